Context: an optimization exercise on an open-source flow, tuned for small area and a short achievable clock period. The choices shown serve that exercise and are no tape-out recipe. Function was checked by simulation only, so behaviour that the tests miss may differ from the original. The runs stand in the order in which they began. Some may have run side by side, so a run need not build on the results above it, and the first need not be the original design. The series may have gaps, and a smaller design here may also do less where the tests do not look. No activity file was given, so power comes from the tool's default toggle rates.

==> flow/design.v <==
module mux2x1 #(parameter bit_size=32) 
	(
	input [bit_size-1:0] a,    
	input [bit_size-1:0] b, 
	input select,
	output [bit_size-1:0] c 
	);
assign c=(select==1)?b:a;
endmodule 
module adder (
	input [31:0]a,     
	input [31:0]b,  
	output [31:0]c   
);
assign c=a+b;
endmodule
module DFF (
	input clk,    
	input rst, 
	input [31:0] d,
	output reg[31:0] q
);
always @(posedge clk or posedge rst) 
	begin 
	if(rst)
		 q<=0;
	else 
		 q<=d;
	end
endmodule
module sign_extend (
	input[15:0] A,    
	output[31:0] extend
);
assign extend={{16{A[15]}},A[15:0]};
endmodule 
module shift2 (
	input [31:0] A,     
	output [31:0] shifted
);
assign shifted=A<<2;
endmodule 
module ALU (
	input[31:0] A,
	input[31:0] B,
	input [2:0] opcode,
	output reg[31:0] C
);
  always@(*)
  begin
  		casex (opcode)
		3'b000: C=A&B;
		3'b001: C=A|B;
		3'b010: C=A+B;
		3'b110: C=A-B;
		3'b111: C=(A<B)?1:0 ;
		default: C=0;
       endcase
  end
endmodule 
module register_file (
	input clk,     
	input rst,
	input WE3,
	input[4:0] A1,
	input[4:0] A2,
	input[4:0] A3,
	output [31:0] RD1,
	output [31:0] RD2,
	input [31:0] WD3
);
reg[31:0]reg_file[31:0];
integer i;
assign RD1=(A1!=0)? reg_file[A1]:0;
assign RD2=(A2!=0)? reg_file[A2]:0;
always @(posedge clk or posedge rst) 
	begin 
	if(rst) 
	begin
	for (i = 0; i < 32; i=i+1) 
		reg_file[i]<=0;
	end 
	else if(WE3==1)
		reg_file[A3]<=WD3;
end
endmodule 
module maindic(
input [5:0]op,
output memtoreg,
output memwrite,
output alusrc,
output regdst,
output regwrite,
output branch,
output jump,
output[1:0]alu_op
);
reg [9:0] temp;
assign {regwrite,regdst,alusrc,branch,memwrite,memtoreg,jump,alu_op}=temp;
always @(*) 
	begin 
	case (op)
		6'b000000:begin temp=10'b110000010; end
		6'b100011:begin temp=10'b101001000; end
		6'b101011:begin temp=10'b001010000; end
		6'b000100:begin temp=10'b000100001; end
		6'b001000:begin temp=10'b101000000; end
		6'b000010:begin temp=10'b000000100; end
		default : begin temp=10'b000000000; end
	endcase
	end
endmodule
module aludec(
input[1:0] alu_op,
input [5:0] funct,
output reg [2:0] alucontrol
);
always @(*) 
	begin 
	if(alu_op==2'b00)
	   alucontrol=3'b010;
	else if(alu_op==2'b01)
	   alucontrol=3'b110;
	else
		begin
			if(funct==6'b100000)
				alucontrol=3'b010;
			else if (funct==6'b100010)
				alucontrol=3'b110;
			else if (funct==6'b100100)
				alucontrol=3'b000;
			else if (funct==6'b100101)
				alucontrol=3'b001;
			else if (funct==6'b101010)
				alucontrol=3'b111;
			else
				alucontrol=3'b000;
		end
	end
endmodule
 module controller(
 input [5:0]op,funct,
 input zero,
 output memtoreg,memwrite,
 output pcsrc,alusrc,
 output regdst,regwrite,
 output jump,
 output[2:0]alucontrol
 );
wire [1:0] alu_op;
wire branch;
maindic m(op,memtoreg,memwrite,alusrc,regdst,regwrite,branch,jump,alu_op);
aludec  a(alu_op,funct,alucontrol);
assign pcsrc =branch&zero;
endmodule 
module datapath (
	input clk,     
	input rst,
	input memtoreg,
 	input pcsrc,alusrc,
 	input regdst,regwrite,
 	input jump,
 	input[2:0]alucontrol,
 	input [31:0] reg_file_from_mem,
 	input [31:0] instr,
 	output [31:0] pc_val,
 	output [31:0] ALU_Result,
	output [31:0] mem_write_data,
	output zero_flag,
	output [5:0] funct, 
	output [5:0] op_code
);
wire [31:0] PCPLUS4;
adder pc_4(pc_val,4,PCPLUS4);
wire[31:0] PCBranch;
wire[31:0] pc_d;
mux2x1 #(.bit_size(32)) mux_pc(PCPLUS4,PCBranch,pcsrc,pc_d);
wire [31:0] jump_address;
assign jump_address={PCPLUS4[31:28],instr[25:0],2'b00};
wire [31:0] pc_dff;
mux2x1 #(.bit_size(32)) pc_input(pc_d,jump_address,jump,pc_dff);
DFF pc_dff_obj(clk,rst,pc_dff,pc_val);
wire [31:0] SignImm;
sign_extend sign_ex(instr[15:0],SignImm);
wire [31:0] SignImmx4;
shift2 inst_numx4(SignImm,SignImmx4);
adder pc_brunch(SignImmx4,PCPLUS4,PCBranch);
wire [4:0] write_into_reg;
wire [31:0] RD1;
wire [31:0] RD2;
wire [31:0] WD3;
register_file regs (clk,rst,regwrite,instr[25:21],instr[20:16],write_into_reg,RD1,RD2,WD3);
mux2x1 #(.bit_size(5)) mux_pc_reg_file(instr[20:16],instr[15:11],regdst,write_into_reg);
mux2x1 #(.bit_size(32)) write_reg_input(ALU_Result,reg_file_from_mem,memtoreg,WD3);
wire [31:0] SRCB;
mux2x1 #(.bit_size(32)) SRCB_mux(RD2,SignImm,alusrc,SRCB);
ALU ALU_cpu(RD1,SRCB,alucontrol,ALU_Result);
assign zero_flag=(ALU_Result==0)?1:0;
assign op_code=instr[31:26];
assign funct=instr[5:0];
assign mem_write_data=RD2;
endmodule 
module MIPS (
	input clk,     
	input rst,
	input [31:0] instr,
	input [31:0] read_mem_data,
	output [31:0] pc,
	output [31:0] data_mem_addr,
	output Mem_Write,
	output [31:0] write_mem_data
);
wire memtoreg,pcsrc,alusrc,regdst,regwrite,jump;
wire [2:0]alucontrol;
wire [5:0]op,funct;
wire zeroFlag;
controller cont_obj(op,funct,zeroFlag,memtoreg,Mem_Write,pcsrc,alusrc,regdst,regwrite,jump,alucontrol);
datapath data_obj(clk,rst,memtoreg,pcsrc,alusrc,regdst,regwrite,jump,alucontrol,read_mem_data,instr,pc,data_mem_addr,write_mem_data,zeroFlag,funct,op);
endmodule
==> flow/run.sh <==
#!/bin/bash
# synth_recipe.tcl (not shown) runs the flow's synth.tcl, then flattens the netlist and writes it again
# the make line also repeats each setting of config.mk as NAME=value (left out here)
make -C /OpenROAD-flow-scripts/flow DESIGN_CONFIG=/design/flow/config.mk WORK_HOME=/design/flow/orfs CLKGATE_MAP_FILE= SYNTH_SCRIPT=/design/flow/synth_recipe.tcl finish
==> flow/config.mk <==
export PLATFORM = sky130hd
export DESIGN_NAME = MIPS
export DESIGN_NICKNAME = MIPS
export VERILOG_FILES = /design/flow/design.v
export SDC_FILE = /design/flow/constraint.sdc
export NUM_CORES = 4
export LEC_CHECK = 0
export CAP_MARGIN = 20
export CORE_MARGIN = 2
export CORE_UTILIZATION = 40
export SETUP_SLACK_MARGIN = 0.3
export SLEW_MARGIN = 20
==> flow/constraint.sdc <==
create_clock -name core_clock -period 12.5 [get_ports {clk}]
set_input_delay 2.5000 -clock core_clock [delete_from_list [all_inputs] [get_ports {clk}]]
set_output_delay 2.5000 -clock core_clock [all_outputs]
set_load 0.01 [all_outputs]
==> flow_summary.toml, run 1 <==
[placement]
place_congestion = 1.00
placed_cells = 7879
port_buffers = 160
place_hpwl_mm = 189
place_ws_ps = 399
placed_cell_area_sq_um = 59800

[critical_path]
r2r_end = "data_obj.pc_dff_obj.q[7]"
critPathCaptureType = "primary output"
crit_type = "in -> out"
r2r_slack_ps = 4960
crit_start = "instr[22]"
worstSetupEndpoint = "data_mem_addr[26]"
reg2reg_depth = 19
cp.arrival_ps = 9700
path_max_fanout = 17
required_ps = 10000
r2r-start = "data_obj.regs.reg_file[3][22]"
startpoint_type = "primary input"

[sta]
hold_viol = 0
clock-skew-final_ps = 48.5
relSlewSlack = 0.154
worst_slew_pin_slew_ps = 1270
setup_viol = 0
post-route-period-util = 0.976
min_period_ps = 12200
maxSlewViolCount = 0
fmax_mhz = 82.0
fin_ws_ps = 302
rsz0062_at_grt = "no"
hold_slack_ps = 510

[min_path]
hp-start = "data_obj.regs.reg_file[27][14]"
hold_class = "reg -> reg"

[cts]
cts.sinks = 1022
root_buffer = "clkbuf_16"
numCtsBuffers = 110
cts_tree = "yes"
clockBufferDepth = 3
cts_hold_buf = 0
insertion_delay_ps = 760
htreeDepth = 3
clk_transition_reported_paths_ps = 60

[detailed_routing]
dr.pass1.iters = 9
vias = 56700
drtIter0Drc = 9707
route.detailed.drc = 0
vias_per_cell = 7.00
wire_per_inst_microns = 37.1
ant_nets = 0
wl_mm = 300

[pwr]
power_mw = 8.04
seqPwrFrac = 0.428
p_leak_nw = 27.1
internal-power_mw = 5.79
combPwrFrac = 0.132
power_density_nw_per_um2 = 126
clkPwrFrac = 0.440
peakVddDrop_mv = 0.0985
net-switching-power_mw = 2.25
swShare = 0.280

[logic_synthesis]
synthArstFlopShare = 1.00
synthTopCellsByArea = "dfrtp_1 (47%), o21ai_0 (9.6%), a22oi_1 (8.4%), nand2_1 (7.8%), clkbuf_1 (3.5%)"
synth_ff_type = "dfrtp_1"
yosys_warnings = 6
ys_seq_elements = 1022
synth_cells = 6215
synthTopCellsByCount = "nand2_1 (1147), o21ai_0 (1059), dfrtp_1 (1022)"
yosys.area.top_type = "dfrtp_1"
synth-edff-count = 0
syn_area_sq_um = 55000
synth_most_common_cell = "nand2_1"
syn-mean-instance-area_sq_um = 8.84
synth_top_area_frac = 0.465
yosysUniqueCellTypes = 98
seq_area_frac_synth = 0.465

[global_routing]
grt_max_degree = 166
grt_pass1_vias = 53000
antenna_found_initial = 16
gr-usage-all-layers = 0.418
grt_pass1_wl_mm = 419
overflow = 0

[finish]
fin_cells = 8103
area_growth_pct = 16.1
fin_nets = 6398
drive_gt1_frac = 0.106
num-fill-cells = 13200
stdcell_area_sq_um = 63800

[floorplan]
core_sq_um = 137000
die_area_sq_um = 140000
initial_core_util = 0.401
io-pin-count = 163
rows = 136
die_x_microns = 375
dieHeight_microns = 375

[job]
maxCapViolations = 0

[outcome]
status = "no timing/DRC/antenna violations"
-- timing repair --
action	in CTS	in global routing
buffers inserted	0	3
gates resized for setup	0	4
setup endpoints to repair	0	6
-- final cells by class --
cell class	instances	area, sq um	share of cell area
flip-flops and latches	1022	25600	0.401
well taps	1794	2240	0.0352
inverters	103	390	0.00612
repair buffers	430	3870	0.0607
clock inverters	50	601	0.00941
multi-input cells	4536	27800	0.436
diodes	13	32.5	0.000510
clock buffers	155	3250	0.0510
-- layout by cell type, fill, tap and decap left out, types with 16 or more instances in the layout --
| master | count |
|---|---|
| xnor2_1 | 39 |
| o21a_1 | 20 |
| a21o_1 | 22 |
| or3_1 | 30 |
| nand4_1 | 92 |
| a22oi_1 | 612 |
| a22o_1 | 145 |
| nand2_4 | 30 |
| clkdlybuf4s50_1 | 160 |
| a21oi_1 | 106 |
| clkbuf_16 | 112 |
| o21ai_0 | 1053 |
| o211ai_1 | 18 |
| nand2_1 | 1115 |
| nor2b_1 | 20 |
| or4_1 | 29 |
| nor2_4 | 63 |
| nand3_1 | 210 |
| xor2_1 | 17 |
| a222oi_1 | 64 |
| a221oi_1 | 155 |
| nor4_1 | 42 |
| o21bai_1 | 19 |
| dfrtp_1 | 1022 |
| nor2_1 | 138 |
| ha_1 | 126 |
| a211oi_1 | 21 |
| nor3_1 | 37 |
| inv_1 | 100 |
| mux2i_2 | 25 |
| clkbuf_8 | 29 |
| buf_4 | 252 |
| o21ai_1 | 16 |
| nand2b_1 | 17 |
| clkinv_2 | 22 |
-- how the worst min path moves through the flow --
stage	end	slack, ps	cells past startpoint
finish	data_obj.regs.reg_file[27][14]	510	2
global route	data_obj.regs.reg_file[15][8]	530	2
CTS	data_obj.regs.reg_file[26][28]	510	2
detailed placement	data_obj.regs.reg_file[8][12]	500	2
global placement	data_obj.regs.reg_file[4][15]	480	2
floorplan	data_obj.regs.reg_file[12][26]	470	2
-- worst max-delay path, stage by stage --
cell	delay (ps)
clkdlybuf4s50_1	790
or3b_2	650
nor2_4	940
buf_4	590
a22oi_1	170
nand4_1	150
nor4_1	70
buf_4	160
inv_1	80
ha_1	260
nor4_1	570
buf_4	220
o21ai_0	70
nand2_1	90
a311oi_2	90
nor3_1	350
nor3_1	120
o21ai_0	410
mux2i_1	160
o211ai_1	380
and2_1	280
clkdlybuf4s50_1	570
-- logic make-up (layout without fill, tap and decap cells) --
| kind of cell | after synthesis | in the layout | synth area share |
|---|---|---|---|
| xor+xnor | 56 | 56 | 0.00892 |
| flops | 1022 | 1022 | 0.465 |
| simple gates | 1912 | 1912 | 0.154 |
| compound gates | 2387 | 2387 | 0.287 |
| buf+inv | 658 | 738 | 0.0463 |
| other cells | 1 | 15 | 0.0000682 |
| fa+ha+maj | 129 | 129 | 0.0298 |
| mux | 50 | 50 | 0.00940 |
-- layer usage --
layer	up-vias	GRT usage	routed length, microns
met5	-	0	365
met4	20	0.227	21300
met3	1450	0.163	43100
met2	4751	0.600	123000
met1	27600	0.538	113000
li1	22900	-	-
-- per-stage QoR --
stage	TNS, ps	utilization
after detailed placement	0	0.436
after global placement	0	0.436
final	0	0.466
after global routing	0	0.465
after floorplan	-4175850	-
after CTS	0	0.464
-- power by group through the flow --
stage	sequential [mW]	combinational (mW)	clock [mW]
4_1_cts	3.44	1.03	3.54
2_1_floorplan	3.50	0.611	0
6_report	3.44	1.06	3.54
5_1_grt	3.45	1.13	3.68
3_5_place_dp	3.50	1.03	0
3_3_place_gp	3.50	1.01	0
-- registers in the layout, summed over array words and instances (netlist names) --
name / flops
data_obj.pc_dff_obj.q: 30
data_obj.regs.reg_file: 992
==> run 2, diff against run 1 <==
==> flow/design.v (replaced) <==
module ALU (
	input  [31:0] A,
	input  [31:0] B,
	input  [5:0]  funct,
	output reg [31:0] C,
	output eq
);
wire        sub = funct[1];
wire [32:0] s   = {1'b0, A} + {1'b0, B ^ {32{sub}}} + {32'd0, sub};
wire        ltu = ~s[32];
assign eq = (A == B);
always @(*)
	case (funct)
	6'h20, 6'h22: C = s[31:0];
	6'h25:        C = A | B;
	6'h2a:        C = {31'd0, ltu};
	default:      C = A & B;
	endcase
endmodule
module register_file (
	input clk,
	input rst,
	input WE3,
	input  [4:0] A1,
	input  [4:0] A2,
	input  [4:0] A3,
	output [31:0] RD1,
	output [31:0] RD2,
	input  [31:0] WD3
);
reg [31:0] data [1:31];
reg [31:1] valid;
wire [31:1] wsel;
genvar i;
generate
	for (i = 1; i < 32; i = i + 1) begin : g
		assign wsel[i] = WE3 & (A3 == i);
		always @(posedge clk)
			data[i] <= (WD3 & {32{wsel[i]}}) | (data[i] & {32{~wsel[i]}});
	end
endgenerate
always @(posedge clk or posedge rst)
	if (rst) valid <= 31'd0;
	else     valid <= valid | wsel;
reg [31:0] r1, r2;
integer k;
always @(*) begin
	r1 = 32'd0;
	r2 = 32'd0;
	for (k = 1; k < 32; k = k + 1) begin
		r1 = r1 | (data[k] & {32{valid[k] & (A1 == k)}});
		r2 = r2 | (data[k] & {32{valid[k] & (A2 == k)}});
	end
end
assign RD1 = r1;
assign RD2 = r2;
endmodule
module MIPS (
	input clk,     
	input rst,
	input [31:0] instr,
	input [31:0] read_mem_data,
	output [31:0] pc,
	output [31:0] data_mem_addr,
	output Mem_Write,
	output [31:0] write_mem_data
);
wire [5:0] op    = instr[31:26];
wire [4:0] rs    = instr[25:21];
wire [4:0] rt    = instr[20:16];
wire [4:0] rd    = instr[15:11];
wire [31:0] imm  = {{16{instr[15]}}, instr[15:0]};
wire is_r    = (op == 6'b000000);
wire is_addi = (op == 6'b001000);
wire is_lw   = (op == 6'b100011);
wire is_sw   = (op == 6'b101011);
wire is_beq  = (op == 6'b000100);
wire is_j    = (op == 6'b000010);
wire [31:0] RD1, RD2;
wire        we    = is_r | is_addi | is_lw;
wire [4:0]  waddr = is_r ? rd : rt;
wire [31:0] wdata;
register_file regs (
	.clk(clk), .rst(rst), .WE3(we), .A1(rs), .A2(rt), .A3(waddr),
	.RD1(RD1), .RD2(RD2), .WD3(wdata)
);
wire [31:0] addr_sum = RD1 + imm;
wire [31:0] alu_out;
wire        eq;
ALU alu (.A(RD1), .B(RD2), .funct(instr[5:0]), .C(alu_out), .eq(eq));
assign wdata = is_lw ? read_mem_data : (is_r ? alu_out : addr_sum);
assign data_mem_addr  = addr_sum;
assign write_mem_data = RD2;
assign Mem_Write      = is_sw;
reg  [29:0] pcw;
wire [29:0] pc4w   = pcw + 30'd1;
wire [30:0] br_sum = {pcw, 1'b1} + {imm[29:0], 1'b1};
wire [29:0] brw    = br_sum[30:1];
wire [29:0] pc_next = is_j ? {pc4w[29:26], instr[25:0]} :
                      (is_beq & eq) ? brw : pc4w;
always @(posedge clk or posedge rst)
	if (rst) pcw <= 30'd0;
	else     pcw <= pc_next;
assign pc = {pcw, 2'b00};
endmodule
==> run 2 against run 1 <==
  * Worst setup slack better by 2.9 ps
  * Clock skew is 20 ps lower
  * Critical path depth is 3 lower
  * Still clean
  * Largest power group is now sequential cells
  * Register-to-register slack better by 300 ps
  * Largest cell class is now sequential cells
  * Routed wire length is 13% lower
  * Highest routed layer unchanged
==> flow_summary.toml, run 2 <==
[finish]
fin_cells = 6002
num-fill-cells = 11200
fin_nets = 4466
final_cell_mix = "edfxtp_1 (992), a22oi_1 (364), a221oi_1 (234)"
final_util = 0.471
drive_gt1_frac = 0.127
area_growth_pct = 16.6
mostFrequentLayoutCell = "edfxtp_1"

[global_routing]
grt_max_degree = 62
overflow = 0
grt_pass1_wl_mm = 349
antenna_found_initial = 7
grt_pass1_vias = 42600
gr-usage-all-layers = 0.383

[min_path]
hold_path_end = "regs.valid[1]"
hold_class = "reg -> reg"
min_path_cells = 1
hp-start = "regs.valid[1]"

[pwr]
p_leak_nw = 20.5
power_density_nw_per_um2 = 148
peakVddDrop_mv = 0.107
power_mw = 8.89

[logic_synthesis]
synthArstFlopShare = 0.0579
yosys_warnings = 4
synth_ff_type = "edfxtp_1"
yosys.area.top_type = "edfxtp_1"
synth_top_area_frac = 0.578
synth_cells = 4040
synthTopCellsByArea = "edfxtp_1 (58%), a22oi_1 (5.3%), a221oi_1 (4.0%), a22o_1 (3.8%), ha_1 (3.8%)"
syn-mean-instance-area_sq_um = 12.8
ys_seq_elements = 1053
synthTopCellsByCount = "edfxtp_1 (992), a22oi_1 (364), a221oi_1 (234)"
synth_most_common_cell = "edfxtp_1"
synth-edff-count = 992
syn_area_sq_um = 51500
seq_area_frac_synth = 0.608
yosysUniqueCellTypes = 80

[sta]
clock-skew-final_ps = 28.8
finalSetupTns_ps = 0
rsz0062_at_grt = "no"
min_period_ps = 12190
hold_viol = 0
post-route-period-util = 0.976
fin_ws_ps = 305
relSlewSlack = 0.132
worst_slew_pin_slew_ps = 1300
fmax_mhz = 82.0
maxSlewViolCount = 0
setup_viol = 0

[cts]
clockBufferDepth = 3
root_buffer = "clkbuf_16"
clk_transition_reported_paths_ps = 60
cts.sinks = 1053
insertion_delay_ps = 750
numCtsBuffers = 109
cts_tree = "yes"
cts_hold_buf = 0
htreeDepth = 3

[detailed_routing]
wire_per_inst_microns = 43.4
vias_per_cell = 7.69
ant_nets = 0
dr.pass1.iters = 13
route.detailed.drc = 0
drtIter0Drc = 11400
wl_mm = 261
vias = 46200

[floorplan]
initial_core_util = 0.404
core_sq_um = 128000
io-pin-count = 163
die_x_microns = 363
die_area_sq_um = 132000
rows = 131
dieHeight_microns = 363

[job]
maxCapViolations = 0

[critical_path]
path_max_fanout = 21
r2r_slack_ps = 5260
required_ps = 10000
cp.arrival_ps = 9690
reg2reg_depth = 18
critPathCaptureType = "primary output"
r2r-start = "regs.valid[11]"
startpoint_type = "primary input"
crit_type = "in -> out"

[placement]
place_congestion = 0.991
port_buffers = 160
placed_cells = 5788
place_hpwl_mm = 155
place_ws_ps = 283

[outcome]
status = "no timing/DRC/antenna violations"
==> run 2: what timing repair did <==
item / CTS / global route
setup endpoints to repair: 1 / 3
gates resized for setup: 1 / 8
buffers inserted: 0 / 0
==> run 2: logic make-up (layout without fill, tap and decap cells) <==
kind of cell / after synthesis / count (layout) / share of synthesized area
DFF: 1053 / 1053 / 0.608
and+or+nand+nor: 930 / 930 / 0.0947
other: 1 / 7 / 0.0000728
adders and majority gates: 159 / 159 / 0.0390
xor gates and xnor gates: 129 / 129 / 0.0219
buffers and inverters: 363 / 657 / 0.0271
AOI/OAI and AO/OA: 1393 / 1393 / 0.207
muxes: 12 / 12 / 0.00240
==> run 2: worst max path at each step <==
| stage | start | end | slack (ps) |
|---|---|---|---|
| 2_1_floorplan | instr[23] | data_mem_addr[31] | 3150 |
| 3_3_place_gp | instr[24] | data_mem_addr[28] | 260 |
| 3_5_place_dp | instr[24] | data_mem_addr[28] | 280 |
| 4_1_cts | instr[23] | data_mem_addr[28] | 410 |
| 5_1_grt | instr[24] | data_mem_addr[28] | 250 |
| 6_report | instr[22] | data_mem_addr[28] | 310 |
==> run 2: critical path: stages <==
cell and delay, ps:
clkdlybuf4s50_1 680, nor2b_1 510, and3_2 1160, a22oi_1 220
and4_1 260, nand3_1 450, ha_1 420, a21o_1 210
a21o_1 170, a21oi_1 210, o21ai_0 170, a2111oi_1 620
buf_4 220, o21ai_0 120, a41oi_1 420, nand2b_1 100
a21oi_1 260, xnor2_1 310, clkdlybuf4s50_1 640
==> run 2: through the flow <==
stage               instance area [sq um]  hold WS, ps
floorplan                           51500          446
global placement                    56200          471
detailed placement                  56200          477
CTS                                 60000          492
global route                        60100          530
finish                              60100          501
==> run 2: area by class of cell <==
| type | instances | area, sq um | area share |
|---|---|---|---|
| sequential | 1053 | 31300 | 0.521 |
| multi-input combinational | 2625 | 19400 | 0.323 |
| timing repair buffer | 348 | 3080 | 0.0513 |
| clock buffer | 121 | 2820 | 0.0468 |
| tap | 1662 | 2080 | 0.0346 |
| clock inverter | 84 | 986 | 0.0164 |
| inverter | 104 | 390 | 0.00650 |
| antenna | 5 | 12.5 | 0.000208 |
==> run 2: per-layer routing <==
metal  track usage  share of wire
met5       0.00654         0.0014
met4         0.245          0.086
met3         0.177           0.18
met2         0.536           0.40
met1         0.474           0.34
==> run 2: power by group <==
group | internal, mW | total, mW | leakage [nW] | switching [mW]
sequential | 4.02 | 4.11 | 9.69 | 0.0878
clock | 2.02 | 3.50 | 1.83 | 1.48
combinational | 0.496 | 1.28 | 8.97 | 0.783
total | 6.54 | 8.89 | 20.5 | 2.35
==> run 3, diff against run 2 <==
--- a/flow/design.v
+++ b/flow/design.v
@@ -84,7 +84,18 @@
 	.clk(clk), .rst(rst), .WE3(we), .A1(rs), .A2(rt), .A3(waddr),
 	.RD1(RD1), .RD2(RD2), .WD3(wdata)
 );
-wire [31:0] addr_sum = RD1 + imm;
+wire [16:0] lo_sum = {1'b0, RD1[15:0]} + {1'b0, instr[15:0]};
+wire        c16    = lo_sum[16];
+wire        sg     = instr[15];
+wire [15:0] hi     = RD1[31:16];
+reg  [15:0] hi_inc, hi_dec;
+integer k;
+always @(*)
+	for (k = 0; k < 16; k = k + 1) begin
+		hi_inc[k] = hi[k] ^ ((hi & ((16'd1 << k) - 16'd1)) == ((16'd1 << k) - 16'd1));
+		hi_dec[k] = hi[k] ^ ((hi & ((16'd1 << k) - 16'd1)) == 16'd0);
+	end
+wire [31:0] addr_sum = {(c16 == sg) ? hi : (c16 ? hi_inc : hi_dec), lo_sum[15:0]};
 wire [31:0] alu_out;
 wire        eq;
 ALU alu (.A(RD1), .B(RD2), .funct(instr[5:0]), .C(alu_out), .eq(eq));
--- a/flow/config.mk
+++ b/flow/config.mk
@@ -8,5 +8,8 @@
 export CAP_MARGIN = 20
 export CORE_MARGIN = 2
 export CORE_UTILIZATION = 40
-export SETUP_SLACK_MARGIN = 0.3
+export CTS_BUF_LIST = sky130_fd_sc_hd__clkbuf_8
+export PLACE_DENSITY = 0.45
+export SETUP_SLACK_MARGIN = 3.5
 export SLEW_MARGIN = 20
+export TNS_END_PERCENT = 5
==> run 3 against run 2 <==
  * Via count is 2.6% higher
  * Combinational power is 9% higher
  * Worst setup slack better by 2700 ps
  * Cell area is 3.5% higher
  * Die area is 0.48% lower
  * Critical path depth is 4 lower
  * Final cell count is 5.9% higher
  * Clock skew is 37 ps higher
  * Critical endpoint is now data_mem_addr[29]
==> flow_summary.toml, run 3 <==
[global_routing]
grt_pass1_vias = 44200
top_usage_layer = "met2"
met3_usage = 0.185
antenna_found_initial = 14
grtUsageMet2 = 0.618
grt_pass1_wl_mm = 388
gr-usage-all-layers = 0.438
overflow = 0
grt_max_degree = 62
met1_usage = 0.555

[logic_synthesis]
synthTopCellsByCount = "edfxtp_1 (992), a22oi_1 (674), nand2_1 (283)"
seq_area_frac_synth = 0.611
synth_cells = 4062
ys_seq_elements = 1053
synth_most_common_cell = "edfxtp_1"
yosys_warnings = 4
syn_area_sq_um = 51300
yosys.area.top_type = "edfxtp_1"
synthTopCellsByArea = "edfxtp_1 (58%), a22oi_1 (9.9%), ha_1 (3.4%), dfrtp_1 (3.0%), nand2_1 (2.1%)"
synth_top_area_frac = 0.581
synth_ff_type = "edfxtp_1"
synth-edff-count = 992
synthArstFlopShare = 0.0579
syn-mean-instance-area_sq_um = 12.6
yosysUniqueCellTypes = 88

[pwr]
net-switching-power_mw = 2.52
swShare = 0.292
clkPwrFrac = 0.353
seqPwrFrac = 0.484
power_mw = 8.62
power_density_nw_per_um2 = 139
internal-power_mw = 6.10
combPwrFrac = 0.162
p_leak_nw = 22.5
peakVddDrop_mv = 0.124

[cts]
cts_tree = "yes"
insertion_delay_ps = 960
cts.sinks = 1053
root_buffer = "clkbuf_8"
clockBufferDepth = 3
htreeDepth = 4
cts_hold_buf = 0
clk_transition_reported_paths_ps = 60
numCtsBuffers = 179

[floorplan]
core_sq_um = 127000
initial_core_util = 0.403
die_x_microns = 362
die_area_sq_um = 131000
rows = 131
io-pin-count = 163
dieHeight_microns = 362

[placement]
placed_cells = 5839
place_ws_ps = 688
place_congestion = 0.984
place_hpwl_mm = 177
port_buffers = 160

[critical_path]
crit_type = "in -> out"
critPathSlowestCell = "a2111oi_1"
critPathCaptureType = "primary output"
cpPeakStageDelay_ps = 940
cp.arrival_ps = 6980
required_ps = 10000
path_cells = "buf_8 > nor3b_4 > and3_4 > buf_4 > a2111oi_1 > nand3_1 > or4_1 > nor4_4 > nand4_4 > nor4_4 > buf_4 > a21oi_2 > xnor2_1 > inv_1 > buf_2"
reg2reg_depth = 20
startpoint_type = "primary input"
path_max_fanout = 16

[detailed_routing]
drtIter0Drc = 10600
vias_per_cell = 7.45
ant_nets = 0
dr.pass1.iters = 14
wl_mm = 295
wire_per_inst_microns = 46.5
vias = 47400
route.detailed.drc = 0

[finish]
mostFrequentLayoutCell = "edfxtp_1"
area_growth_pct = 21.3
final_cell_mix = "edfxtp_1 (992), a22oi_1 (671), buf_4 (328)"
final_util = 0.488
fin_cells = 6356
drive_gt1_frac = 0.205
fin_nets = 4743

[sta]
setup_viol = 0
maxSlewViolCount = 0
relSlewSlack = 0.185
fin_ws_ps = 3020
hold_viol = 0
fmax_mhz = 105
finalSetupTns_ps = 0
worst_slew_pin_slew_ps = 1220
min_period_ps = 9480
rsz0062_at_grt = "yes"
post-route-period-util = 0.759
clock-skew-final_ps = 65.9

[min_path]
hold_class = "reg -> reg"
min_path_cells = 1

[outcome]
status = "no timing/DRC/antenna violations"

[job]
maxCapViolations = 0
-- run 3: what timing repair did --
action	4_1_cts	5_1_grt
resized for setup	298	65
gates cloned	5	3
setup buffers	136	31
pin swaps	95	60
setup endpoints to repair	374	331
-- run 3: cell families (layout without fill, tap and decap cells) --
| kind of cell | Yosys count | in the layout | share of synthesized area |
|---|---|---|---|
| flops | 1053 | 1053 | 0.611 |
| buf+inv | 369 | 980 | 0.0295 |
| simple gates | 1028 | 1031 | 0.106 |
| mux | 10 | 10 | 0.00200 |
| fa+ha+maj | 144 | 144 | 0.0356 |
| other cells | 1 | 18 | 0.0000731 |
| compound gates | 1319 | 1320 | 0.193 |
| xor+xnor | 138 | 138 | 0.0236 |
-- run 3: final cells by class --
type                    count  area, sq um
diodes                     16         40.0
repair buffers            546         5020
clock inverters           144          863
multi-input cells        2645        20000
clock buffers             182         2500
inverters                 108          405
flip-flops and latches   1053        31300
well taps                1662         2080
fillers                 11300        65200
-- run 3: critical path, delay by kind of cell --
kind | cells | cell delay (ps)
AO/OA/AOI/OAI | 2 | 970
AND/OR/NAND/NOR | 7 | 2390
XOR/XNOR | 1 | 260
buffers and inverters | 5 | 830
-- run 3: routing by layer --
layer / wire [microns] / part of all wire / up-vias
met5: 48 / 0.00016 / -
met4: 21800 / 0.074 / 6
met3: 48400 / 0.16 / 1312
met2: 121000 / 0.41 / 5094
met1: 104000 / 0.35 / 23500
li1: - / - / 17500
-- run 3: power by group through the flow --
stage	logic, mW	registers, mW	clock network [mW]
2_1_floorplan	0.703	4.23	0
3_3_place_gp	1.25	4.24	0
3_5_place_dp	1.27	4.24	0
4_1_cts	1.33	4.17	3.05
5_1_grt	1.49	4.18	3.21
6_report	1.40	4.17	3.05
-- run 3: worst paths after layout --
kind | start | end | slack (ps)
min in group asynchronous | rst | pcw[17] | 2170
worst max-delay path | instr[22] | data_mem_addr[29] | 3020
worst min-delay path | pcw[29] | pcw[29] | 470
max in group asynchronous | rst | regs.valid[8] | 9680
worst max register to register | regs.valid[19] | register | 5110
worst min register to register | pcw[29] | pcw[29] | 470
-- run 3: stage by stage --
step / hold WS, ps / instance area (sq um)
after global routing: 498 / 62200
after CTS: 478 / 61500
after detailed placement: 468 / 56100
after global placement: 470 / 56100
after floorplan: 461 / 51400
final: 473 / 62200
==> run 4, diff against run 3 <==
--- a/flow/design.v
+++ b/flow/design.v
@@ -2,13 +2,14 @@
 	input  [31:0] A,
 	input  [31:0] B,
 	input  [5:0]  funct,
+	input         op_beq,
 	output reg [31:0] C,
 	output eq
 );
-wire        sub = funct[1];
+wire        sub = funct[1] | op_beq;
 wire [32:0] s   = {1'b0, A} + {1'b0, B ^ {32{sub}}} + {32'd0, sub};
 wire        ltu = ~s[32];
-assign eq = (A == B);
+assign eq = (s[31:0] == 32'd0);
 always @(*)
 	case (funct)
 	6'h20, 6'h22: C = s[31:0];
@@ -28,32 +29,41 @@
 	output [31:0] RD2,
 	input  [31:0] WD3
 );
-reg [31:0] data [1:31];
-reg [31:1] valid;
+reg  [31:1] valid;
+wire [31:0] data [1:31];
 wire [31:1] wsel;
 genvar i;
 generate
 	for (i = 1; i < 32; i = i + 1) begin : g
+		reg [31:0] r;
 		assign wsel[i] = WE3 & (A3 == i);
 		always @(posedge clk)
-			data[i] <= (WD3 & {32{wsel[i]}}) | (data[i] & {32{~wsel[i]}});
+			if (wsel[i]) r <= WD3;
+		assign data[i] = r;
 	end
 endgenerate
 always @(posedge clk or posedge rst)
 	if (rst) valid <= 31'd0;
 	else     valid <= valid | wsel;
-reg [31:0] r1, r2;
-integer k;
-always @(*) begin
-	r1 = 32'd0;
-	r2 = 32'd0;
-	for (k = 1; k < 32; k = k + 1) begin
-		r1 = r1 | (data[k] & {32{valid[k] & (A1 == k)}});
-		r2 = r2 | (data[k] & {32{valid[k] & (A2 == k)}});
+wire [31:1] sel1, sel2;
+generate
+	for (i = 1; i < 32; i = i + 1) begin : s
+		assign sel1[i] = valid[i] & (A1 == i);
+		assign sel2[i] = valid[i] & (A2 == i);
 	end
-end
-assign RD1 = r1;
-assign RD2 = r2;
+endgenerate
+genvar b;
+generate
+	for (b = 0; b < 32; b = b + 1) begin : rb
+		wire [31:1] t1, t2;
+		for (i = 1; i < 32; i = i + 1) begin : t
+			assign t1[i] = data[i][b] & sel1[i];
+			assign t2[i] = data[i][b] & sel2[i];
+		end
+		assign RD1[b] = |t1;
+		assign RD2[b] = |t2;
+	end
+endgenerate
 endmodule
 module MIPS (
 	input clk,     
@@ -84,21 +94,10 @@
 	.clk(clk), .rst(rst), .WE3(we), .A1(rs), .A2(rt), .A3(waddr),
 	.RD1(RD1), .RD2(RD2), .WD3(wdata)
 );
-wire [16:0] lo_sum = {1'b0, RD1[15:0]} + {1'b0, instr[15:0]};
-wire        c16    = lo_sum[16];
-wire        sg     = instr[15];
-wire [15:0] hi     = RD1[31:16];
-reg  [15:0] hi_inc, hi_dec;
-integer k;
-always @(*)
-	for (k = 0; k < 16; k = k + 1) begin
-		hi_inc[k] = hi[k] ^ ((hi & ((16'd1 << k) - 16'd1)) == ((16'd1 << k) - 16'd1));
-		hi_dec[k] = hi[k] ^ ((hi & ((16'd1 << k) - 16'd1)) == 16'd0);
-	end
-wire [31:0] addr_sum = {(c16 == sg) ? hi : (c16 ? hi_inc : hi_dec), lo_sum[15:0]};
+wire [31:0] addr_sum = RD1 + imm;
 wire [31:0] alu_out;
 wire        eq;
-ALU alu (.A(RD1), .B(RD2), .funct(instr[5:0]), .C(alu_out), .eq(eq));
+ALU alu (.A(RD1), .B(RD2), .funct(instr[5:0]), .op_beq(is_beq), .C(alu_out), .eq(eq));
 assign wdata = is_lw ? read_mem_data : (is_r ? alu_out : addr_sum);
 assign data_mem_addr  = addr_sum;
 assign write_mem_data = RD2;
==> flow/flow/run.sh (new file) <==
#!/bin/bash
set -euo pipefail
here=$(pwd)
rm -rf "$here/scripts_abc"
cp -r "$FLOW_HOME/scripts" "$here/scripts_abc"
cp "$here/flow/abc_speed.script" "$here/scripts_abc/abc_speed.script"
bash standard.sh SCRIPTS_DIR="$here/scripts_abc" synth > "$here/synth_make.log" 2>&1
bash standard.sh "BUFFER_PORTS_ARGS=-buffer_cell sky130_fd_sc_hd__buf_2" finish > "$here/layout_make.log" 2>&1
==> flow/flow/abc_speed.script (new file) <==
strash
map -D 3500
topo
stime -c
buffer -c
upsize -c
dnsize -c
strash
&get -n
&nf -p -C 32
&put
upsize -c
dnsize -c
==> flow/standard.sh (new file) <==
#!/bin/bash
# synth_recipe.tcl (not shown) runs the flow's synth.tcl, then flattens the netlist and writes it again
# the make line also repeats each setting of config.mk as NAME=value (left out here)
make -C /OpenROAD-flow-scripts/flow DESIGN_CONFIG=/design/flow/config.mk WORK_HOME=/design/flow/orfs CLKGATE_MAP_FILE= SYNTH_SCRIPT=/design/flow/synth_recipe.tcl "${@:-finish}"
--- a/flow/config.mk
+++ b/flow/config.mk
@@ -7,9 +7,9 @@
 export LEC_CHECK = 0
 export CAP_MARGIN = 20
 export CORE_MARGIN = 2
-export CORE_UTILIZATION = 40
+export CORE_UTILIZATION = 50
 export CTS_BUF_LIST = sky130_fd_sc_hd__clkbuf_8
-export PLACE_DENSITY = 0.45
-export SETUP_SLACK_MARGIN = 3.5
+export PLACE_DENSITY = 0.6
+export SETUP_SLACK_MARGIN = 3.6
 export SLEW_MARGIN = 20
 export TNS_END_PERCENT = 5
removed: flow/run.sh
==> run 4 against run 3 <==
  * Utilization grew 11 points
  * Via count decreased by 1.6%
  * Die area fell by 19%
  * Count of clock-buffer cells in the layout down 1
  * Clock power down 7.9%
  * Routed wire length decreased by 18%
  * Total power shrank 5.6%
  * Clock skew is 10 ps lower
  * Combinational power shrank 11%
  * Final cell count down 2.6%
  * Critical endpoint is now data_mem_addr[31]
==> flow_summary.toml, run 4 <==
[outcome]
status = "no timing/DRC/antenna violations"

[floorplan]
die_x_microns = 325
die_area_sq_um = 106000
core_sq_um = 102000
initial_core_util = 0.505
rows = 117
io-pin-count = 163
dieHeight_microns = 325

[logic_synthesis]
yosys.area.top_type = "edfxtp_1"
synth_top_area_frac = 0.578
syn_area_sq_um = 51500
yosysUniqueCellTypes = 86
ys_seq_elements = 1053
synth_cells = 4092
syn-mean-instance-area_sq_um = 12.6
seq_area_frac_synth = 0.608
synth_most_common_cell = "edfxtp_1"
synthTopCellsByCount = "edfxtp_1 (992), a22oi_1 (700), nand2_1 (337)"
synthTopCellsByArea = "edfxtp_1 (58%), a22oi_1 (10%), nand4_1 (3.5%), dfrtp_1 (3.0%), nand2_1 (2.5%)"
synth-edff-count = 992
synth_ff_type = "edfxtp_1"
yosys_warnings = 3
synthArstFlopShare = 0.0579

[detailed_routing]
vias_per_cell = 7.53
route.detailed.drc = 0
dr.pass1.iters = 7
wire_per_inst_microns = 39.1
ant_nets = 0
vias = 46600
wl_mm = 242
drtIter0Drc = 8455

[pwr]
swShare = 0.291
clkPwrFrac = 0.345
p_leak_nw = 20.5
seqPwrFrac = 0.502
peakVddDrop_mv = 0.110
power_density_nw_per_um2 = 132
internal-power_mw = 5.77
combPwrFrac = 0.153
net-switching-power_mw = 2.37

[finish]
drive_gt1_frac = 0.198
mostFrequentLayoutCell = "edfxtp_1"
multi_input_area_sq_um = 21600
num-fill-cells = 8379
fin_nets = 4852
final_util = 0.602
largest_register_ffs = 992
area_growth_pct = 19.1
seq_area_sq_um = 31300
final_cell_mix = "edfxtp_1 (992), a22oi_1 (700), nand2_1 (323)"
reg_top3 = "regs.g.r x992, regs.valid x31, pcw x30"
top_register = "regs.g.r"

[cts]
cts_tree = "yes"
cts_hold_buf = 0
insertion_delay_ps = 890
root_buffer = "clkbuf_8"
numCtsBuffers = 171
htreeDepth = 4
clockBufferDepth = 3
clk_transition_reported_paths_ps = 60
cts.sinks = 1053

[global_routing]
grt_pass1_wl_mm = 329
overflow = 0
antenna_found_initial = 10
gr-usage-all-layers = 0.443
grt_pass1_vias = 44000
grt_max_degree = 62

[critical_path]
cpPeakStageDelay_ps = 750
path_max_fanout = 17
critPathSlowestCell = "nor4_4"
crit_type = "in -> out"
critPathCaptureType = "primary output"
path_cells = "buf_6 > nor2b_2 > and3_4 > buf_4 > a22oi_1 > nand4_1 > nor4_4 > clkinv_2 > ha_4 > a21oi_4 > o21a_1 > nor2_2 > a2111oi_4 > o311ai_1 > xnor2_1 > buf_2"
required_ps = 10000
cp.arrival_ps = 6680
startpoint_type = "primary input"

[sta]
min_period_ps = 9180
setup_viol = 0
rsz0062_at_grt = "yes"
worst_slew_pin_slew_ps = 1270
hold_viol = 0
maxSlewViolCount = 0
relSlewSlack = 0.152
fmax_mhz = 109
clock-skew-final_ps = 55.5
hold_slack_ps = 523
post-route-period-util = 0.735
finalSetupTns_ps = 0

[placement]
place_hpwl_mm = 150
place_congestion = 1.00
port_buffers = 160

[min_path]
hold_class = "reg -> reg"

[job]
maxCapViolations = 0
run 4: cell count changes after synthesis, sizes merged, moves of 41 or more:
| cell | previous run | this run |
|---|---|---|
| nor2 | 124 | 179 |
| a221oi | 39 | 82 |
| a22o | 98 | 56 |
| inv | 108 | 1 |
| clkbuf | 159 | 0 |
| nand2 | 283 | 338 |
| a21oi | 111 | 156 |
| nor4 | 44 | 85 |
| nand4 | 85 | 290 |
| clkinv | 0 | 109 |
| ha | 141 | 94 |
| and3 | 111 | 27 |
| buf | 102 | 2 |
run 4: logic make-up after synthesis:
group / Yosys count / synth area share
compound gates: 1434 / 0.206
xor+xnor: 141 / 0.0240
fa+ha+maj: 97 / 0.0240
buf+inv: 113 / 0.00893
flops: 1053 / 0.608
mux: 6 / 0.00117
other cells: 1 / 0.0000728
simple gates: 1247 / 0.128
run 4: final cells by class:
cell class,count,area share
inverter,111,0.00778
sequential,1053,0.510
multi-input combinational,2929,0.352
timing repair inverter,1,0.000183
tap,1368,0.0279
antenna,8,0.000326
clock buffer,181,0.0406
clock inverter,117,0.00984
timing repair buffer,422,0.0510
run 4: repair_timing:
item	CTS	global route
setup buffers	63	13
pin swaps	50	22
cloned	3	4
resized for setup	208	70
endpoints found under the setup margin	278	260
run 4: path summary, 6_finish.rpt:
path | slack [ps] | start | to | cells after the start
hold reg to reg | 520 | regs.valid[31] | regs.valid[31] | 1
setup reg to reg | 5550 | regs.valid[25] | pcw[20] | 20
hold / removal | 520 | regs.valid[31] | regs.valid[31] | 1
min in group asynchronous | 1920 | rst | regs.valid[3] | 3
setup / recovery | 3320 | instr[24] | data_mem_addr[31] | 16
max in group asynchronous | 9930 | rst | pcw[15] | 3
run 4: power by group through the flow:
| stage | Sequential, mW | Clock [mW] | Combinational (mW) |
|---|---|---|---|
| 3_3_place_gp | 4.15 | 0 | 1.14 |
| 3_5_place_dp | 4.15 | 0 | 1.13 |
| 6_report | 4.08 | 2.81 | 1.25 |
| 2_1_floorplan | 4.14 | 0 | 0.654 |
| 4_1_cts | 4.07 | 2.80 | 1.18 |
| 5_1_grt | 4.08 | 2.95 | 1.31 |
run 4: worst max-delay path: cells and delay by family:
kind	cells	cell delay (ps)
AOI/OAI and AO/OA	5	1070
xor gates and xnor gates	1	330
adders and majority gates	1	320
buffers and inverters	4	850
and+or+nand+nor	5	1570
run 4: per-stage QoR:
stage	instance area, sq um	power, mW	setup WS [ps]	cells
after floorplan	51600	4.79	3590	4093
after global placement	56100	5.28	1700	5800
after detailed placement	56200	5.28	1650	5801
after CTS	60800	8.05	3480	6165
after global routing	61400	8.34	3290	6183
final	61400	8.13	3320	6190
run 4: per-layer routing:
metal  global-route usage  up-vias  wire length, microns
li1                     -    18700                     -
met1                0.540    22900                 83600
met2                0.660     4040                104000
met3                0.166      979                 35200
met4                0.286        8                 18600
met5                    0        -                    97
==> run 5, diff against run 4 <==
--- a/flow/design.v
+++ b/flow/design.v
@@ -2,14 +2,13 @@
 	input  [31:0] A,
 	input  [31:0] B,
 	input  [5:0]  funct,
-	input         op_beq,
 	output reg [31:0] C,
 	output eq
 );
-wire        sub = funct[1] | op_beq;
+wire        sub = funct[1];
 wire [32:0] s   = {1'b0, A} + {1'b0, B ^ {32{sub}}} + {32'd0, sub};
 wire        ltu = ~s[32];
-assign eq = (s[31:0] == 32'd0);
+assign eq = (A == B);
 always @(*)
 	case (funct)
 	6'h20, 6'h22: C = s[31:0];
@@ -97,7 +96,7 @@
 wire [31:0] addr_sum = RD1 + imm;
 wire [31:0] alu_out;
 wire        eq;
-ALU alu (.A(RD1), .B(RD2), .funct(instr[5:0]), .op_beq(is_beq), .C(alu_out), .eq(eq));
+ALU alu (.A(RD1), .B(RD2), .funct(instr[5:0]), .C(alu_out), .eq(eq));
 assign wdata = is_lw ? read_mem_data : (is_r ? alu_out : addr_sum);
 assign data_mem_addr  = addr_sum;
 assign write_mem_data = RD2;
--- a/flow/config.mk
+++ b/flow/config.mk
@@ -7,9 +7,9 @@
 export LEC_CHECK = 0
 export CAP_MARGIN = 20
 export CORE_MARGIN = 2
-export CORE_UTILIZATION = 50
+export CORE_UTILIZATION = 40
 export CTS_BUF_LIST = sky130_fd_sc_hd__clkbuf_8
-export PLACE_DENSITY = 0.6
+export PLACE_DENSITY = 0.45
 export SETUP_SLACK_MARGIN = 3.6
 export SLEW_MARGIN = 20
 export TNS_END_PERCENT = 5
==> run 5 against run 4 <==
  * Still clean
  * Die area up 26%
  * Sequential power grew 2%
  * Final cell count increased by 6.1%
  * Non-clock buffer count fell by 16
  * Sequential share of layout area fell by 0.46 points
  * Cell area rose by 0.90%
==> flow_summary.toml, run 5 <==
[cts]
cts.sinks = 1053
root_buffer = "clkbuf_8"
insertion_delay_ps = 930
clockBufferDepth = 3
numCtsBuffers = 178
htreeDepth = 4
cts_tree = "yes"
clk_transition_reported_paths_ps = 60

[logic_synthesis]
synthTopCellsByCount = "edfxtp_1 (992), a22oi_1 (390), nand2_1 (338)"
synth_top_area_frac = 0.574
yosysUniqueCellTypes = 85
ys_seq_elements = 1053
synthTopCellsByArea = "edfxtp_1 (57%), a22oi_1 (5.6%), a221oi_1 (3.8%), ha_1 (3.8%), dfrtp_1 (2.9%)"
syn-mean-instance-area_sq_um = 12.7
synth_ff_type = "edfxtp_1"
yosys_warnings = 3
syn_area_sq_um = 51900
yosys.area.top_type = "edfxtp_1"
synthArstFlopShare = 0.0579
seq_area_frac_synth = 0.603
synth-edff-count = 992
synth_cells = 4087
synth_most_common_cell = "edfxtp_1"

[placement]
port_buffers = 160
place_hpwl_mm = 155
place_congestion = 0.923

[pwr]
clkPwrFrac = 0.339
power_mw = 8.75
p_leak_nw = 21.1
combPwrFrac = 0.184
internal-power_mw = 5.99
swShare = 0.315
peakVddDrop_mv = 0.118
seqPwrFrac = 0.477
net-switching-power_mw = 2.76
power_density_nw_per_um2 = 141

[global_routing]
grt_pass1_wl_mm = 322
grt_max_degree = 62
overflow = 0
grt_pass1_vias = 42200
gr-usage-all-layers = 0.347
antenna_found_initial = 10

[floorplan]
io-pin-count = 163
rows = 132
die_x_microns = 364
dieHeight_microns = 364
core_sq_um = 129000
die_area_sq_um = 133000
initial_core_util = 0.402

[detailed_routing]
wire_per_inst_microns = 35.8
dr.pass1.iters = 11
ant_nets = 0
vias_per_cell = 6.68
wl_mm = 235
drtIter0Drc = 5734
vias = 43800
route.detailed.drc = 0

[finish]
area_growth_pct = 19.4
drive_gt1_frac = 0.196
mostFrequentLayoutCell = "edfxtp_1"
num-fill-cells = 11900
largest_register_ffs = 992
top_register = "regs.g.r"
final_util = 0.480
fin_nets = 4899
reg_top3 = "regs.g.r x992, regs.valid x31, pcw x30"
final_cell_mix = "edfxtp_1 (992), a22oi_1 (390), nand2_1 (326)"

[sta]
worst_slew_pin_slew_ps = 1230
finalSetupTns_ps = 0
hold_viol = 0
rsz0062_at_grt = "yes"
clock-skew-final_ps = 79.7
fmax_mhz = 108
setup_viol = 0
relSlewSlack = 0.180
post-route-period-util = 0.739
maxSlewViolCount = 0
min_period_ps = 9240

[critical_path]
startpoint_type = "primary input"
r2r_end = "regs.g[28].r[27]"
reg2reg_depth = 19
path_max_fanout = 32
crit_type = "in -> out"
cp.arrival_ps = 6740
r2r-start = "regs.valid[2]"
required_ps = 10000
critPathCaptureType = "primary output"
r2r_slack_ps = 5450

[min_path]
hold_path_end = "regs.valid[15]"
min_path_cells = 1
hp-start = "regs.valid[15]"
hold_class = "reg -> reg"

[job]
maxCapViolations = 0

[outcome]
status = "no timing/DRC/antenna violations"
run 5: changes by cell type after synthesis, moves of 30 or more:
cell	previous run	this run
a22oi_1	700	390
a221oi_1	82	224
nor4_1	84	20
a221o_1	33	67
a22o_1	56	166
nand4_1	286	209
nor2_1	173	226
a41oi_1	32	2
ha_1	94	156
nand3_1	118	176
run 5: layout make-up:
class	instances	area (sq um)	share of cell area
Clock inverter	144	855	0.0138
Timing Repair Buffer	406	2890	0.0466
Tap cell	1742	2180	0.0352
Multi-Input combinational cell	2922	21800	0.352
Antenna cell	6	15.0	0.000242
Clock buffer	179	2460	0.0398
Inverter	113	455	0.00735
Sequential cell	1053	31300	0.505
run 5: worst max path at each step:
stage | startpoint | to | slack (ps) | cells past startpoint
global route | instr[24] | data_mem_addr[28] | 3210 | 22
floorplan | instr[18] | regs.g[10].r[16] | 3830 | 17
finish | instr[19] | write_mem_data[13] | 3260 | 12
global placement | instr[25] | data_mem_addr[19] | 1640 | 16
CTS | instr[18] | write_mem_data[27] | 3300 | 13
detailed placement | instr[25] | data_mem_addr[19] | 1590 | 15
run 5: through the flow:
stage / worst slack (ps) / cell area (sq um) / hold slack (ps) / cells
2_1_floorplan: 3830 / 51900 / 466 / 4088
3_3_place_gp: 1640 / 56600 / 494 / 6149
3_5_place_dp: 1590 / 56600 / 501 / 6149
4_1_cts: 3300 / 61700 / 515 / 6554
5_1_grt: 3210 / 62000 / 550 / 6561
6_report: 3260 / 62000 / 515 / 6565
run 5: cells by family (layout without fill, tap and decap cells):
group,count (synthesis),in the layout,share of synthesized area
buffers and inverters,115,842,0.00902
and+or+nand+nor,1198,1199,0.118
xor gates and xnor gates,141,141,0.0238
other,1,8,0.0000723
adders and majority gates,159,159,0.0388
DFF,1053,1053,0.603
muxes,14,14,0.00272
AOI/OAI and AO/OA,1406,1407,0.204
run 5: what timing repair did:
item                                    in CTS  in global routing
endpoints found under the setup margin      59                298
gates resized for setup                    249                 42
buffers inserted                            79                  4
pin swaps                                   90                 20
cloned                                       3                  1
hold buffers                                 0                  0
endpoints found under the hold margin        0                  0
run 5: worst max-delay path, stage by stage:
cell      delay (ps)
buf_2            450
nor2_1           250
and4_2           270
buf_4            300
a22o_1           270
a221oi_1         210
nand3_1          130
a221oi_1         260
nand4_1          590
nor2_1           890
clkinv_1         330
buf_2            230
run 5: routing by layer:
metal,global-route usage,wire length (microns),vias up
met5,0,22,-
met4,0.131,8910,4
met3,0.0711,23000,439
met2,0.546,107000,2468
met1,0.473,96500,22400
li1,-,-,18500
run 5: power groups by stage:
stage	clock network, mW	logic, mW	registers, mW
6_report	2.97	1.61	4.17
5_1_grt	3.17	1.71	4.18
4_1_cts	3.01	1.57	4.17
3_5_place_dp	0	1.50	4.24
3_3_place_gp	0	1.50	4.24
2_1_floorplan	0	0.819	4.24
==> run 6, diff against run 5 <==
--- a/flow/design.v
+++ b/flow/design.v
@@ -2,13 +2,14 @@
 	input  [31:0] A,
 	input  [31:0] B,
 	input  [5:0]  funct,
+	input         op_beq,
 	output reg [31:0] C,
 	output eq
 );
-wire        sub = funct[1];
+wire        sub = funct[1] | op_beq;
 wire [32:0] s   = {1'b0, A} + {1'b0, B ^ {32{sub}}} + {32'd0, sub};
 wire        ltu = ~s[32];
-assign eq = (A == B);
+assign eq = (s[31:0] == 32'd0);
 always @(*)
 	case (funct)
 	6'h20, 6'h22: C = s[31:0];
@@ -96,7 +97,7 @@
 wire [31:0] addr_sum = RD1 + imm;
 wire [31:0] alu_out;
 wire        eq;
-ALU alu (.A(RD1), .B(RD2), .funct(instr[5:0]), .C(alu_out), .eq(eq));
+ALU alu (.A(RD1), .B(RD2), .funct(instr[5:0]), .op_beq(is_beq), .C(alu_out), .eq(eq));
 assign wdata = is_lw ? read_mem_data : (is_r ? alu_out : addr_sum);
 assign data_mem_addr  = addr_sum;
 assign write_mem_data = RD2;
--- a/flow/config.mk
+++ b/flow/config.mk
@@ -7,9 +7,9 @@
 export LEC_CHECK = 0
 export CAP_MARGIN = 20
 export CORE_MARGIN = 2
-export CORE_UTILIZATION = 40
+export CORE_UTILIZATION = 60
 export CTS_BUF_LIST = sky130_fd_sc_hd__clkbuf_8
-export PLACE_DENSITY = 0.45
+export PLACE_DENSITY = 0.7
 export SETUP_SLACK_MARGIN = 3.6
 export SLEW_MARGIN = 20
 export TNS_END_PERCENT = 5
==> run 6 against run 5 <==
  * Sequential share of layout area rose by 0.44 points
  * Non-clock buffer count rose by 8
  * Critical path type is now in -> reg
  * Via count rose by 7.6%
  * Critical path depth rose by 6
  * Critical endpoint is now regs.g[18].r[20]
  * Register-to-register slack improved by 140 ps
  * Combinational power fell by 22%
  * Largest cell class unchanged
  * Highest routed layer unchanged
  * Total power fell by 7.7%
  * Clock skew fell by 29 ps
  * First-iteration DRC count rose by 58%
  * Cell area fell by 0.86%
  * Sequential power fell by 2%
  * Clock power fell by 7.4%
==> flow_summary.toml, run 6 <==
[logic_synthesis]
ys_seq_elements = 1053
syn_area_sq_um = 51500
syn-mean-instance-area_sq_um = 12.6
synthTopCellsByArea = "edfxtp_1 (58%), a22oi_1 (10%), nand4_1 (3.5%), dfrtp_1 (3.0%), nand2_1 (2.5%)"
synth-edff-count = 992
yosys_warnings = 3
synthArstFlopShare = 0.0579
synth_most_common_cell = "edfxtp_1"
synth_ff_type = "edfxtp_1"
synth_cells = 4092
synthTopCellsByCount = "edfxtp_1 (992), a22oi_1 (700), nand2_1 (337)"
synth_top_area_frac = 0.578
seq_area_frac_synth = 0.608
yosys.area.top_type = "edfxtp_1"
yosysUniqueCellTypes = 86

[finish]
area_growth_pct = 19.2
fin_nets = 4836
top_register = "regs.g.r"
largest_register_ffs = 992
num-fill-cells = 5892
final_cell_mix = "edfxtp_1 (992), a22oi_1 (696), nand2_1 (310)"
drive_gt1_frac = 0.207
mostFrequentLayoutCell = "edfxtp_1"
reg_top3 = "regs.g.r x992, regs.valid x31, pcw x30"
stdcell_area_sq_um = 61400

[critical_path]
path_cells = "buf_2 > bufinv_16 > and4_1 > buf_4 > a22oi_1 > nand4_1 > nor4_2 > xnor2_1 > ha_1 > a21oi_1 > o21ai_0 > a21oi_1 > o211ai_1 > xnor2_1 > a2bb2oi_1 > o311ai_0 > o21ai_0 > o21ai_2"
r2r_slack_ps = 5590
crit_start = "instr[20]"
cp.arrival_ps = 9450
r2r_end = "regs.g[18].r[20]"
startpoint_type = "primary input"
cpPeakStageDelay_ps = 1020
r2r-start = "regs.valid[30]"
path_buf_inv = 3
path_max_fanout = 35
crit_family = "compound AO/OA/AOI/OAI gates"
required_ps = 12950
reg2reg_depth = 16
crit_type = "in -> reg"
critPathSlowestCell = "nor4_2"
worstSetupEndpoint = "regs.g[18].r[20]"
worst-path-stages = 18
critPathCaptureType = "register"

[sta]
clock-skew-final_ps = 50.9
rsz0062_at_grt = "yes"
fmax_mhz = 111
maxSlewViolCount = 0
setup_viol = 0
worst_slew_pin_slew_ps = 1240
finalSetupTns_ps = 0
hold_viol = 0
post-route-period-util = 0.720
relSlewSlack = 0.165
min_period_ps = 9000

[detailed_routing]
wl_met2_mm = 97.0
ant_nets = 0
route.detailed.drc = 0
vias = 47200
topRoutingLayerUsed = "met5"
wire_per_inst_microns = 37.4
drtIter0Drc = 9077
met1_length_mm = 70.4
vias_per_cell = 7.92
dr.pass1.iters = 10
wl_met3_mm = 36.5
wl_mm = 223

[floorplan]
die_x_microns = 297
rows = 107
dieHeight_microns = 297
initial_core_util = 0.605
core_sq_um = 85100
die_area_sq_um = 88300
io-pin-count = 163

[job]
maxCapViolations = 0

[cts]
cts.sinks = 1053
insertion_delay_ps = 860
clockBufferDepth = 3
numCtsBuffers = 165
clk_transition_reported_paths_ps = 60
cts_hold_buf = 0
htreeDepth = 4
root_buffer = "clkbuf_8"
cts_tree = "yes"

[global_routing]
grt_pass1_wl_mm = 311
grt_max_degree = 62
antenna_found_initial = 12
gr-usage-all-layers = 0.494
grt_pass1_vias = 45100
overflow = 0

[pwr]
peakVddDrop_mv = 0.149
p_leak_nw = 20.6
power_density_nw_per_um2 = 131

[min_path]
hold_class = "reg -> reg"
min_path_cells = 1

[placement]
place_hpwl_mm = 141
port_buffers = 160
place_congestion = 1.01
placed_cell_area_sq_um = 55800

[outcome]
status = "no timing/DRC/antenna violations"
run 6: worst reg2reg max path, delay by kind of cell (launching register included):
family | cells | cell delay, ps
AO/OA/AOI/OAI | 9 | 3340
XOR/XNOR | 2 | 420
adder cells (fa/ha/maj) | 1 | 500
buffers and inverters | 1 | 390
flip-flops | 1 | 440
AND/OR/NAND/NOR | 3 | 1420
run 6: what timing repair did:
item,CTS,global route
buffers inserted,50,20
setup endpoints to repair,402,103
resized for setup,288,117
pin swaps,69,71
gates cloned,1,2
run 6: how the worst min path moves through the flow:
stage	from	end	slack (ps)
floorplan	regs.valid[10]	regs.valid[10]	450
global placement	regs.valid[10]	regs.valid[10]	470
detailed placement	regs.valid[10]	regs.valid[10]	480
CTS	regs.valid[10]	regs.valid[10]	500
global route	regs.valid[10]	regs.valid[10]	530
finish	regs.valid[10]	regs.valid[10]	520
run 6: report_power, final:
| group | leakage (nW) | switching, mW | total [mW] | internal [mW] |
|---|---|---|---|---|
| combinational | 9.11 | 0.855 | 1.25 | 0.396 |
| clock | 1.78 | 1.40 | 2.75 | 1.35 |
| sequential | 9.70 | 0.0864 | 4.08 | 3.99 |
run 6: metal layers:
| layer | GRT usage | vias up |
|---|---|---|
| met3 | 0.205 | 1255 |
| li1 | - | 18700 |
| met4 | 0.334 | 10 |
| met1 | 0.580 | 22500 |
| met2 | 0.743 | 4748 |
| met5 | 0 | - |
run 6: final cells by class:
type                    count  area (sq um)  share of cell area
clock buffers             167          2300              0.0374
clock inverters           134           757              0.0123
well taps                1144          1430              0.0233
diodes                     10          25.0            0.000407
multi-input cells        2928         22200               0.361
repair buffers            414          2940              0.0479
flip-flops and latches   1053         31300               0.510
inverters                 111           503             0.00819
run 6: cells by family (layout without fill, tap and decap cells):
logic type               count (synthesis)  in the layout  synth area share
multiplexers                             6              6           0.00117
flip-flops                            1053           1053             0.608
buffers and inverters                  113            826           0.00893
adder cells (fa/ha/maj)                 97             97            0.0240
XOR/XNOR                               141            141            0.0240
AO/OA/AOI/OAI                         1434           1434             0.206
other                                    1             12         0.0000728
AND/OR/NAND/NOR                       1247           1248             0.128
run 6: stage by stage:
step                worst slack (ps)  instances  utilization  total power [mW]  hold WS (ps)
global placement                1310       5575        0.655              5.24           473
detailed placement              1290       5577        0.655              5.25           482
finish                          3500       5961        0.721              8.08           516
global route                    3470       5953        0.721              8.28           525
floorplan                       3590       4093            -              4.79           450
CTS                             3560       5929        0.711              7.97           503
==> run 7, diff against run 6 <==
==> flow/config.mk (replaced) <==
export PLATFORM = sky130hd
export DESIGN_NAME = MIPS
export DESIGN_NICKNAME = MIPS
export VERILOG_FILES = /design/flow/design.v
export SDC_FILE = /design/flow/constraint.sdc
export NUM_CORES = 4
export LEC_CHECK = 0
export CAP_MARGIN = 20
export CORE_MARGIN = 2
export CORE_UTILIZATION = 55
export CTS_BUF_LIST = sky130_fd_sc_hd__clkbuf_16
export CTS_CLUSTER_DIAMETER = 80
export CTS_CLUSTER_SIZE = 24
export PLACE_DENSITY = 0.65
export SETUP_SLACK_MARGIN = 3.45
export SLEW_MARGIN = 20
export TNS_END_PERCENT = 10
==> run 7 against run 6 <==
  * Hold slack gained 7.8 ps
  * Register-to-register slack gained 70 ps
  * Critical path type is now in -> out
  * Synthesized cell count is the same
  * Die area grew 9.0%
  * Worst setup slack lost 220 ps
  * Critical path depth shrank 1
  * Utilization shrank 7.4 points
  * Highest routed layer unchanged
  * Largest power group unchanged
  * First-iteration DRC count shrank 10%
  * Clock skew shrank 8.4 ps
  * Cell area shrank 1.9%
  * Final cell count shrank 1.5%
  * Routed wire length grew 0.66%
==> flow_summary.toml, run 7 <==
[placement]
port_buffers = 160
place_congestion = 1.01
place_hpwl_mm = 141
place_ws_ps = 1820

[logic_synthesis]
syn-mean-instance-area_sq_um = 12.6
seq_area_frac_synth = 0.608
yosys_warnings = 3
synth_ff_type = "edfxtp_1"
syn_area_sq_um = 51500
synth_top_area_frac = 0.578
yosysUniqueCellTypes = 86
yosys.area.top_type = "edfxtp_1"
ys_seq_elements = 1053
synthTopCellsByCount = "edfxtp_1 (992), a22oi_1 (700), nand2_1 (337)"
synthArstFlopShare = 0.0579
synth_most_common_cell = "edfxtp_1"
synth_cells = 4092
synthTopCellsByArea = "edfxtp_1 (58%), a22oi_1 (10%), nand4_1 (3.5%), dfrtp_1 (3.0%), nand2_1 (2.5%)"
synth-edff-count = 992

[finish]
area_growth_pct = 16.9
fin_nets = 4748
mostFrequentLayoutCell = "edfxtp_1"
drive_gt1_frac = 0.189
reg_top3 = "regs.g.r x992, regs.valid x31, pcw x30"
final_util = 0.647
largest_register_ffs = 992
final_cell_mix = "edfxtp_1 (992), a22oi_1 (691), nand2_1 (310)"
top_register = "regs.g.r"

[global_routing]
overflow = 0
grt_pass1_vias = 42300
gr-usage-all-layers = 0.449
grt_pass1_wl_mm = 305
grt_max_degree = 62
antenna_found_initial = 7

[critical_path]
path_cells = "buf_16 > clkinv_16 > buf_16 > and3_1 > buf_8 > a22oi_1 > nand4_1 > nor4_4 > clkinv_2 > ha_4 > a21oi_2 > o21a_1 > nor2_1 > a2111oi_2 > o311ai_2 > xnor2_1 > buf_2"
critPathSlowestCell = "nor4_4"
crit_type = "in -> out"
crit_top_cell = "buf_16"
required_ps = 10000
cp.arrival_ps = 6720
startpoint_type = "primary input"
critPathCaptureType = "primary output"
cpPeakStageDelay_ps = 870
path_max_fanout = 31

[cts]
clk_transition_reported_paths_ps = 90
cts_tree = "yes"
cts.sinks = 1053
clockBufferDepth = 3
htreeDepth = 2
numCtsBuffers = 52
insertion_delay_ps = 680
root_buffer = "clkbuf_16"

[floorplan]
dieHeight_microns = 310
core_sq_um = 93000
die_area_sq_um = 96200
rows = 112
die_x_microns = 310
initial_core_util = 0.554
io-pin-count = 163

[sta]
setup_viol = 0
worst_slew_pin_slew_ps = 1230
hold_slack_ps = 524
clock-skew-final_ps = 42.4
finalSetupTns_ps = 0
fin_ws_ps = 3280
maxSlewViolCount = 0
relSlewSlack = 0.176
post-route-period-util = 0.738
min_period_ps = 9220
rsz0062_at_grt = "yes"
fmax_mhz = 108
hold_viol = 0

[pwr]
power_density_nw_per_um2 = 120
peakVddDrop_mv = 0.170
p_leak_nw = 19.7

[detailed_routing]
vias_per_cell = 7.79
drtIter0Drc = 8164
wl_mm = 224
vias = 45800
dr.pass1.iters = 10
ant_nets = 0
route.detailed.drc = 0
wire_per_inst_microns = 38.2

[job]
maxCapViolations = 0

[outcome]
status = "no timing/DRC/antenna violations"

[min_path]
hold_class = "reg -> reg"
run 7: changes by cell type in the layout (fill, tap and decap cells not counted), sizes merged, moves of 3 or more:
cell      before  now
clkbuf       168   64
clkinv       160  108
inv           74   23
buf          413  426
bufinv         5    1
clkinvlp       6    3
diode         10    7
run 7: final cells by class:
cell class	count	area (sq um)
Tap cell	1254	1570
Multi-Input combinational cell	2931	21900
Clock inverter	24	170
Inverter	111	495
Fill cell	7167	32800
Sequential cell	1053	31300
Timing Repair Buffer	436	3380
Clock buffer	54	1350
Antenna cell	7	17.5
run 7: path summary, 6_finish.rpt:
path	startpoint	endpoint	slack [ps]	cells past startpoint
setup / recovery	instr[25]	data_mem_addr[31]	3280	17
hold reg to reg	regs.valid[10]	regs.valid[10]	520	1
hold / removal	regs.valid[10]	regs.valid[10]	520	1
min in group asynchronous	rst	pcw[24]	2090	3
setup reg to reg	regs.valid[2]	pcw[22]	5660	18
max in group asynchronous	rst	regs.valid[4]	9780	3
run 7: per-layer routing:
layer	track usage	vias to the layer above	routed length, microns
li1	-	18400	-
met1	0.564	22300	75600
met2	0.678	4176	97100
met3	0.160	909	35500
met4	0.248	8	16200
met5	0.00758	-	137
run 7: kinds of logic (layout without fill, tap and decap cells):
logic type	Yosys count	after routing	synth area share
compound gates	1434	1435	0.206
xor+xnor	141	141	0.0240
fa+ha+maj	97	97	0.0240
buf+inv	113	625	0.00893
flops	1053	1053	0.608
mux	6	6	0.00117
other cells	1	9	0.0000728
simple gates	1247	1250	0.128
run 7: what timing repair did:
item / CTS / global route
gates resized for setup: 267 / 148
setup endpoints to repair: 92 / 149
cloned: 2 / 10
hold buffers: 0 / 0
endpoints found under the hold margin: 0 / 0
pin swaps: 62 / 64
buffers inserted: 44 / 40
run 7: critical path, delay by kind of cell:
kind	cells	cell delay [ps]
AO/OA/AOI/OAI	5	980
XOR/XNOR	1	240
adder cells (fa/ha/maj)	1	310
buffers and inverters	6	1050
AND/OR/NAND/NOR	4	1580
run 7: stage by stage:
step / cells / power (mW) / instance area, sq um
after global placement: 5686 / 5.26 / 55900
after CTS: 5812 / 7.15 / 59000
after detailed placement: 5688 / 5.27 / 56000
after global routing: 5863 / 7.44 / 60200
after floorplan: 4093 / 4.79 / 51600
final: 5870 / 7.26 / 60200
run 7: power breakdown:
group          internal (mW)  switching (mW)  leakage (nW)
Combinational          0.403           0.868          9.19
Clock                  0.794            1.12         0.801
Sequential              3.98          0.0843          9.70
Total                   5.18            2.07          19.7
==> run 8, diff against run 7 <==
--- a/flow/config.mk
+++ b/flow/config.mk
@@ -7,11 +7,11 @@
 export LEC_CHECK = 0
 export CAP_MARGIN = 20
 export CORE_MARGIN = 2
-export CORE_UTILIZATION = 55
+export CORE_UTILIZATION = 60
 export CTS_BUF_LIST = sky130_fd_sc_hd__clkbuf_16
 export CTS_CLUSTER_DIAMETER = 80
 export CTS_CLUSTER_SIZE = 24
-export PLACE_DENSITY = 0.65
-export SETUP_SLACK_MARGIN = 3.45
+export PLACE_DENSITY = 0.7
+export SETUP_SLACK_MARGIN = 3.6
 export SLEW_MARGIN = 20
-export TNS_END_PERCENT = 10
+export TNS_END_PERCENT = 5
==> run 8 against run 7 <==
  * Synthesized cell count unchanged
  * Final cell count decreased by 2.2%
  * First-iteration DRC count increased by 9.9%
  * Utilization increased by 5.8 points
  * Total power increased by 0.36%
  * Clock skew increased by 4.1 ps
  * Critical path type unchanged
  * Highest routed layer unchanged
==> flow_summary.toml, run 8 <==
[critical_path]
startpoint_type = "primary input"
path_cells = "buf_6 > nand2_2 > nor3_1 > and3_1 > buf_6 > a221o_1 > a221oi_2 > nand2_2 > nor4_4 > buf_4 > clkinv_2 > ha_4 > a21oi_4 > o21ai_4 > a21oi_2 > a21boi_4 > nand4b_1 > o311ai_4 > xnor2_1 > buf_2"
path_max_fanout = 31
critPathCaptureType = "primary output"
crit_family = "compound AO/OA/AOI/OAI gates"
worst-path-stages = 20
worstSetupEndpoint = "data_mem_addr[31]"
crit_start = "instr[21]"
crit_type = "in -> out"
reg2reg_depth = 23
required_ps = 10000
cp.arrival_ps = 6460
r2r_end = "pcw[20]"
path_buf_inv = 5
cpPeakStageDelay_ps = 430
r2r_slack_ps = 5720
r2r-start = "regs.valid[10]"
critPathSlowestCell = "a221o_1"

[pwr]
power_density_nw_per_um2 = 121
combPwrFrac = 0.173
seqPwrFrac = 0.559
internal-power_mw = 5.21
net-switching-power_mw = 2.07
p_leak_nw = 19.7
power_mw = 7.28
swShare = 0.284
peakVddDrop_mv = 0.127
clkPwrFrac = 0.268

[cts]
cts_tree = "yes"
insertion_delay_ps = 700
htreeDepth = 2
cts.sinks = 1053
clockBufferDepth = 3
clk_transition_reported_paths_ps = 100
numCtsBuffers = 52
cts_hold_buf = 0
root_buffer = "clkbuf_16"

[placement]
placed_cell_area_sq_um = 55800
place_congestion = 1.01
place_hpwl_mm = 141
place_ws_ps = 1290
port_buffers = 160

[logic_synthesis]
synth_ff_type = "edfxtp_1"
ys_seq_elements = 1053
synthTopCellsByArea = "edfxtp_1 (58%), a22oi_1 (10%), nand4_1 (3.5%), dfrtp_1 (3.0%), nand2_1 (2.5%)"
synth_top_area_frac = 0.578
yosys.area.top_type = "edfxtp_1"
yosysUniqueCellTypes = 86
syn-mean-instance-area_sq_um = 12.6
syn_area_sq_um = 51500
synthArstFlopShare = 0.0579
yosys_warnings = 3
synth-edff-count = 992
seq_area_frac_synth = 0.608
synth_cells = 4092
synth_most_common_cell = "edfxtp_1"
synthTopCellsByCount = "edfxtp_1 (992), a22oi_1 (700), nand2_1 (337)"

[finish]
top_register = "regs.g.r"
fin_nets = 4734
final_cell_mix = "edfxtp_1 (992), a22oi_1 (697), nand2_1 (306)"
reg_top3 = "regs.g.r x992, regs.valid x31, pcw x30"
area_growth_pct = 16.6
drive_gt1_frac = 0.190
stdcell_area_sq_um = 60100
mostFrequentLayoutCell = "edfxtp_1"
largest_register_ffs = 992
num-fill-cells = 5979

[sta]
finalSetupTns_ps = 0
worst_slew_pin_slew_ps = 1250
rsz0062_at_grt = "yes"
post-route-period-util = 0.717
clock-skew-final_ps = 46.5
setup_viol = 0
relSlewSlack = 0.166
hold_viol = 0
maxSlewViolCount = 0
min_period_ps = 8960
fmax_mhz = 112
fin_ws_ps = 3540
hold_slack_ps = 505

[floorplan]
core_sq_um = 85100
io-pin-count = 163
die_area_sq_um = 88300
die_x_microns = 297
initial_core_util = 0.605
dieHeight_microns = 297
rows = 107

[global_routing]
grtUsageMet2 = 0.737
grt_max_degree = 62
grt_pass1_wl_mm = 307
met1_usage = 0.573
grt_pass1_vias = 44100
overflow = 0
top_usage_layer = "met2"
gr-usage-all-layers = 0.486
met3_usage = 0.191
antenna_found_initial = 6

[detailed_routing]
drtIter0Drc = 8974
ant_nets = 0
vias = 46200
wire_per_inst_microns = 38.4
route.detailed.drc = 0
vias_per_cell = 8.04
dr.pass1.iters = 10
wl_mm = 221

[job]
maxCapViolations = 0

[outcome]
status = "no timing/DRC/antenna violations"

[min_path]
hold_class = "reg -> reg"
run 8: cell counts after synthesis:
No cell type changed its count.
run 8: cells by family after synthesis:
kind of cell               Yosys count  synth area share
AOI/OAI and AO/OA                 1434             0.206
xor gates and xnor gates           141            0.0240
adders and majority gates           97            0.0240
buffers and inverters              113           0.00893
DFF                               1053             0.608
muxes                                6           0.00117
other                                1         0.0000728
and+or+nand+nor                   1247             0.128
run 8: layout make-up:
cell class                      count  area, sq um  area share
Inverter                          111          495     0.00825
Multi-Input combinational cell   2928        22200       0.369
Antenna cell                        4         10.0    0.000167
Timing Repair Buffer              425         3070      0.0511
Sequential cell                  1053        31300       0.521
Clock inverter                     25          240     0.00400
Tap cell                         1144         1430      0.0238
Clock buffer                       53         1330      0.0221
run 8: power by group through the flow:
stage / clock [mW] / combinational [mW] / sequential (mW)
2_1_floorplan: 0 / 0.654 / 4.14
3_3_place_gp: 0 / 1.10 / 4.15
4_1_cts: 1.93 / 1.17 / 4.07
5_1_grt: 2.05 / 1.33 / 4.07
6_report: 1.95 / 1.26 / 4.07
3_5_place_dp: 0 / 1.10 / 4.15
run 8: timing repair:
item,in CTS,in global routing
resized for setup,308,115
gates cloned,2,1
pin swaps,80,65
setup endpoints to repair,526,164
setup buffers,60,21
run 8: through the flow:
step,util,std cells
after floorplan,-,4093
after global placement,0.655,5575
after detailed placement,0.655,5577
after CTS,0.696,5717
after global routing,0.706,5739
final,0.706,5743
run 8: worst min-delay path by stage:
stage | from | to | depth (start not counted)
floorplan | regs.valid[10] | regs.valid[10] | 1
global placement | regs.valid[10] | regs.valid[10] | 1
detailed placement | regs.valid[10] | regs.valid[10] | 1
CTS | regs.valid[10] | regs.valid[10] | 1
global route | regs.valid[10] | regs.valid[10] | 1
finish | regs.valid[10] | regs.valid[10] | 1
run 8: routing by layer:
layer | share of wire | vias up
met5 | 0.00042 | -
met4 | 0.083 | 6
met3 | 0.16 | 1194
met2 | 0.44 | 4427
met1 | 0.32 | 22200
li1 | - | 18400
==> run 9, diff against run 8 <==
--- a/flow/config.mk
+++ b/flow/config.mk
@@ -5,7 +5,7 @@
 export SDC_FILE = /design/flow/constraint.sdc
 export NUM_CORES = 4
 export LEC_CHECK = 0
-export CAP_MARGIN = 20
+export CAP_MARGIN = 30
 export CORE_MARGIN = 2
 export CORE_UTILIZATION = 60
 export CTS_BUF_LIST = sky130_fd_sc_hd__clkbuf_16
@@ -13,5 +13,5 @@
 export CTS_CLUSTER_SIZE = 24
 export PLACE_DENSITY = 0.7
 export SETUP_SLACK_MARGIN = 3.6
-export SLEW_MARGIN = 20
+export SLEW_MARGIN = 30
 export TNS_END_PERCENT = 5
==> run 9 against run 8 <==
  * Register-to-register slack better by 160 ps
  * Fmax fell by 0.43%
  * Flip-flop and latch count is the same
  * Sequential share of layout area shrank 0.096 points
  * Non-clock buffer count is 6 higher
  * Count of clock-buffer cells in the layout is the same
  * Via count is 0.89% higher
  * Final cell count increased by 0.16%
  * Sequential power is essentially flat
  * Global-route usage grew 0.19 points
  * Combinational power hardly changed
  * Critical path type unchanged
  * Critical endpoint is now data_mem_addr[22]
==> flow_summary.toml, run 9 <==
[outcome]
status = "no timing/DRC/antenna violations"

[logic_synthesis]
yosysUniqueCellTypes = 86
synthTopCellsByArea = "edfxtp_1 (58%), a22oi_1 (10%), nand4_1 (3.5%), dfrtp_1 (3.0%), nand2_1 (2.5%)"
seq_area_frac_synth = 0.608
yosys_warnings = 3
synth-edff-count = 992
synthArstFlopShare = 0.0579
synth_cells = 4092
syn-mean-instance-area_sq_um = 12.6
synth_most_common_cell = "edfxtp_1"
ys_seq_elements = 1053
yosys.area.top_type = "edfxtp_1"
syn_area_sq_um = 51500
synth_ff_type = "edfxtp_1"
synthTopCellsByCount = "edfxtp_1 (992), a22oi_1 (700), nand2_1 (337)"
synth_top_area_frac = 0.578

[sta]
setup_viol = 0
relSlewSlack = 0.239
finalSetupTns_ps = 0
hold_viol = 0
post-route-period-util = 0.720
rsz0062_at_grt = "yes"
clock-skew-final_ps = 31.6
min_period_ps = 9000
fmax_mhz = 111
maxSlewViolCount = 0
worst_slew_pin_slew_ps = 1130
fin_ws_ps = 3500

[placement]
placed_cells = 5577
placed_cell_area_sq_um = 55900
place_congestion = 1.01
port_buffers = 160
place_hpwl_mm = 141
place_ws_ps = 1300

[critical_path]
path_max_fanout = 31
cp.arrival_ps = 6500
path_buf_inv = 5
crit_family = "buffers and inverters"
r2r_slack_ps = 5880
reg2reg_depth = 22
cpPeakStageDelay_ps = 640
critPathCaptureType = "primary output"
path_cells = "buf_4 > nand4b_1 > nor3b_4 > buf_4 > a22oi_1 > nand4_1 > nor3_1 > buf_4 > clkinv_2 > ha_2 > a21oi_1 > o21ai_2 > a31o_4 > and3_1 > a211oi_4 > xnor2_2 > buf_2"
crit_top_cell = "buf_4"
r2r_end = "pcw[20]"
r2r-start = "regs.valid[15]"
critPathSlowestCell = "buf_4"
crit_type = "in -> out"
required_ps = 10000
startpoint_type = "primary input"

[finish]
largest_register_ffs = 992
final_cell_mix = "edfxtp_1 (992), a22oi_1 (697), nand2_1 (313)"
fin_nets = 4740
top_register = "regs.g.r"
stdcell_area_sq_um = 60200
num-fill-cells = 6003
fin_cells = 5752
area_growth_pct = 16.8
drive_gt1_frac = 0.191
mostFrequentLayoutCell = "edfxtp_1"
reg_top3 = "regs.g.r x992, regs.valid x31, pcw x30"

[detailed_routing]
wire_per_inst_microns = 38.5
dr.pass1.iters = 14
vias = 46600
vias_per_cell = 8.10
route.detailed.drc = 0
drtIter0Drc = 9102
ant_nets = 0
wl_mm = 222

[cts]
clk_transition_reported_paths_ps = 100
insertion_delay_ps = 680
root_buffer = "clkbuf_16"
clockBufferDepth = 3
numCtsBuffers = 52
htreeDepth = 2
cts.sinks = 1053
cts_tree = "yes"

[pwr]
power_density_nw_per_um2 = 121
peakVddDrop_mv = 0.149
p_leak_nw = 19.8
power_mw = 7.28

[floorplan]
initial_core_util = 0.605
dieHeight_microns = 297
die_x_microns = 297
core_sq_um = 85100
die_area_sq_um = 88300
rows = 107
io-pin-count = 163

[min_path]
min_path_cells = 1
hold_class = "reg -> reg"
hold_path_end = "regs.valid[10]"
hp-start = "regs.valid[10]"

[global_routing]
overflow = 0
grt_max_degree = 62
gr-usage-all-layers = 0.487
grt_pass1_wl_mm = 308
antenna_found_initial = 8
grt_pass1_vias = 44500

[job]
maxCapViolations = 0
## run 9: kinds of logic after synthesis
family	share of synthesized area
AO/OA/AOI/OAI	0.206
AND/OR/NAND/NOR	0.128
flip-flops	0.608
XOR/XNOR	0.0240
buffers and inverters	0.00893
adder cells (fa/ha/maj)	0.0240
multiplexers	0.00117
other	0.0000728
## run 9: worst max-delay path by stage
stage                          from  cells past startpoint                 to  slack (ps)
final                     instr[23]                     17  data_mem_addr[22]        3500
after global routing      instr[22]                     23  data_mem_addr[27]        3460
after CTS                 instr[25]                     20  data_mem_addr[31]        3510
after detailed placement  instr[25]                     17  data_mem_addr[31]        1300
after global placement    instr[25]                     17  data_mem_addr[31]        1310
after floorplan           instr[18]                     21   regs.g[10].r[28]        3590
## run 9: worst register-to-register path, delay by kind of cell, from the launching register on
kind | cells | cell delay, ps
fa+ha+maj | 1 | 460
xor+xnor | 1 | 140
compound gates | 10 | 2790
simple gates | 5 | 1270
buf+inv | 5 | 1420
flops | 1 | 410
## run 9: through the flow
stage | hold WS (ps) | util
5_1_grt | 530 | 0.707
3_3_place_gp | 473 | 0.655
4_1_cts | 504 | 0.696
2_1_floorplan | 450 | -
3_5_place_dp | 482 | 0.656
6_report | 510 | 0.707
## run 9: report_power, final
| part | internal, mW | switching (mW) | total, mW |
|---|---|---|---|
| sequential | 3.98 | 0.0861 | 4.07 |
| combinational | 0.405 | 0.863 | 1.27 |
| clock | 0.826 | 1.12 | 1.94 |
| total | 5.21 | 2.07 | 7.28 |
## run 9: cell type report
class                   instances  area (sq um)  area share
flip-flops and latches       1053         31300       0.520
multi-input cells            2928         22200       0.369
repair buffers                431          3150      0.0524
well taps                    1144          1430      0.0238
clock buffers                  53          1330      0.0220
inverters                     111           499     0.00829
clock inverters                24           230     0.00382
diodes                          8          20.0    0.000333
## run 9: routing by layer
layer / vias to the layer above / track usage / share of wire
met3: 1271 / 0.206 / 0.17
met1: 22300 / 0.568 / 0.31
met2: 4611 / 0.733 / 0.44
li1: 18300 / - / -
met4: 10 / 0.335 / 0.086
met5: - / 0.00379 / 0.00070
## run 9: what timing repair did
action	in CTS	in global routing
hold buffers	0	0
gates cloned	2	1
setup buffers	59	24
pin swaps	74	67
endpoints found under the setup margin	495	119
gates resized for setup	300	115

[separate check: timing with driven ports]
No port has a modelled driver above. Below, the same layouts with a new extraction and two added sets of constraints. Step 1, drivers: a clkbuf_16 drives clk and a buf_2 each remaining input, both assumed. Step 2 times the ports against the registers' clock, not the clock port: input delays grow and output delays shrink by t, the midpoint of the rising clock arrivals with the driver on. Slacks: no drivers / after step 1 / after step 2; pairs: no drivers / after step 1.
run | t (ns) | slack for setup (ns) | pins driven straight from the clock port
run 1 | 0.816 | 0.302 / 0.258 / 0.258 | 1
run 2 | 0.812 | 0.305 / 0.282 / 0.282 | 1
run 3 | 0.996 | 3.016 / 2.907 / 2.263 | 1
run 4 | 0.932 | 3.318 / 3.193 / 2.796 | 1
run 5 | 0.962 | 3.258 / 3.232 / 2.566 | 1
run 6 | 0.905 | 3.500 / 3.481 / 2.643 | 1
run 7 | 0.723 | 3.279 / 3.195 / 2.692 | 1
run 8 | 0.748 | 3.542 / 3.459 / 2.992 | 1
run 9 | 0.737 | 3.504 / 3.480 / 2.905 | 1
After both steps setup and hold are still met in every run listed. For run 6, which loses most, drivers alone change the setup slack by -0.019 ns; drivers and shift together by -0.857 ns.
